This design comes from an exercise in tuning for a short achievable clock period and few clock cycles on the open sky130 flow, not from production work. At most, simulation tests tie the RTL to the original design; equivalence was not proved. Order is by start time. A run may have started before the one above it ended, and the first run may already hold edits. Not every run is shown, and edits may drop behaviour that the tests do not exercise. For run 2, only the layout was checked, not whether the RTL still works.

==> flow/design.v <==
module fetch(f_PC,imem_data,imem_error,f_icode,f_ifun,instr_valid,need_regids,need_valC,f_rA,f_rB,f_valC,f_valP,predPC,f_stat);
input [63:0]f_PC;
input [79:0]imem_data;
reg [63:0]Bytes18;
output reg imem_error;
output reg[3:0]f_icode,f_ifun;
output reg  instr_valid,need_regids,need_valC;
output reg [3:0]f_rA,f_rB;
output reg[63:0]f_valC;
output reg [63:0] f_valP;
reg halt;
output reg [63:0]predPC;
output reg [2:0] f_stat;
wire [7:0] byte0 = imem_data[7:0];
wire [7:0] byte1 = imem_data[15:8];
always@(*)begin
halt = 0;
imem_error=0;
f_icode=4'h1;
f_ifun=4'h0;
f_rA=4'hF;
f_rB=4'hF;
f_valC=64'd0;
f_valP=f_PC+1;
Bytes18=64'd0;
need_valC=1'b0;
need_regids=1'b0;
instr_valid=1'b1;
if(f_PC>64'd1023)begin
    imem_error=1;
end
else begin
f_icode=byte0[7:4];
f_ifun=byte0[3:0];
if(f_icode==4'h0)begin   
    halt=1;
    f_valP=f_PC+1;
end
if(f_icode==4'h1)begin  
    f_valP=f_PC+1;
end
if(f_icode==4'h2)begin  
    f_rA=byte1[7:4];
    f_rB=byte1[3:0];
    f_valP=f_PC+2;
end
if(f_icode==4'h3 || f_icode==4'h4 || f_icode==4'h5)begin  
    f_rA=byte1[7:4];
    f_rB=byte1[3:0];
    Bytes18 = imem_data[79:16];
    f_valC=Bytes18;
    f_valP=f_PC+10;
end
if(f_icode==4'h6)begin 
    f_rA=byte1[7:4];
    f_rB=byte1[3:0];
    f_valP=f_PC+2;
end
if(f_icode==4'h7 || f_icode==4'h8)begin  
    Bytes18 = imem_data[71:8];
    f_valC=Bytes18;
    f_valP=f_PC+9;
end
if(f_icode==4'h9)begin 
    f_valP=f_PC+1;
end
if(f_icode==4'hA || f_icode==4'hB)begin 
    f_rA=byte1[7:4];
    f_rB=byte1[3:0];
    f_valP=f_PC+2;
end
if((f_icode)==4'h3 || (f_icode)==4'h4 || (f_icode)==4'h5 || (f_icode)==4'h7 || (f_icode)==4'h8 )
begin
     need_valC=1'b1;
end
else begin
     need_valC=1'b0;
end
if((f_icode==4'h2) || (f_icode==4'h3) || (f_icode==4'h4) || (f_icode==4'h5) || (f_icode==4'h6) || (f_icode==4'hA) || (f_icode==4'hB) )begin
     need_regids=1'b1;
end
else begin
     need_regids=1'b0;
end
if(f_icode ==4'h0 || f_icode==4'h1 || f_icode==4'h2 || f_icode==4'h3 ||f_icode==4'h4 ||f_icode==4'h5 ||f_icode==4'h6 ||f_icode==4'h7 ||f_icode==4'h8 ||f_icode==4'h9 ||f_icode==4'hA ||f_icode==4'hB)begin
     instr_valid = 1'b1;
end
else begin
     instr_valid = 1'b0;
end
end
end
always@(*)begin
if(f_icode==4'h7)begin 
    predPC=f_valC;
end
else if(f_icode==4'h8) 
begin
    predPC=f_valC;
end
else begin
    predPC=f_valP;
end
end
always@(*)begin
    if(imem_error==1)begin
        f_stat=3'h2;
    end
    else if(instr_valid==0)begin
        f_stat=3'h3;
    end
    else if(halt==1)begin
        f_stat=3'h4;
    end
    else begin
        f_stat=3'h1;
    end
end
endmodule
module selectPC(F_predPC,W_valM,M_valA,M_Cnd,M_icode,W_icode,updatedPC);
input [63:0]F_predPC,W_valM,M_valA;
input M_Cnd;
input [3:0]M_icode,W_icode;
output reg[63:0]updatedPC;
always@(*)begin
    if(W_icode==4'h9)begin
        updatedPC=W_valM; 
    end
    else if(M_icode==4'h7 && M_Cnd==0)begin
        updatedPC=M_valA;
    end
    else begin
        updatedPC=F_predPC;
    end
end
endmodule
module f_reg(clk,rst,F_stall,f_PC,predPC,F_predPC);
input clk,rst;
input F_stall;
input[63:0]predPC,f_PC;
output reg [63:0]F_predPC;
always@(posedge clk)begin
  if(rst==1)begin
    F_predPC <= 64'd0;
  end
  else if(F_stall==1)begin
    F_predPC <= f_PC;
  end
  else begin
    F_predPC <= predPC;
  end
end
endmodule
module D_register(clk, rst, f_stat, f_icode, f_ifun, f_rA, f_rB, f_valC, f_valP, D_stat, D_stall, D_bubble, D_icode, D_ifun,D_rA,D_rB,D_valC,D_valP);
input clk,rst, D_bubble, D_stall;
input [3:0] f_rA, f_rB, f_icode,f_ifun;
input [63:0] f_valC, f_valP;
input [2:0] f_stat;
output reg [3:0] D_rA, D_rB, D_icode, D_ifun;
output reg [63:0] D_valC, D_valP;
output reg [2:0] D_stat;
always @(posedge(clk)) begin
    if (rst == 1'b1) begin
        D_icode <= 4'h1;
        D_ifun <= 4'h0;
        D_rA <= 4'hF;
        D_rB <= 4'hF;
        D_stat <= 3'd1;
    end
    else if (D_stall == 1'b0)  
    begin
        if (D_bubble == 1'b0) begin
            D_icode <= f_icode;
            D_ifun <= f_ifun;
            D_rA <= f_rA;
            D_rB <= f_rB;
            D_valC <= f_valC;
            D_valP <= f_valP;
            D_stat <= f_stat;
        end
        else begin  
            D_icode <= 4'h1;
            D_ifun <= 4'h0;
            D_rA <= 4'hF;
            D_rB <= 4'hF;
            D_stat <= 3'd1;
        end
    end
end
endmodule
module decode(D_stat,D_icode,D_ifun,D_rA,D_rB,D_valC,D_valP,
e_dstE,e_valE,M_dstE,M_valE,M_dstM,m_valM,W_dstM, W_valM,W_dstE,W_valE,
d_icode, d_ifun, d_valA, d_valB, d_valC, d_dstE,d_dstM, d_srcA,d_srcB, d_stat,
rax, rcx, rdx, rbx, rsp, rbp, rsi, rdi, r8, r9, r10, r11, r12, r13, r14);
input [2:0] D_stat;
input [3:0] D_icode, D_ifun;
input [3:0] D_rA,D_rB;
input [63:0] e_valE, M_valE, m_valM,W_valM,W_valE, D_valC, D_valP;
input [3:0] e_dstE, M_dstE, M_dstM, W_dstM, W_dstE;
input [63:0] rax;
input [63:0] rcx;
input [63:0] rdx;
input [63:0] rbx;
input [63:0] rsp;
input [63:0] rbp;
input [63:0] rsi;
input [63:0] rdi;
input [63:0] r8;
input [63:0] r9;
input [63:0] r10;
input [63:0] r11;
input [63:0] r12;
input [63:0] r13;
input [63:0] r14;
output reg [2:0] d_stat;
output reg [3:0] d_icode, d_ifun;
output reg [63:0] d_valA,d_valB, d_valC;
output reg [3:0] d_dstE, d_dstM, d_srcA, d_srcB;
reg [63:0] register_file[0:14];
always@(*) begin
register_file[0] = rax;
register_file[1] = rcx;
register_file[2] = rdx;
register_file[3] = rbx;
register_file[4] = rsp;
register_file[5] = rbp;
register_file[6] = rsi;
register_file[7] = rdi;
register_file[8] = r8;
register_file[9] = r9;
register_file[10] = r10;
register_file[11] = r11;
register_file[12] = r12;
register_file[13] = r13;
register_file[14] = r14;
d_icode = D_icode;
d_ifun = D_ifun;
d_valC = D_valC;
d_stat = D_stat;
case(D_icode)
    4'h2,4'h4,4'h6,4'hA : d_srcA = D_rA;
    4'h9,4'hB : d_srcA = 4'h4;
    default : d_srcA = 4'hF;
endcase
case(D_icode)
    4'h4,4'h6,4'h5 : d_srcB = D_rB;
    4'hA,4'hB,4'h8, 4'h9 : d_srcB = 4'h4;
    default : d_srcB = 4'hF;
endcase
case(D_icode)
    4'h2,4'h3, 4'h6 : d_dstE = D_rB;
    4'hA,4'hB,4'h8,4'h9 : d_dstE = 4'h4;
    default : d_dstE = 4'hF;
endcase
case(D_icode)
    4'h5,4'hB: d_dstM = D_rA;
    default : d_dstM = 4'hF;
endcase
end
always@(*) begin
    d_valA = 64'd0;
    if (D_icode == 4'h8 ||D_icode == 4'h7)
    d_valA = D_valP;  
    if (d_srcA != 15) begin
    if (d_srcA == e_dstE)
    d_valA = e_valE;  
    else if(d_srcA == M_dstM)
    d_valA = m_valM;  
    else if(d_srcA == M_dstE)
    d_valA = M_valE;  
    else if(d_srcA == W_dstM)
    d_valA = W_valM;  
    else if(d_srcA == W_dstE)
    d_valA = W_valE;  
    else
    d_valA = register_file[d_srcA]; 
    end
end
always @(*) begin
    d_valB = 64'd0;
    if (d_srcB != 15) begin
    if(d_srcB == e_dstE)
    d_valB = e_valE;  
    else if(d_srcB == M_dstM)
    d_valB = m_valM;  
    else if(d_srcB == M_dstE)
    d_valB = M_valE;  
    else if(d_srcB == W_dstM)
    d_valB = W_valM;  
    else if(d_srcB == W_dstE)
    d_valB = W_valE;  
    else
    d_valB = register_file[d_srcB];
    end
end
endmodule
module e_reg(clk,rst,E_bubble,D_icode,D_ifun,D_valC,d_valA,d_valB,d_dstE,d_dstM,D_stat,E_stat,E_icode,E_ifun,E_valC,E_valA,E_valB,E_dstE,E_dstM);
input clk,rst,E_bubble;
input [2:0] D_stat;
input [3:0] D_icode,D_ifun,d_dstE,d_dstM;
input [63:0] D_valC,d_valA,d_valB;
output reg [2:0]E_stat;
output reg [3:0]E_icode,E_ifun;
output reg [63:0]E_valC,E_valB,E_valA;
output reg[3:0]  E_dstE ,E_dstM;
always@(posedge(clk))begin
    if(rst == 1 || E_bubble == 1)begin
        E_icode<=4'h1;
        E_ifun<=4'h0;
        E_dstE<=4'hF;
        E_dstM<=4'hF;
        E_stat<=3'd1;
    end
    else begin  
        E_stat <= D_stat ;
        E_icode<=D_icode;
        E_ifun<=D_ifun;
        E_dstE<=d_dstE;
        E_dstM<=d_dstM;
        E_valA <= d_valA ;
        E_valB <=d_valB ;
        E_valC <= D_valC ;
    end
end
endmodule
module full_adder_1bit(A,B,Cin,Sum,Carry);
input A,B,Cin;
output Sum,Carry;
wire temp1,temp2,temp3,temp4;
xor(temp1,A,B);
xor(Sum,temp1,Cin);
and(temp2,temp1,Cin);
and(temp3,A,B);
or(Carry,temp2,temp3);
endmodule
module adder_64bit(A,B,Sum,carry_overflow);
input [63:0]A;
input [63:0]B;
output [63:0] Sum;
output carry_overflow;
wire [64:0] Cin;
assign Cin[0]=1'b0;
genvar iterator_add;
generate
    for(iterator_add=0;iterator_add<64;iterator_add=iterator_add+1)begin
      full_adder_1bit inst3(A[iterator_add],B[iterator_add],Cin[iterator_add],Sum[iterator_add],Cin[iterator_add+1]);
    end
endgenerate
assign carry_overflow=Cin[64];
endmodule
module and_1bit(A,B,Y);
input A,B;
output Y;
wire temp;
and(temp,A,B);
assign Y=temp;
endmodule
module and_64bit(A,B,Y);
input [63:0] A;
input [63:0] B;
output[63:0] Y;
genvar iterator_and;
generate
    for(iterator_and=0;iterator_and<64;iterator_and=iterator_and+1)begin
      and_1bit inst1(A[iterator_and],B[iterator_and],Y[iterator_and]);
    end
endgenerate
endmodule
module full_subtractor_1bit(A,B,Cin,M,Sum,Carry);
input A,B,Cin,M;
output Sum,Carry;
wire temp1,temp2,temp3,temp4;
wire bxorM;
xor(bxorM,B,M);
xor(temp1,A,bxorM);
xor(Sum,temp1,Cin);
and(temp2,temp1,Cin);
and(temp3,A,bxorM);
or(Carry,temp2,temp3);
endmodule
module subtractor_64bit(A,B,Sum,carry_overflow);
input [63:0]A;
input [63:0]B;
output [63:0] Sum;
output carry_overflow;
wire M;
assign M=1'b1;
wire [64:0] Cin;
assign Cin[0]=1'b1;
genvar iterator_sub;
generate
    for(iterator_sub=0;iterator_sub<64;iterator_sub=iterator_sub+1)begin
      full_subtractor_1bit inst3(A[iterator_sub],B[iterator_sub],Cin[iterator_sub],M,Sum[iterator_sub],Cin[iterator_sub+1]);
    end
endgenerate
assign carry_overflow=Cin[64];
endmodule
module xor_1bit(A,B,Y);
input A,B;
output Y;
wire temp;
xor(temp,A,B);
assign Y=temp;
endmodule
module xor_64bit(A,B,Y);
input [63:0] A;
input [63:0] B;
output[63:0] Y;
genvar iterator_xor;
generate
    for(iterator_xor=0;iterator_xor<64;iterator_xor=iterator_xor+1)begin
      xor_1bit inst2(A[iterator_xor],B[iterator_xor],Y[iterator_xor]);
    end
endgenerate
endmodule
module alu_64bit(Control,X,Y,Result,carry,Zero_flag,Sign_flag,Overflow_flag);
input [63:0]X;
input [63:0]Y;
input [1:0] Control;
output reg [63:0] Result;
output reg carry;
output reg Zero_flag,Sign_flag,Overflow_flag;
wire[63:0]adder_out;
wire adder_overflow;
wire[63:0]subtractor_out;
wire subtractor_overflow;
wire[63:0]and_out;
wire[63:0]xor_out;
adder_64bit inst10(X,Y,adder_out,adder_overflow);
subtractor_64bit inst1(X,Y,subtractor_out,subtractor_overflow);
and_64bit inst2(X,Y,and_out);
xor_64bit inst3(X,Y,xor_out);
always@(*)
begin
    Result=64'd0;
    carry=1'b0;
    Zero_flag=1'b0;
    Sign_flag=1'b0;
    Overflow_flag=1'b0;
    case(Control)
    2'b00:begin
        Result=adder_out;
        carry=adder_overflow;
        Overflow_flag=(X[63]==Y[63]) && (Result[63]!=X[63]);
    end
    2'b01:begin
        Result=subtractor_out;
        carry=subtractor_overflow;
        Overflow_flag=(X[63]!=Y[63]) && (Result[63]!=X[63]);
    end
    2'b10:begin
        Result=and_out;
    end
    2'b11:begin
        Result=xor_out;
    end
    endcase
    Zero_flag=(Result==64'd0);
    Sign_flag=Result[63];
end
endmodule
module ALU_A(E_icode,E_valA,E_valC,alu_A);
input [3:0]E_icode;
input [63:0]E_valA,E_valC;
output reg [63:0] alu_A;
always @(*)begin
alu_A=64'd0;
if(E_icode==4'h2 || E_icode==4'h6)
begin
     alu_A=E_valA;
end
else if(E_icode==4'h3|| E_icode==4'h4||E_icode==4'h5)
begin
     alu_A=E_valC;
end
else if(E_icode==4'h8||E_icode==4'hA)
begin
     alu_A=-64'd8;
end
else if(E_icode==4'h9||E_icode==4'hB)
begin
     alu_A=64'd8;
end
end
endmodule
module ALU_B(E_icode,E_valB,alu_B);
input [3:0]E_icode;
input [63:0]E_valB;
output reg[63:0]alu_B;
always @(*)begin
alu_B=64'b0;
if(E_icode==4'h4||E_icode==4'h5|| E_icode==4'h6|| E_icode==4'h8||E_icode==4'h9|| E_icode==4'hA||E_icode==4'hB)begin
     alu_B=E_valB;
end
else if(E_icode==4'h2||E_icode==4'h3)begin
   alu_B=64'b0;
end
end
endmodule
module alu_exe(clk,rst,set_cc,E_icode,E_ifun,alu_A,alu_B,e_valE,e_Cnd,ZF,SF,OF,alu_fn,carry);
input clk,rst;
input [3:0]E_icode,E_ifun;
input[63:0]alu_A,alu_B;
output reg [63:0]e_valE;
output reg e_Cnd,ZF,SF,OF;
input set_cc;
wire tempzf,tempsf,tempof;
output reg [1:0]alu_fn;
wire[63:0] tempvale;
output reg carry;
wire carrytemp;
always @(*)begin
if(E_icode==4'h6)begin
     alu_fn[0]=E_ifun[0];
     alu_fn[1]=E_ifun[1];
end
else
begin
     alu_fn=2'b0;
end
end
alu_64bit inst(alu_fn,alu_B,alu_A,tempvale,carrytemp,tempzf,tempsf,tempof);
always @(posedge clk)begin
if(rst==1)begin
    ZF<=1'b1;
    SF<=1'b0;
    OF<=1'b0;
end
else if(set_cc==1)begin
    ZF<=tempzf;
    SF<=tempsf;
    OF<=tempof;
end
end
always @(*)begin
    e_valE=tempvale;
    carry=carrytemp;
e_Cnd=0;
if(E_icode==4'h7||E_icode==4'h2)begin
    if(E_ifun==4'h0)begin  
        e_Cnd=1;
    end
    else if (E_ifun==4'h1)begin 
        e_Cnd=(SF^OF)|ZF;
    end
     else if(E_ifun==4'h2)begin 
        e_Cnd=SF^OF;
     end
    else if(E_ifun==4'h3)begin 
        e_Cnd=ZF;
    end
    else if(E_ifun==4'h4)begin 
        e_Cnd=~ZF;
    end
    else if(E_ifun==4'h5)begin 
        e_Cnd=~(SF^OF);
    end
    else if(E_ifun==4'h6)begin 
        e_Cnd=~(SF^OF) & ~ZF;
    end
end
end
endmodule
module execute(clk,rst,E_stat,set_cc,E_icode,E_ifun,E_valC,E_valA,E_valB,E_dstE,E_dstM,e_stat ,e_icode ,e_Cnd ,e_valE ,e_valA ,e_dstE ,e_dstM);
input clk,rst;
input [3:0]E_icode,E_ifun;
input set_cc;
input [2:0] E_stat;
input [63:0]E_valA,E_valC,E_valB;
input [3:0] E_dstE,E_dstM;
wire ZF,SF,OF;
wire[1:0]alu_fn;
wire [63:0] alu_A;
wire [63:0] alu_B;
wire carry;
output reg [63:0] e_valA ;
output wire[63:0] e_valE;
output reg [3:0] e_dstE ,e_dstM;
output reg [3:0]  e_icode;
output reg [2:0]  e_stat ;
output wire e_Cnd;
ALU_A inst1(E_icode,E_valA,E_valC,alu_A);
ALU_B inst2(E_icode,E_valB,alu_B);
alu_exe inst3(clk,rst,set_cc,E_icode,E_ifun,alu_A,alu_B,e_valE,e_Cnd,ZF,SF,OF,alu_fn,carry);
always @(*) begin
    e_icode = E_icode;
    e_stat  = E_stat ;
    e_valA  = E_valA ;
    e_dstM  = E_dstM ;
    if(E_icode==4'h2 && !e_Cnd)
    e_dstE = 4'hF;
    else
    e_dstE = E_dstE;
end
endmodule
module M_register(clk, rst, E_stat, E_icode, e_dstE, E_dstM, E_valA, e_valE, e_Cnd, M_bubble, M_stat, M_icode, M_Cnd, M_valE, M_valA, M_dstE, M_dstM);
input clk, rst;
input [2:0] E_stat;
input [3:0] E_icode;
input [3:0] e_dstE, E_dstM;
input [63:0] E_valA, e_valE;
input e_Cnd, M_bubble;
output reg [2:0] M_stat;
output reg [3:0] M_icode;
output reg [3:0] M_dstE, M_dstM;
output reg [63:0] M_valA, M_valE;
output reg M_Cnd;
always@(posedge clk)
    begin
        if(rst == 1'b1 || M_bubble == 1'b1) 
        begin
            M_icode <= 4'b1;
            M_dstE <= 4'hF;
            M_dstM <= 4'hF;
            M_stat <= 3'd1;
        end
        else begin
            M_icode <= E_icode;
            M_dstE <= e_dstE;
            M_dstM <= E_dstM;
            M_valA <= E_valA;
            M_valE <= e_valE;
            M_Cnd <= e_Cnd;
            M_stat <= E_stat;
        end
    end
endmodule
module memory(M_icode, M_stat, M_valE, M_dstE, M_dstM, M_valA, m_stat, m_icode, m_valE, m_valM,m_dstE, m_dstM,mem_read, mem_write, mem_addr, dmem_error, dmem_rdata, dmem_we);
input [3:0] M_icode;
input [2:0] M_stat;
input [63:0] M_valE, M_valA;
input [3:0] M_dstE, M_dstM;
input [63:0] dmem_rdata;
output reg[2:0] m_stat;
output reg [3:0] m_icode;
output reg [63:0] m_valE, m_valM;
output reg [3:0] m_dstE, m_dstM;
output reg dmem_error;
output reg mem_read,mem_write;
output reg [63:0] mem_addr;
output reg dmem_we;
always@(*) begin
    dmem_error = 0;
    mem_read = 0;
    mem_write= 0;
    mem_addr = 64'd0;
    if (M_icode == 4'h5 || M_icode == 4'hB || M_icode == 4'h9) begin
        mem_read = 1'b1;
    end
    if (M_icode == 4'h4|| M_icode == 4'hA || M_icode == 4'h8) begin
        mem_write = 1'b1;
    end
    if(M_icode == 4'h4 || M_icode == 4'hA || M_icode == 4'h8 || M_icode == 4'h5) begin
        mem_addr = M_valE;
    end
    else if (M_icode == 4'hB || M_icode == 4'h9) begin
        mem_addr = M_valA;
    end
    if ((mem_read || mem_write) && mem_addr > 64'd2000)
    begin
        dmem_error = 1;
    end
    dmem_we = mem_write && !dmem_error;
    m_valM = dmem_rdata;
end
always@(*) begin
    if(dmem_error == 1'b1)
    m_stat = 3'd2;  
    else
    m_stat = M_stat;
end
always@(*) begin
    m_icode = M_icode;
    m_dstE = M_dstE;
    m_dstM = M_dstM;
    m_valE = M_valE;
end
endmodule
module W_register(clk,rst,m_stat,M_icode,M_valE,m_valM, M_dstE, M_dstM,W_stall, W_stat,W_icode, W_valE, W_valM,W_dstE,W_dstM);
input clk,rst;
input [2:0] m_stat;
input [3:0] M_icode;
input [63:0] M_valE, m_valM;
input [3:0] M_dstE, M_dstM;
input W_stall;
output reg [2:0] W_stat;
output reg [3:0] W_icode;
output reg [63:0] W_valE, W_valM;
output reg [3:0] W_dstE, W_dstM;
always @(posedge clk)begin
    if(rst == 1'b1)begin
        W_stat <= 3'd1;
        W_icode <= 4'h1;
        W_dstE <= 4'hF;
        W_dstM <= 4'hF;
    end
    else if(W_stall == 1'b0)begin
        W_stat <= m_stat;
        W_icode <= M_icode;
        W_valE <= M_valE;
        W_valM <= m_valM;
        W_dstE <= M_dstE;
        W_dstM <= M_dstM;
    end
end
endmodule
module writeBack(clk,rst,W_icode, W_stat,W_valE, W_valM, W_dstE, W_dstM, stat, wbe_en, wbm_en, rax, rcx, rdx, rbx, rsp, rbp, rsi, rdi, r8, r9, r10, r11, r12, r13, r14);
input clk,rst;
input [2:0] W_stat;
input [3:0] W_icode;
input [63:0] W_valE,W_valM;
input [3:0] W_dstE, W_dstM;
output reg [2:0] stat;
output reg wbe_en, wbm_en;
output reg [63:0] rax;
output reg [63:0] rcx;
output reg [63:0] rdx;
output reg [63:0] rbx;
output reg [63:0] rsp;
output reg [63:0] rbp;
output reg [63:0] rsi;
output reg [63:0] rdi;
output reg [63:0] r8;
output reg [63:0] r9;
output reg [63:0] r10;
output reg [63:0] r11;
output reg [63:0] r12;
output reg [63:0] r13;
output reg [63:0] r14;
reg [63:0] register_file[0:14];
always @(*) begin
    wbe_en = (W_stat == 3'd1) && (W_dstE != 4'hF);
    wbm_en = (W_stat == 3'd1) && (W_dstM != 4'hF);
end
always@(posedge clk)begin
    if(rst == 1'b1) begin
        register_file[0] <= 64'h1;
        register_file[1] <= 64'h8;
        register_file[2] <= 64'h6;
        register_file[3] <= 64'h5;
        register_file[4] <= 64'h100;
        register_file[5] <= 64'h6;
        register_file[6] <= 64'h7;
        register_file[7] <= 64'h5;
        register_file[8] <= 64'h9;
        register_file[9] <= 64'ha;
        register_file[10] <= 64'hb;
        register_file[11] <= 64'h1;
        register_file[12] <= 64'h2;
        register_file[13] <= 64'h3;
        register_file[14] <= 64'h4;
    end
    else begin
        if(wbe_en)
        register_file[W_dstE] <= W_valE;
        if(wbm_en)
        register_file[W_dstM] <= W_valM;
    end
end
always @(*) begin
    stat = W_stat;
    rax = register_file[0];
    rcx = register_file[1];
    rdx = register_file[2];
    rbx = register_file[3];
    rsp = register_file[4];
    rbp = register_file[5];
    rsi = register_file[6];
    rdi = register_file[7];
    r8 = register_file[8];
    r9 = register_file[9];
    r10 = register_file[10];
    r11 = register_file[11];
    r12 = register_file[12];
    r13 = register_file[13];
    r14 = register_file[14];
end
endmodule
module control(W_stat,m_stat,M_icode,e_Cnd,E_dstM,E_icode,d_srcA,d_srcB,D_icode,W_stall,M_bubble,set_cc,E_bubble,D_bubble,D_stall,F_stall);
input [2:0] W_stat,m_stat;
input [3:0] M_icode,E_icode,D_icode;
input e_Cnd;
input [3:0] E_dstM,d_srcA,d_srcB;
output reg W_stall, M_bubble, set_cc, E_bubble, D_bubble, D_stall, F_stall;
always @(*)begin
    if((E_icode == 4'h5 || E_icode == 4'hB) &&(E_dstM == d_srcA || E_dstM == d_srcB) || (D_icode == 4'h9 || E_icode == 4'h9 ||M_icode == 4'h9))
    F_stall = 1'b1;
    else
    F_stall = 1'b0;
    if((E_icode == 4'h5 || E_icode == 4'hB) &&(E_dstM == d_srcA || E_dstM == d_srcB))
    D_stall= 1'b1;
    else
    D_stall = 1'b0;
    if (((E_icode == 4'h7) && !e_Cnd) || (!((E_icode == 4'h5 || E_icode == 4'hb) && (E_dstM == d_srcA || E_dstM == d_srcB)) && (D_icode == 4'h9 || E_icode == 4'h9 || M_icode == 4'h9)))
    D_bubble =1'b1;
    else
    D_bubble = 1'b0;
    if (((E_icode == 4'h7) && !e_Cnd) || ((E_icode == 4'h5 || E_icode == 4'hb) && (E_dstM == d_srcA || E_dstM == d_srcB)))
    E_bubble =1'b1;
    else
    E_bubble = 1'b0;
    if(E_icode == 4'h6 && !(m_stat==3'd2 || m_stat == 3'd3 || m_stat==3'd4) && !(W_stat==3'd2 || W_stat == 3'd3 || W_stat==3'd4))
    set_cc = 1'b1;
    else
    set_cc=1'b0;
    if(m_stat != 3'd1 || W_stat != 3'd1 )
    M_bubble = 1'b1;
    else
    M_bubble=1'b0;
    if(W_stat != 3'd1)
    W_stall = 1'b1;
    else
    W_stall=1'b0;
end
endmodule
module y86_pipe(clk, rst, imem_addr, imem_data, dmem_addr, dmem_wdata, dmem_we, dmem_rdata,
stat, wbe_en, wbe_dst, wbe_val, wbm_en, wbm_dst, wbm_val);
input clk;
input rst;
output [9:0] imem_addr;
input [79:0] imem_data;
output [10:0] dmem_addr;
output [63:0] dmem_wdata;
output dmem_we;
input [63:0] dmem_rdata;
output [2:0] stat;
output wbe_en;
output [3:0] wbe_dst;
output [63:0] wbe_val;
output wbm_en;
output [3:0] wbm_dst;
output [63:0] wbm_val;
wire [63:0] f_PC;
wire imem_error;
wire[3:0]f_icode,f_ifun;
wire  instr_valid,need_regids,need_f_valC;
wire [3:0]f_rA,f_rB;
wire[63:0]f_valC;
wire [63:0] f_valP;
wire [63:0]predPC;
wire [2:0] f_stat;
wire F_stall;
wire [63:0]F_predPC;
wire [63:0] updatedPC;
wire D_bubble, D_stall;
wire [3:0] D_rA, D_rB, D_icode, D_ifun;
wire [63:0] D_valC, D_valP;
wire [2:0] D_stat;
wire [63:0] rax;
wire [63:0] rcx;
wire [63:0] rdx;
wire [63:0] rbx;
wire [63:0] rsp;
wire [63:0] rbp;
wire [63:0] rsi;
wire [63:0] rdi;
wire [63:0] r8;
wire [63:0] r9;
wire [63:0] r10;
wire [63:0] r11;
wire [63:0] r12;
wire [63:0] r13;
wire [63:0] r14;
wire [2:0] d_stat;
wire [3:0] d_icode, d_ifun;
wire [63:0] d_valA,d_valB, d_valC;
wire [3:0] d_dstE, d_dstM, d_srcA, d_srcB;
wire E_bubble;
wire [2:0]E_stat;
wire [3:0]E_icode,E_ifun;
wire [63:0]E_valC,E_valB,E_valA;
wire[3:0]  E_dstE ,E_dstM;
wire set_cc;
wire [63:0] e_valA ;
wire[63:0] e_valE;
wire [3:0] e_dstE ,e_dstM;
wire [3:0]  e_icode;
wire [2:0]  e_stat ;
wire e_Cnd;
wire M_bubble;
wire [2:0] M_stat;
wire [3:0] M_icode;
wire [3:0] M_dstE, M_dstM;
wire [63:0] M_valA, M_valE;
wire M_Cnd;
wire[2:0] m_stat;
wire [3:0] m_icode;
wire [63:0] m_valE, m_valM;
wire [3:0] m_dstE, m_dstM;
wire dmem_error;
wire mem_read,mem_write;
wire [63:0] mem_addr;
wire W_stall;
wire [2:0] W_stat;
wire [3:0] W_icode;
wire [63:0] W_valE, W_valM;
wire [3:0] W_dstE, W_dstM;
selectPC inst0(F_predPC,W_valM,M_valA,M_Cnd,M_icode,W_icode,updatedPC);
assign f_PC = updatedPC;
f_reg inst1(clk,rst,F_stall,f_PC,predPC,F_predPC);
fetch inst2(f_PC,imem_data,imem_error,f_icode,f_ifun,instr_valid,need_regids,need_f_valC,f_rA,f_rB,f_valC,f_valP,predPC,f_stat);
D_register inst3(clk, rst, f_stat, f_icode, f_ifun, f_rA, f_rB, f_valC, f_valP, D_stat, D_stall, D_bubble, D_icode, D_ifun,D_rA,D_rB,D_valC,D_valP);
decode inst4(D_stat,D_icode,D_ifun,D_rA,D_rB,D_valC,D_valP,
e_dstE,e_valE,M_dstE,M_valE,M_dstM,m_valM,W_dstM, W_valM,W_dstE,W_valE,
d_icode, d_ifun, d_valA, d_valB, d_valC, d_dstE,d_dstM, d_srcA,d_srcB, d_stat,
rax, rcx, rdx, rbx, rsp, rbp, rsi, rdi, r8, r9, r10, r11, r12, r13, r14);
e_reg inst5(clk,rst,E_bubble,D_icode,D_ifun,D_valC,d_valA,d_valB,d_dstE,d_dstM,D_stat,E_stat,E_icode,E_ifun,E_valC,E_valA,E_valB,E_dstE,E_dstM);
execute inst6(clk,rst,E_stat,set_cc,E_icode,E_ifun,E_valC,E_valA,E_valB,E_dstE,E_dstM,e_stat ,e_icode ,e_Cnd ,e_valE ,e_valA ,e_dstE ,e_dstM);
M_register inst7(clk, rst, E_stat, E_icode, e_dstE, E_dstM, E_valA, e_valE, e_Cnd, M_bubble, M_stat, M_icode, M_Cnd, M_valE, M_valA, M_dstE, M_dstM);
memory inst8(M_icode, M_stat, M_valE, M_dstE, M_dstM, M_valA, m_stat, m_icode, m_valE, m_valM,m_dstE, m_dstM,mem_read, mem_write, mem_addr, dmem_error, dmem_rdata, dmem_we);
W_register inst9(clk,rst,m_stat,M_icode,M_valE,m_valM, M_dstE, M_dstM,W_stall, W_stat,W_icode, W_valE, W_valM,W_dstE,W_dstM);
writeBack inst10(clk,rst,W_icode, W_stat,W_valE, W_valM, W_dstE, W_dstM, stat, wbe_en, wbm_en, rax, rcx, rdx, rbx, rsp, rbp, rsi, rdi, r8, r9, r10, r11, r12, r13, r14);
control inst11(W_stat,m_stat,M_icode,e_Cnd,E_dstM,E_icode,d_srcA,d_srcB,D_icode,W_stall,M_bubble,set_cc,E_bubble,D_bubble,D_stall,F_stall);
assign imem_addr = f_PC[9:0];
assign dmem_addr = mem_addr[10:0];
assign dmem_wdata = M_valA;
assign wbe_dst = W_dstE;
assign wbe_val = W_valE;
assign wbm_dst = W_dstM;
assign wbm_val = W_valM;
endmodule
==> flow/run.sh <==
#!/bin/bash
# synth_recipe.tcl (not shown) runs the flow's synth.tcl, then flattens the netlist and writes it again
# the make line also repeats each setting of config.mk as NAME=value (left out here)
make -C /OpenROAD-flow-scripts/flow DESIGN_CONFIG=/design/flow/config.mk WORK_HOME=/design/flow/orfs CLKGATE_MAP_FILE= SYNTH_SCRIPT=/design/flow/synth_recipe.tcl finish
==> flow/config.mk <==
export PLATFORM = sky130hd
export DESIGN_NAME = y86_pipe
export DESIGN_NICKNAME = y86_pipe
export VERILOG_FILES = /design/flow/design.v
export SDC_FILE = /design/flow/constraint.sdc
export NUM_CORES = 4
export LEC_CHECK = 0
export CAP_MARGIN = 20
export CORE_MARGIN = 2
export CORE_UTILIZATION = 25
export GPL_ROUTABILITY_DRIVEN = 1
export PLACE_DENSITY = 0.4
export SLEW_MARGIN = 20
==> flow/constraint.sdc <==
create_clock -name core_clock -period 33.0 [get_ports {clk}]
set_input_delay 6.6000 -clock core_clock [delete_from_list [all_inputs] [get_ports {clk}]]
set_output_delay 6.6000 -clock core_clock [all_outputs]
set_load 0.01 [all_outputs]
==> results of run 1 <==
[final cells by class]
| class | count | area, um2 |
|---|---|---|
| Clock inverter | 98 | 777 |
| Fill cell | 39300 | 269000 |
| Tap cell | 5038 | 6300 |
| Antenna cell | 43 | 108 |
| Timing Repair Buffer | 844 | 7460 |
| Multi-Input combinational cell | 6296 | 42900 |
| Clock buffer | 267 | 5610 |
| Inverter | 196 | 746 |
| Sequential cell | 1672 | 48900 |
[synth_stat cells, drive strengths merged, types with 22 or more instances]
cell type / number
o31ai: 22
fa: 124
a2bb2oi: 29
dfxtp: 135
or3: 45
o2bb2ai: 27
o211ai: 110
inv: 195
a221oi: 95
nor2: 470
a21oi: 296
buf: 230
o21ai: 667
mux2i: 62
and4: 27
and3: 74
a22oi: 668
o221ai: 77
a32oi: 24
a211oi: 71
nor4: 123
ha: 68
a31oi: 123
a21o: 25
nand2b: 53
edfxtp: 1537
and2: 40
clkbuf: 845
a221o: 37
a22o: 770
a311oi: 22
o22ai: 93
nand3: 209
xor2: 36
nand4: 163
a2111oi: 29
xnor2: 71
nor3: 106
nand2: 1111
a222oi: 79
[stage by stage]
step	setup slack (ns)	std cells	hold slack (ns)	util	cell area (um2)
6_report	1.00	14500	0.414	0.295	113000
5_1_grt	0.0171	14400	0.420	0.295	113000
4_1_cts	0.372	14400	0.418	0.295	113000
3_5_place_dp	0.430	14000	0.405	0.278	106000
3_3_place_gp	0.375	14000	0.404	0.278	106000
2_1_floorplan	2.35	9239	0.386	-	95700
[critical path: cells and delay by family (launching register included)]
family | cells | cell delay (ns)
simple gates | 7 | 1.21
compound gates | 4 | 0.69
buf+inv | 5 | 0.52
mux | 1 | 0.12
fa+ha+maj | 63 | 29.08
flops | 1 | 0.35
[sequential cells by signal, indices dropped and copies added (netlist names), 64 cells and up]
name / cells
inst5.E_valB: 64
inst3.D_valC: 64
inst9.W_valE: 64
inst5.E_valA: 64
inst7.M_valE: 64
inst10.register_file: 960
inst5.E_valC: 64
inst3.D_valP: 64
inst1.F_predPC: 64
inst9.W_valM: 64
inst7.M_valA: 64
[cell families after synthesis]
kind of cell               share of synthesized area
adders and majority gates                     0.0349
and+or+nand+nor                                0.123
xor gates and xnor gates                     0.00979
AOI/OAI and AO/OA                              0.261
buffers and inverters                         0.0522
DFF                                            0.510
muxes                                        0.00836
[worst paths after layout]
kind	from	end	slack, ns
worst max-delay path	inst5.E_icode[2]$_SDFF_PP0_	inst6.inst3.ZF$_SDFFE_PP1P_	1.00
worst min-delay path	inst3.D_valC[44]$_DFFE_PP_	inst5.E_valC[44]$_DFFE_PN_	0.41
worst max register to register	inst5.E_icode[2]$_SDFF_PP0_	inst6.inst3.ZF$_SDFFE_PP1P_	1.00
worst min register to register	inst3.D_valC[44]$_DFFE_PP_	inst5.E_valC[44]$_DFFE_PN_	0.41
[metal layers]
metal | GRT usage | share of wire
met2 | 0.480 | 0.42
met4 | 0.237 | 0.090
met1 | 0.396 | 0.38
met3 | 0.0859 | 0.11
met5 | 0.00235 | 0.00048
[cells in the final DEF (no fill, tap or decap), types with 121 or more instances in the layout]
cell type,instances
edfxtp_1,1537
nand2_1,1103
a22o_1,768
a22oi_1,666
o21ai_0,656
buf_4,455
nor2_1,434
clkdlybuf4s50_1,371
a21oi_1,292
clkbuf_16,212
nand3_1,196
inv_1,188
nand4_1,157
dfxtp_1,131
fa_1,121
==> flow_summary.yaml, run 1 <==
outcome:
  status: "complete, no violations"
final_layout:
  final_layout_size_suffix_gt1_frac: 0.110
  area_delta_synth_final_pct: 17.8
  final_nets: 9553
critical_path:
  rr_worst_depth: 80
  cp-start-kind: "flop"
  arrival_ns: 32.83
  cp_slowest_cell: "fa_1"
  cp_common_cell: "fa_1"
  cp-end-kind: "flop"
  crit_required_ns: 33.83
  max_stage_delay_ns: 0.51
  cp_max_fo: 6
  critical_path_class: "reg2reg"
logic_synthesis:
  synth_cell_types: 107
  ys_warn_count: 17
  synth-edff-count: 1537
  syn_area_um2: 95700
  synthTopCellsByArea: "edfxtp_1, a22o_1, a22oi_1"
  async_flop_share: 0
  syn_inst: 9239
  ys_seq_area_frac: 0.510
  avgSynthCellArea_um2: 10.4
  synth_top_cell_by_area: "edfxtp_1"
  netlist.area_leader.share: 0.482
  synth_fp_nets: 9577
  ys.flop_type: "edfxtp_1"
  synth-seq-cells: 1672
clock_network:
  clock_latency_ns: 0.93
  cts_setup_buffers: 0
  numCtsBuffers: 205
  cts_tree: "done"
  clkTransAtPathRegs_ns: 0.06
  cts_buffer_depth: 4
  htree_levels: 4
  clockRootBuffer: "clkbuf_16"
  cts_sinks: 1672
  post_cts_resized: 0
  cts_hold_buf: 0
job:
  max_cap_viol_count: 0
floorplan:
  design.die.area_um2: 388000
  core_um2: 382000
  ioPinCount: 373
  num_rows: 227
  fp.dieH_um: 623
  die_w_um: 623
  start_util: 0.251
timing:
  slew-limit-headroom: 0.145
  slew_violations: 0
  fin_skew_ns: 0.0499
  worst_slew_pin_slew_ns: 1.28
  rsz0062_at_grt: "no"
  timing.fmax_ghz: 0.0313
  hold_violations: 0
  finalSetupViolCount: 0
  finalCritPeriodShare: 0.970
  finalSetupTns_ns: 0
  min_period_ns: 32.00
placed_design:
  io_buffer_count: 372
  gp_congestion: 1.01
  dp_hpwl_um: 423000
detailed_routing:
  final_antenna_net_count: 0
  wl_per_cell_um: 44.8
  drc: 0
  wl_um: 648000
  dr.pass1.iters: 8
  vias: 93400
  via_per_inst: 6.46
  drtIter0Drc: 15700
global_routing:
  antenna_found_initial: 68
  grt_usage: 0.321
  grt_overflow: 0
  grt_max_degree: 130
  grt_pass1_vias: 87900
  grt_pass1_wl_um: 851000
min_path:
  worstHoldPathCells: 0
  min_path_type: "reg2reg"
Testbench counts, summed over its fixed seeds: cycles 37,549.
Power of run 1 is not shown: the default activity estimate is doubtful for this run.
==> run 2: changes to the inputs <==
==> flow/design.v (replaced) <==
module y86_pipe(clk, rst, imem_addr, imem_data, dmem_addr, dmem_wdata, dmem_we, dmem_rdata,
stat, wbe_en, wbe_dst, wbe_val, wbm_en, wbm_dst, wbm_val);
input clk;
input rst;
output [9:0] imem_addr;
input [79:0] imem_data;
output [10:0] dmem_addr;
output [63:0] dmem_wdata;
output dmem_we;
input [63:0] dmem_rdata;
output [2:0] stat;
output wbe_en;
output [3:0] wbe_dst;
output [63:0] wbe_val;
output wbm_en;
output [3:0] wbm_dst;
output [63:0] wbm_val;
localparam [2:0] S_AOK = 3'd1, S_ADR = 3'd2, S_INS = 3'd3, S_HLT = 3'd4;
localparam [3:0] RNONE = 4'hF;
function cond;
    input [3:0] fn;
    input zf, sf, of;
    begin
        case (fn)
            4'h0: cond = 1'b1;
            4'h1: cond = (sf ^ of) | zf;
            4'h2: cond = sf ^ of;
            4'h3: cond = zf;
            4'h4: cond = ~zf;
            4'h5: cond = ~(sf ^ of);
            4'h6: cond = ~(sf ^ of) & ~zf;
            default: cond = 1'b0;
        endcase
    end
endfunction
reg [10:0] pc;
reg        D_valid;
reg [79:0] D_bytes;
reg [10:0] D_valP;
reg [2:0]  D_stat;
reg [10:0] D_pred;
reg        M_valid;
reg [2:0]  M_stat;
reg [3:0]  M_dstE, M_dstM;      
reg [63:0] M_valE, M_valA;
reg [10:0] M_addr;
reg        M_we;
reg        M_ret;
reg [10:0] M_pred;
reg [2:0]  W_stat;
reg        W_en_e, W_en_m;
reg [3:0]  W_dstE, W_dstM;
reg [63:0] W_valE, W_valM;
reg ZF, SF, OF;
reg [10:0] ras [0:7];
reg [2:0]  ras_ptr;
reg [63:0] rf [0:14];
wire halted = (W_stat != S_AOK);
wire [3:0] d_icode = D_bytes[7:4];
wire [3:0] d_ifun  = D_bytes[3:0];
wire [3:0] d_rA    = D_bytes[15:12];
wire [3:0] d_rB    = D_bytes[11:8];
wire [63:0] d_valC = D_bytes[79:16];
wire d_ok = D_valid && (D_stat == S_AOK);
reg [3:0] srcA, srcB, dstE, dstM;
always @(*) begin
    case (d_icode)
        4'h2, 4'h4, 4'h6, 4'hA: srcA = d_rA;
        4'h9, 4'hB: srcA = 4'h4;
        default: srcA = RNONE;
    endcase
    case (d_icode)
        4'h4, 4'h5, 4'h6: srcB = d_rB;
        4'h8, 4'h9, 4'hA, 4'hB: srcB = 4'h4;
        default: srcB = RNONE;
    endcase
    case (d_icode)
        4'h2, 4'h3, 4'h6: dstE = d_rB;
        4'h8, 4'h9, 4'hA, 4'hB: dstE = 4'h4;
        default: dstE = RNONE;
    endcase
    case (d_icode)
        4'h5, 4'hB: dstM = d_rA;
        default: dstM = RNONE;
    endcase
    if (!d_ok) begin
        srcA = RNONE; srcB = RNONE; dstE = RNONE; dstM = RNONE;
    end
end
wire is_store = (d_icode == 4'h4) || (d_icode == 4'hA);
wire hazA = (srcA != RNONE) && (srcA == M_dstM);
wire hazB = (srcB != RNONE) && (srcB == M_dstM);
wire bypassA = hazA && is_store;
wire stall = (hazA && !is_store) || hazB;
wire [63:0] rdA = (srcA == RNONE) ? 64'd0 :
                  (srcA == M_dstE) ? M_valE : rf[srcA];
wire [63:0] rdB = (srcB == RNONE) ? 64'd0 :
                  (srcB == M_dstE) ? M_valE : rf[srcB];
wire [63:0] d_valA = (d_icode == 4'h7 || d_icode == 4'h8) ? {53'd0, D_valP} : rdA;
reg [63:0] aluA, aluB;
always @(*) begin
    case (d_icode)
        4'h2, 4'h6: aluA = rdA;
        4'h3, 4'h4, 4'h5: aluA = d_valC;
        4'h8, 4'hA: aluA = -64'd8;
        4'h9, 4'hB: aluA = 64'd8;
        default: aluA = 64'd0;
    endcase
    case (d_icode)
        4'h4, 4'h5, 4'h6, 4'h8, 4'h9, 4'hA, 4'hB: aluB = rdB;
        default: aluB = 64'd0;
    endcase
end
wire [1:0] alufn = (d_icode == 4'h6) ? d_ifun[1:0] : 2'd0;
wire [63:0] sum  = aluB + aluA;
wire [63:0] diff = aluB - aluA;
reg [63:0] valE;
reg a_of;
always @(*) begin
    case (alufn)
        2'd0: valE = sum;
        2'd1: valE = diff;
        2'd2: valE = aluB & aluA;
        default: valE = aluB ^ aluA;
    endcase
    case (alufn)
        2'd0: a_of = (aluB[63] == aluA[63]) && (sum[63] != aluB[63]);
        2'd1: a_of = (aluB[63] != aluA[63]) && (diff[63] != aluB[63]);
        default: a_of = 1'b0;
    endcase
end
wire a_zf = (valE == 64'd0);
wire a_sf = valE[63];
wire d_cnd = cond(d_ifun, ZF, SF, OF);
wire [3:0] e_dstE = (d_icode == 4'h2 && !d_cnd) ? RNONE : dstE;
wire mem_rd = (d_icode == 4'h5) || (d_icode == 4'hB) || (d_icode == 4'h9);
wire mem_wr = (d_icode == 4'h4) || (d_icode == 4'hA) || (d_icode == 4'h8);
wire [63:0] addr = (d_icode == 4'hB || d_icode == 4'h9) ? rdA : valE;
wire addr_err = d_ok && (mem_rd || mem_wr) && (addr > 64'd2000);
assign dmem_addr  = M_addr;
assign dmem_wdata = M_valA;
assign dmem_we    = M_we;
wire [10:0] ret_tgt = {(|dmem_rdata[63:10]), dmem_rdata[9:0]};
wire redirect = M_ret && (ret_tgt != M_pred);
wire m_err = M_valid && (M_stat != S_AOK);
wire kill = redirect || m_err || halted;
wire de_go = D_valid && !stall && !kill;
wire de_wr = de_go && d_ok && !addr_err;
wire set_cc = de_wr && (d_icode == 4'h6);
wire [3:0] f_icode = imem_data[7:4];
wire [3:0] f_ifun  = imem_data[3:0];
wire f_bad = pc[10];
wire [10:0] pc1  = {1'b0, pc[9:0]} + 11'd1;
wire [10:0] pc2  = {1'b0, pc[9:0]} + 11'd2;
wire [10:0] pc9  = {1'b0, pc[9:0]} + 11'd9;
wire [10:0] pc10 = {1'b0, pc[9:0]} + 11'd10;
reg [10:0] f_valP;
always @(*) begin
    case (f_icode)
        4'h2, 4'h6, 4'hA, 4'hB: f_valP = pc2;
        4'h3, 4'h4, 4'h5: f_valP = pc10;
        4'h7, 4'h8: f_valP = pc9;
        default: f_valP = pc1;
    endcase
end
wire [10:0] f_tgt = {(|imem_data[71:18]), imem_data[17:8]};
wire de_op = d_ok && (d_icode == 4'h6);
wire f_zf = de_op ? a_zf : ZF;
wire f_sf = de_op ? a_sf : SF;
wire f_of = de_op ? a_of : OF;
wire f_cnd = cond(f_ifun, f_zf, f_sf, f_of);
wire [2:0] ras_top = ras_ptr - 3'd1;
wire [10:0] f_pred = ras[ras_top];
reg [10:0] f_next;
always @(*) begin
    if (f_bad) f_next = pc;
    else case (f_icode)
        4'h7: f_next = f_cnd ? f_tgt : pc9;
        4'h8: f_next = f_tgt;
        4'h9: f_next = f_pred;
        default: f_next = f_valP;
    endcase
end
reg [2:0] f_stat;
always @(*) begin
    if (f_bad) f_stat = S_ADR;
    else if (f_icode >= 4'hC) f_stat = S_INS;
    else if (f_icode == 4'h0) f_stat = S_HLT;
    else f_stat = S_AOK;
end
wire f_go = !stall && !redirect;
integer i;
always @(posedge clk) begin
    if (rst) begin
        pc <= 11'd0;
        D_valid <= 1'b0;
        ras_ptr <= 3'd0;
        for (i = 0; i < 8; i = i + 1) ras[i] <= 11'd0;
    end else begin
        if (redirect) begin
            pc <= ret_tgt;
            D_valid <= 1'b0;
        end else if (!stall) begin
            pc <= f_next;
            D_valid <= 1'b1;
            D_bytes <= imem_data;
            D_valP <= f_valP;
            D_stat <= f_stat;
            D_pred <= f_pred;
            if (!f_bad && f_icode == 4'h8) begin
                ras[ras_ptr] <= pc9;
                ras_ptr <= ras_ptr + 3'd1;
            end else if (!f_bad && f_icode == 4'h9) begin
                ras_ptr <= ras_top;
            end
        end
    end
end
always @(posedge clk) begin
    if (rst) begin
        M_valid <= 1'b0;
        M_stat <= S_AOK;
        M_dstE <= RNONE;
        M_dstM <= RNONE;
        M_we <= 1'b0;
        M_ret <= 1'b0;
    end else begin
        M_valid <= de_go;
        M_stat <= !d_ok ? D_stat : (addr_err ? S_ADR : S_AOK);
        M_dstE <= de_wr ? e_dstE : RNONE;
        M_dstM <= de_wr ? dstM : RNONE;
        M_we <= de_wr && mem_wr;
        M_ret <= de_wr && (d_icode == 4'h9);
        M_valE <= valE;
        M_valA <= bypassA ? dmem_rdata : d_valA;
        M_addr <= addr[10:0];
        M_pred <= D_pred;
    end
end
always @(posedge clk) begin
    if (rst) begin
        ZF <= 1'b1; SF <= 1'b0; OF <= 1'b0;
    end else if (set_cc) begin
        ZF <= a_zf; SF <= a_sf; OF <= a_of;
    end
end
always @(posedge clk) begin
    if (rst) begin
        W_stat <= S_AOK;
        W_en_e <= 1'b0;
        W_en_m <= 1'b0;
    end else if (!halted) begin
        W_stat <= M_valid ? M_stat : S_AOK;
        W_en_e <= (M_dstE != RNONE);
        W_en_m <= (M_dstM != RNONE);
        W_dstE <= M_dstE;
        W_dstM <= M_dstM;
        W_valE <= M_valE;
        W_valM <= dmem_rdata;
    end
end
always @(posedge clk) begin
    if (rst) begin
        rf[0] <= 64'h1;   rf[1] <= 64'h8;   rf[2] <= 64'h6;   rf[3] <= 64'h5;
        rf[4] <= 64'h100; rf[5] <= 64'h6;   rf[6] <= 64'h7;   rf[7] <= 64'h5;
        rf[8] <= 64'h9;   rf[9] <= 64'ha;   rf[10] <= 64'hb;  rf[11] <= 64'h1;
        rf[12] <= 64'h2;  rf[13] <= 64'h3;  rf[14] <= 64'h4;
    end else begin
        for (i = 0; i < 15; i = i + 1) begin
            if (M_dstM == i) rf[i] <= dmem_rdata;
            else if (M_dstE == i) rf[i] <= M_valE;
        end
    end
end
assign imem_addr = pc[9:0];
assign stat = W_stat;
assign wbe_en = W_en_e;
assign wbe_dst = W_dstE;
assign wbe_val = W_valE;
assign wbm_en = W_en_m;
assign wbm_dst = W_dstM;
assign wbm_val = W_valM;
endmodule
==> run 2 against run 1 <==
  * Routed wire length down 9.6%
  * Critical endpoint is now pc[3]$_SDFFE_PP0P_
  * Die area down 7.5%
  * Global-route usage down 0.94 points
  * Synthesized cell count up 9.8%
  * Worst hold slack better by 0.0014 ns
  * Clock-buffer cell count up 22
  * Clock skew up 0.037 ns
  * Final cell count up 3.2%
  * Setup slack better by 19 ns
  * Still clean
==> flow_summary.yaml, run 2 <==
logic_synthesis:
  synth_common_cells: "nor2_1, mux2i_1, dfxtp_1"
  synth-seq-cells: 1476
  netlist.area_leader.share: 0.226
  syn_inst: 10100
  synth_top_cell_by_area: "dfxtp_1"
  syn_area_um2: 88500
  synth.most_common_cell: "nor2_1"
  avgSynthCellArea_um2: 8.72
  ys_seq_area_frac: 0.388
  synthTopCellsByArea: "dfxtp_1, edfxtp_1, mux2i_1"
  async_flop_share: 0
  ys_warn_count: 2
  synth-edff-count: 479
  ys.flop_type: "dfxtp_1"
  synth_fp_nets: 10400
  synth_cell_types: 104
clock_network:
  numCtsBuffers: 195
  cts_buffer_depth: 4
  clkTransAtPathRegs_ns: 0.06
  cts_hold_buf: 0
  cts_sinks: 1476
  cts_setup_buffers: 0
  htree_levels: 4
  post_cts_resized: 0
  cts_tree: "done"
  clock_latency_ns: 0.97
  clockRootBuffer: "clkbuf_16"
final_layout:
  largest_reg_flops: 960
  final_cell_mix: "nor2_1, mux2i_1, dfxtp_1"
  largestRegisters: "rf x960, ras x88, D_bytes x80"
  area_delta_synth_final_pct: 18.2
  final_common_cell: "nor2_1"
  top_register: "rf"
  final_nets: 10300
  final_layout_size_suffix_gt1_frac: 0.0936
detailed_routing:
  final_antenna_net_count: 0
  vias: 93900
  via_per_inst: 6.30
  drtIter0Drc: 16000
  wl_um: 586000
  dr.pass1.iters: 11
  wl_per_cell_um: 39.3
  drc: 0
critical_path:
  crit_required_ns: 33.84
  critical_path_class: "reg2reg"
  arrival_ns: 13.66
  cp-start-kind: "flop"
  cp_slowest_cell: "edfxtp_1"
  cp-end-kind: "flop"
  reg2reg_to: "pc[3]$_SDFFE_PP0P_"
  crit_family: "compound AO/OA/AOI/OAI gates"
  cp_max_fo: 24
  cp_num_buf_inv: 4
  r2r_setup_slack_ns: 20.18
  max_stage_delay_ns: 0.85
  cp_common_cell: "buf_4"
  r2r_start: "D_bytes[7]$_DFFE_PP_"
  rr_worst_depth: 31
timing:
  rsz0062_at_grt: "no"
  finalSetupViolCount: 0
  worst_slew_pin_slew_ns: 1.39
  slew_violations: 0
  finalSetupTns_ns: 0
  timing.fmax_ghz: 0.0780
  slew-limit-headroom: 0.0651
  finalCritPeriodShare: 0.388
  min_period_ns: 12.82
  fin_skew_ns: 0.0864
  hold_violations: 0
floorplan:
  ioPinCount: 373
  design.die.area_um2: 359000
  start_util: 0.251
  die_w_um: 599
  num_rows: 218
  fp.dieH_um: 599
  core_um2: 352000
placed_design:
  gp_congestion: 0.979
  dp_hpwl_um: 378000
  io_buffer_count: 372
global_routing:
  grt_pass1_vias: 86400
  grt_pass1_wl_um: 776000
  grt_overflow: 0
  grt_usage: 0.311
  grt_max_degree: 161
  antenna_found_initial: 88
min_path:
  hp-start: "D_pred[2]$_DFFE_PP_"
  worstHoldPathCells: 0
  min_path_type: "reg2reg"
  min_to: "M_pred[2]$_DFFE_PN_"
outcome:
  status: "complete, no violations"
job:
  max_cap_viol_count: 0
[run 2: logic make-up (layout without fill, tap and decap cells)]
family,Yosys count,count (layout),synth area share
xor gates and xnor gates,67,67,0.00663
AOI/OAI and AO/OA,3128,3128,0.256
buffers and inverters,1347,1350,0.0574
DFF,1476,1476,0.388
adders and majority gates,141,141,0.0200
and+or+nand+nor,2855,2855,0.140
muxes,1130,1130,0.132
other,0,35,0
[run 2: metal layers]
metal  vias up  track usage  wire [um]
met5         -     0.000134        277
met4        40        0.188      41600
met3      1870       0.0941      69900
met2      7321        0.454     242000
met1     46600        0.402     232000
li1      38100            -          -
[run 2: final cells by class]
cell class / count / area (um2)
inverter: 201 / 762
tap: 4730 / 5920
multi-input combinational: 7321 / 50100
clock buffer: 289 / 5710
sequential: 1476 / 34300
timing repair buffer: 797 / 7170
clock inverter: 63 / 586
antenna: 35 / 87.6
fill: 37100 / 248000
[run 2: worst reg2reg max path: cells and delay by family (launching register included)]
kind / cells / cell delay (ns)
adder cells (fa/ha/maj): 1 / 0.50
buffers and inverters: 4 / 1.81
flip-flops: 1 / 0.85
multiplexers: 1 / 0.36
AND/OR/NAND/NOR: 11 / 3.09
AO/OA/AOI/OAI: 14 / 6.15
[run 2: worst max-delay path by stage]
stage,startpoint,end,slack [ns],cells after the start
finish,D_bytes[7]$_DFFE_PP_,pc[3]$_SDFFE_PP0P_,20.18,31
global placement,dmem_rdata[50],ras[6][1]$_SDFFCE_PN0P_,19.64,13
detailed placement,dmem_rdata[50],D_bytes[46]$_DFFE_PP_,19.68,11
global route,D_bytes[7]$_DFFE_PP_,pc[3]$_SDFFE_PP0P_,19.95,29
CTS,D_bytes[7]$_DFFE_PP_,pc[3]$_SDFFE_PP0P_,20.64,27
floorplan,rst,W_dstE[0]$_DFFE_PP_,12.04,4
[run 2: stage by stage]
stage                     instance area (um2)  hold slack [ns]   util  setup WS, ns  cells
after global placement                  98100            0.404  0.278         19.64  14500
after floorplan                         88500            0.400      -         12.04  10100
final                                  105000            0.416  0.297         20.18  14900
after CTS                              104000            0.416  0.296         20.64  14900
after global routing                   105000            0.427  0.297         19.95  14900
after detailed placement                98200            0.405  0.279         19.68  14500
Power of run 2 is not shown: the default activity estimate is doubtful for this run.
==> run 3: changes to the inputs <==
--- a/flow/design.v
+++ b/flow/design.v
@@ -146,6 +146,7 @@
 wire kill = redirect || m_err || halted;
 wire de_go = D_valid && !stall && !kill;
 wire de_wr = de_go && d_ok && !addr_err;
+wire de_err = D_valid && !stall && !redirect && !m_err && (!d_ok || addr_err);
 wire set_cc = de_wr && (d_icode == 4'h6);
 wire [3:0] f_icode = imem_data[7:4];
 wire [3:0] f_ifun  = imem_data[3:0];
@@ -249,8 +250,13 @@
         W_stat <= S_AOK;
         W_en_e <= 1'b0;
         W_en_m <= 1'b0;
-    end else if (!halted) begin
-        W_stat <= M_valid ? M_stat : S_AOK;
+    end else if (halted) begin
+        W_en_e <= 1'b0;
+        W_en_m <= 1'b0;
+    end else begin
+        if (m_err) W_stat <= M_stat;
+        else if (de_err) W_stat <= d_ok ? S_ADR : D_stat;
+        else W_stat <= S_AOK;
         W_en_e <= (M_dstE != RNONE);
         W_en_m <= (M_dstM != RNONE);
         W_dstE <= M_dstE;
==> run 3 against run 2 <==
  * Synthesized cell count down 1.2%
  * Routed wire length up 2.4%
  * Fmax down 2.1%
  * Clock-buffer cell count down 33
  * Clock skew up 0.027 ns
  * Via count about the same
==> flow_summary.yaml, run 3 <==
timing:
  finalCritPeriodShare: 0.397
  timing.fmax_ghz: 0.0764
  finalSetupTns_ns: 0
  slew_violations: 0
  worst_slew_pin_slew_ns: 1.36
  fin_skew_ns: 0.114
  min_period_ns: 13.10
  finalSetupViolCount: 0
  hold_violations: 0
  rsz0062_at_grt: "no"
  slew-limit-headroom: 0.0850
global_routing:
  grt_max_degree: 168
  grt_pass1_wl_um: 794000
  grt_overflow: 0
  antenna_found_initial: 60
  grt_usage: 0.320
  grt_pass1_vias: 86300
logic_synthesis:
  synth_fp_nets: 10300
  async_flop_share: 0
  netlist.area_leader.share: 0.225
  synthTopCellsByArea: "dfxtp_1, edfxtp_1, mux2i_1"
  synth-seq-cells: 1476
  avgSynthCellArea_um2: 8.85
  syn_area_um2: 88700
  syn_inst: 10000
  ys.flop_type: "dfxtp_1"
  synth.most_common_cell: "nor2_1"
  synth_top_cell_by_area: "dfxtp_1"
  ys_seq_area_frac: 0.387
  ys_warn_count: 2
  synth_cell_types: 122
  synth-edff-count: 479
  synth_common_cells: "nor2_1, mux2i_1, dfxtp_1"
detailed_routing:
  wl_um: 600000
  wl_per_cell_um: 40.5
  final_antenna_net_count: 0
  vias: 93900
  drc: 0
  met3_length_um: 69700
  highest_layer: "met5"
  dr.pass1.iters: 9
  wl_met2_um: 237000
  drtIter0Drc: 16100
  via_per_inst: 6.33
  m1WireLength_um: 250000
clock_network:
  cts_hold_buf: 0
  numCtsBuffers: 193
  cts_buffer_depth: 4
  htree_levels: 4
  clkTransAtPathRegs_ns: 0.06
  clockRootBuffer: "clkbuf_16"
  cts_setup_buffers: 0
  clock_latency_ns: 0.99
  cts_tree: "done"
  post_cts_resized: 0
  cts_sinks: 1476
placed_design:
  dp_hpwl_um: 397000
  gp_congestion: 0.987
  io_buffer_count: 372
outcome:
  status: "complete, no violations"
final_layout:
  largest_reg_flops: 960
  area_delta_synth_final_pct: 18.7
  largestRegisters: "rf x960, ras x88, D_bytes x80"
  final_layout_size_suffix_gt1_frac: 0.105
  top_register: "rf"
  final_cell_mix: "nor2_1, mux2i_1, dfxtp_1"
  final_common_cell: "nor2_1"
  final_nets: 10200
  n_fill_cell: 37100
critical_path:
  cp_max_fo: 21
  rr_worst_depth: 24
  arrival_ns: 13.86
  critical_path_class: "reg2reg"
  crit_required_ns: 33.76
  cp-end-kind: "flop"
  cp-start-kind: "flop"
floorplan:
  ioPinCount: 373
  core_um2: 353000
  die_w_um: 600
  design.die.area_um2: 360000
  num_rows: 218
  fp.dieH_um: 600
  start_util: 0.251
min_path:
  worstHoldPathCells: 0
  min_path_type: "reg2reg"
job:
  max_cap_viol_count: 0
[run 3: cell count changes in the layout (fill, tap and decap cells not counted), sizes merged, moves of 55 or more]
cell / change
a222oi: -120
a21oi: -75
nor2: -55
a22o: +58
a22oi: +305
nand2: -107
a221oi: -72
[run 3: area by class of cell]
class,count,area [um2],share of cell area
repair buffers,825,7370,0.0700
well taps,4730,5920,0.0562
clock inverters,95,1300,0.0123
clock buffers,256,5390,0.0512
flip-flops and latches,1476,34300,0.326
diodes,33,82.6,0.000784
inverters,179,687,0.00652
multi-input cells,7244,50200,0.477
[run 3: logic make-up (layout without fill, tap and decap cells)]
family / Yosys count / after routing / synth area share
AOI/OAI and AO/OA: 3272 / 3272 / 0.268
xor gates and xnor gates: 58 / 58 / 0.00573
adders and majority gates: 139 / 139 / 0.0198
buffers and inverters: 1304 / 1355 / 0.0579
DFF: 1476 / 1476 / 0.387
muxes: 1084 / 1084 / 0.126
other: 0 / 33 / 0
and+or+nand+nor: 2691 / 2691 / 0.135
[run 3: critical path, cell delays in order, from the launching register on]
cell	delay, ns
edfxtp_1	0.63
and2b_1	0.71
nand3_1	0.65
nor2b_4	0.82
buf_4	0.60
buf_4	0.58
a22oi_1	0.22
nand4_1	0.17
a221oi_1	0.06
a31oi_1	0.82
ha_1	0.67
inv_2	0.23
nor4_4	0.52
o2111ai_1	0.39
a31oi_1	0.78
a41o_2	0.57
a21boi_0	0.20
o31ai_1	0.31
a21oi_1	0.28
nor4_2	0.77
nand4_1	0.75
nor2b_1	0.38
o41ai_2	1.02
and3_1	0.51
nand4b_1	0.13
[run 3: worst paths after layout]
| kind | slack (ns) | to | startpoint |
|---|---|---|---|
| min reg2reg | 0.41 | M_pred[4]$_DFFE_PN_ | D_pred[4]$_DFFE_PP_ |
| min | 0.41 | M_pred[4]$_DFFE_PN_ | D_pred[4]$_DFFE_PP_ |
| max reg2reg | 19.90 | M_dstM[0]$_SDFF_PP1_ | D_bytes[7]$_DFFE_PP_ |
| max | 19.90 | M_dstM[0]$_SDFF_PP1_ | D_bytes[7]$_DFFE_PP_ |
[run 3: through the flow]
stage                util  std cells  hold slack [ns]  instance area [um2]  worst slack (ns)
CTS                 0.298      14800            0.409               105000             20.78
finish              0.298      14800            0.409               105000             19.90
global route        0.298      14800            0.429               105000             20.23
floorplan               -      10000            0.400                88700             15.45
global placement    0.279      14400            0.407                98400             19.18
detailed placement  0.279      14500            0.405                98500             19.91
[run 3: metal layers]
metal  vias to the layer above  GRT usage
met5                         -          0
met4                        22      0.192
met3                      1660     0.0895
met2                      7341      0.443
met1                     47000      0.436
li1                      37900          -
Testbench counts for the RTL of run 3, summed over its fixed seeds: cycles 28,848.
Power of run 3 is not shown: the default activity estimate is doubtful for this run.
==> run 4: changes to the inputs <==
==> flow/design.v (replaced) <==
module y86_pipe(clk, rst, imem_addr, imem_data, dmem_addr, dmem_wdata, dmem_we, dmem_rdata,
stat, wbe_en, wbe_dst, wbe_val, wbm_en, wbm_dst, wbm_val);
input clk;
input rst;
output [9:0] imem_addr;
input [79:0] imem_data;
output [10:0] dmem_addr;
output [63:0] dmem_wdata;
output dmem_we;
input [63:0] dmem_rdata;
output [2:0] stat;
output wbe_en;
output [3:0] wbe_dst;
output [63:0] wbe_val;
output wbm_en;
output [3:0] wbm_dst;
output [63:0] wbm_val;
localparam [2:0] S_AOK = 3'd1, S_ADR = 3'd2, S_INS = 3'd3, S_HLT = 3'd4;
localparam [3:0] RNONE = 4'hF;
function cond;
    input [3:0] fn;
    input zf, sf, of;
    begin
        case (fn)
            4'h0: cond = 1'b1;
            4'h1: cond = (sf ^ of) | zf;
            4'h2: cond = sf ^ of;
            4'h3: cond = zf;
            4'h4: cond = ~zf;
            4'h5: cond = ~(sf ^ of);
            4'h6: cond = ~(sf ^ of) & ~zf;
            default: cond = 1'b0;
        endcase
    end
endfunction
reg [10:0] pc;
reg [52:0] pc_hi;               
reg        D_valid;
reg        D_ok;         
reg [2:0]  D_stat;
reg [3:0]  D_ifun;
reg [63:0] D_valC;
reg [10:0] D_valP;
reg [10:0] D_pred;
reg [3:0]  D_srcA, D_srcB, D_dstE, D_dstM;
reg [14:0] D_selA, D_selB;     
reg        D_fwdA, D_fwdB;     
reg        D_fmA, D_fmB;       
reg        D_hzA, D_hzB;       
reg        D_cmov, D_op, D_store, D_call, D_ret, D_jmp;
reg        D_rd, D_wr, D_addrA, D_stk;   
reg [2:0]  D_aA;               
reg        D_aB;               
reg [1:0]  D_fn;
reg        E_valid;
reg        E_split;            
reg [3:0]  E_ifun;
reg [3:0]  E_srcA, E_srcB, E_dstE;
reg [14:0] E_selA, E_selB;
reg        E_fwdA, E_fwdB, E_fmA, E_fmB, E_hzA, E_hzB;
reg        E_cmov, E_op, E_push;
reg [2:0]  E_aA;
reg        E_aB;
reg [1:0]  E_fn;
reg        M_valid;
reg [2:0]  M_stat;
reg [3:0]  M_dstE, M_dstM;      
reg        M_okE, M_okM;        
reg        M_mALU;              
reg [63:0] M_valE, M_valM2, M_valA;
reg [10:0] M_addr;
reg        M_we;
reg        M_ret;
reg [10:0] M_pred;
reg [2:0]  W_stat;
reg        W_en_e, W_en_m;
reg [3:0]  W_dstE, W_dstM;
reg [63:0] W_valE, W_valM;
reg ZF, SF, OF;
reg [10:0] ras [0:7];
reg [2:0]  ras_ptr;
reg [63:0] rf [0:14];
wire halted = (W_stat != S_AOK);
wire pexec = E_valid && !E_split;      
wire split = D_valid && E_valid && E_split;
wire stall = D_valid && (((D_hzA && !D_store) || D_hzB) || (pexec && (E_hzA || E_hzB)) ||
                         (M_ret && (D_wr || (E_valid && E_push))));
wire bypassA = D_hzA && D_store;
reg [63:0] rfA, rfB, rfA1, rfB1;
integer k;
always @(*) begin
    rfA = 64'd0;
    rfB = 64'd0;
    rfA1 = 64'd0;
    rfB1 = 64'd0;
    for (k = 0; k < 15; k = k + 1) begin
        rfA = rfA | (rf[k] & {64{D_selA[k]}});
        rfB = rfB | (rf[k] & {64{D_selB[k]}});
        rfA1 = rfA1 | (rf[k] & {64{E_selA[k]}});
        rfB1 = rfB1 | (rf[k] & {64{E_selB[k]}});
    end
end
wire [63:0] rdA = D_fmA ? M_valM2 : D_fwdA ? M_valE : rfA;
wire [63:0] rdB = D_fmB ? M_valM2 : D_fwdB ? M_valE : rfB;
wire [63:0] rdA1 = E_fmA ? M_valM2 : E_fwdA ? M_valE : rfA1;
wire [63:0] rdB1 = E_fmB ? M_valM2 : E_fwdB ? M_valE : rfB1;
wire [63:0] d_valA = (D_call || D_jmp) ? {53'd0, D_valP} : rdA;
reg [63:0] aluA, aluA1;
always @(*) begin
    case (D_aA)
        3'd1: aluA = rdA;
        3'd2: aluA = D_valC;
        3'd3: aluA = -64'd8;
        3'd4: aluA = 64'd8;
        default: aluA = 64'd0;
    endcase
    case (E_aA)
        3'd1: aluA1 = rdA1;
        3'd3: aluA1 = -64'd8;
        default: aluA1 = 64'd0;
    endcase
end
wire [63:0] aluB = D_aB ? rdB : 64'd0;
wire [63:0] aluB1 = E_aB ? rdB1 : 64'd0;
wire [63:0] valE, valE1;
wire a_zf, a_sf, a_of, b_zf, b_sf, b_of;
y86_alu alu0(.fn(D_fn), .a(aluA), .b(aluB), .r(valE), .zf(a_zf), .sf(a_sf), .of(a_of));
y86_alu alu1(.fn(E_fn), .a(aluA1), .b(aluB1), .r(valE1), .zf(b_zf), .sf(b_sf), .of(b_of));
wire d_cnd = cond(D_ifun, ZF, SF, OF);
wire [3:0] e_dstE = (D_cmov && !d_cnd) ? RNONE : D_dstE;
wire c_zf = D_op ? a_zf : ZF;
wire c_sf = D_op ? a_sf : SF;
wire c_of = D_op ? a_of : OF;
wire e_cnd = cond(E_ifun, c_zf, c_sf, c_of);
wire [3:0] e_dstE1 = (E_cmov && !e_cnd) ? RNONE : E_dstE;
wire [63:0] addr = D_addrA ? rdA : valE;
wire stk_err = (rdB > 64'd2008) || (rdB < 64'd8);
wire addr_err = D_ok && (D_rd || D_wr) &&
                (D_addrA ? (rdA > 64'd2000) : D_stk ? stk_err : (valE > 64'd2000));
wire addr_err1 = E_push && ((rdB1 > 64'd2008) || (rdB1 < 64'd8));
assign dmem_addr  = M_addr;
assign dmem_wdata = M_valA;
assign dmem_we    = M_we;
reg squash;
reg ZFb, SFb, OFb;       
wire redirect = M_ret && !squash && (dmem_rdata != {53'd0, M_pred});
wire m_valid = M_valid && !squash;
wire m_err = m_valid && (M_stat != S_AOK);
wire kill = squash || m_err || halted;
wire de_go = D_valid && !stall && !kill;
wire de_wr = de_go && D_ok;
wire de_err = D_valid && !stall && !kill && !D_ok;
wire set_cc = de_wr && (D_op || (pexec && E_op && !(D_stk && stk_err)));
wire [63:0] lane_m = M_mALU ? M_valM2 : dmem_rdata;
wire [3:0] f_icode = imem_data[7:4];
wire [3:0] f_ifun  = imem_data[3:0];
wire [3:0] f_rA    = imem_data[15:12];
wire [3:0] f_rB    = imem_data[11:8];
wire [3:0] g_icode = imem_data[23:20];
wire [3:0] g_ifun  = imem_data[19:16];
wire [3:0] g_rA    = imem_data[31:28];
wire [3:0] g_rB    = imem_data[27:24];
wire f_bad = pc[10] || (|pc_hi);
wire f_s0 = (f_icode == 4'h2) || (f_icode == 4'h6) || (f_icode == 4'hA);
wire g_s1 = (g_icode == 4'h2) || (g_icode == 4'h6) || (g_icode == 4'hA);
wire f_pair = !f_bad && f_s0 && g_s1 && !(f_icode == 4'hA && g_icode == 4'hA);
wire f_skip = !f_bad && (f_s0 || f_icode == 4'hB) && (g_icode == 4'h1);
wire [10:0] pc1  = {1'b0, pc[9:0]} + 11'd1;
wire [10:0] pc2  = {1'b0, pc[9:0]} + 11'd2;
wire [10:0] pc3  = {1'b0, pc[9:0]} + 11'd3;
wire [10:0] pc4  = {1'b0, pc[9:0]} + 11'd4;
wire [10:0] pc9  = {1'b0, pc[9:0]} + 11'd9;
wire [10:0] pc10 = {1'b0, pc[9:0]} + 11'd10;
reg [10:0] f_valP;
always @(*) begin
    case (f_icode)
        4'h2, 4'h6, 4'hA, 4'hB: f_valP = pc2;
        4'h3, 4'h4, 4'h5: f_valP = pc10;
        4'h7, 4'h8: f_valP = pc9;
        default: f_valP = pc1;
    endcase
end
wire [10:0] f_tgt = imem_data[18:8];
wire [52:0] f_tgt_hi = imem_data[71:19];
wire f_zf = (D_ok && E_valid && E_op) ? b_zf : (D_ok && D_op) ? a_zf : ZF;
wire f_sf = (D_ok && E_valid && E_op) ? b_sf : (D_ok && D_op) ? a_sf : SF;
wire f_of = (D_ok && E_valid && E_op) ? b_of : (D_ok && D_op) ? a_of : OF;
wire f_cnd = cond(f_ifun, f_zf, f_sf, f_of);
wire [2:0] ras_top = ras_ptr - 3'd1;
wire [10:0] f_pred = ras[ras_top];
reg [10:0] f_next;
reg f_far;       
always @(*) begin
    f_far = 1'b0;
    if (f_bad) f_next = pc;
    else if (f_pair) f_next = pc4;
    else if (f_skip) f_next = pc3;
    else case (f_icode)
        4'h7: begin f_next = f_cnd ? f_tgt : pc9; f_far = f_cnd; end
        4'h8: begin f_next = f_tgt; f_far = 1'b1; end
        4'h9: f_next = f_pred;
        default: f_next = f_valP;
    endcase
end
reg [2:0] f_stat;
always @(*) begin
    if (f_bad) f_stat = S_ADR;
    else if (f_icode >= 4'hC) f_stat = S_INS;
    else if (f_icode == 4'h0) f_stat = S_HLT;
    else f_stat = S_AOK;
end
wire f_ok = (f_stat == S_AOK);
reg [3:0] f_srcA, f_srcB, f_dstE, f_dstM;
reg [2:0] f_aA;
reg f_aB;
always @(*) begin
    case (f_icode)
        4'h2, 4'h4, 4'h6, 4'hA: f_srcA = f_rA;
        4'h9, 4'hB: f_srcA = 4'h4;
        default: f_srcA = RNONE;
    endcase
    case (f_icode)
        4'h4, 4'h5, 4'h6: f_srcB = f_rB;
        4'h8, 4'h9, 4'hA, 4'hB: f_srcB = 4'h4;
        default: f_srcB = RNONE;
    endcase
    case (f_icode)
        4'h2, 4'h3, 4'h6: f_dstE = f_rB;
        4'h8, 4'h9, 4'hA, 4'hB: f_dstE = 4'h4;
        default: f_dstE = RNONE;
    endcase
    case (f_icode)
        4'h5, 4'hB: f_dstM = f_rA;
        default: f_dstM = RNONE;
    endcase
    if (!f_ok) begin
        f_srcA = RNONE; f_srcB = RNONE; f_dstE = RNONE; f_dstM = RNONE;
    end
    case (f_icode)
        4'h2, 4'h6: f_aA = 3'd1;
        4'h3, 4'h4, 4'h5: f_aA = 3'd2;
        4'h8, 4'hA: f_aA = 3'd3;
        4'h9, 4'hB: f_aA = 3'd4;
        default: f_aA = 3'd0;
    endcase
    case (f_icode)
        4'h4, 4'h5, 4'h6, 4'h8, 4'h9, 4'hA, 4'hB: f_aB = 1'b1;
        default: f_aB = 1'b0;
    endcase
end
wire [3:0] g_srcA = g_rA;
wire [3:0] g_srcB = (g_icode == 4'h6) ? g_rB : (g_icode == 4'hA) ? 4'h4 : RNONE;
wire [3:0] g_dstE = (g_icode == 4'hA) ? 4'h4 : g_rB;
wire [3:0] n_dstE = D_ok ? e_dstE : RNONE;
wire [3:0] n_dstM = !D_ok ? RNONE : pexec ? e_dstE1 : D_dstM;
wire n_mALU = pexec;
function [14:0] onehot;
    input [3:0] r;
    integer j;
    begin
        for (j = 0; j < 15; j = j + 1) onehot[j] = (r == j);
    end
endfunction
wire f_fwdA = (f_srcA != RNONE) && (f_srcA == n_dstE) && (f_srcA != n_dstM);
wire f_fwdB = (f_srcB != RNONE) && (f_srcB == n_dstE) && (f_srcB != n_dstM);
wire f_mA = (f_srcA != RNONE) && (f_srcA == n_dstM);
wire f_mB = (f_srcB != RNONE) && (f_srcB == n_dstM);
wire g_fwdA = (g_srcA != RNONE) && (g_srcA == n_dstE) && (g_srcA != n_dstM);
wire g_fwdB = (g_srcB != RNONE) && (g_srcB == n_dstE) && (g_srcB != n_dstM);
wire g_mA = (g_srcA != RNONE) && (g_srcA == n_dstM);
wire g_mB = (g_srcB != RNONE) && (g_srcB == n_dstM);
wire g_dep = (f_dstE != RNONE) &&
             (((g_srcA != RNONE) && (g_srcA == f_dstE)) || ((g_srcB != RNONE) && (g_srcB == f_dstE)));
integer i;
always @(posedge clk) begin
    if (rst) begin
        pc <= 11'd0;
        pc_hi <= 53'd0;
        D_valid <= 1'b0;
        D_ok <= 1'b0;
        E_valid <= 1'b0;
    end else if (squash) begin
        pc <= W_valM[10:0];
        pc_hi <= W_valM[63:11];
        D_valid <= 1'b0;
        D_ok <= 1'b0;
        E_valid <= 1'b0;
    end else if (stall) begin
    end else if (split) begin
        E_valid <= 1'b0;
    end else begin
        pc <= f_next;
        if (!f_bad) pc_hi <= f_far ? f_tgt_hi : 53'd0;
        D_valid <= 1'b1;
        D_ok <= f_ok;
        E_valid <= f_pair;
    end
end
always @(posedge clk) begin
    begin
        if (stall) begin
            D_hzA <= 1'b0;
            D_hzB <= 1'b0;
            D_fwdA <= 1'b0;
            D_fwdB <= 1'b0;
            D_fmA <= 1'b0;
            D_fmB <= 1'b0;
            E_hzA <= 1'b0;
            E_hzB <= 1'b0;
            E_fwdA <= 1'b0;
            E_fwdB <= 1'b0;
            E_fmA <= 1'b0;
            E_fmB <= 1'b0;
        end else if (split) begin
            D_ifun <= E_ifun;
            D_srcA <= E_srcA;
            D_srcB <= E_srcB;
            D_dstE <= E_dstE;
            D_dstM <= RNONE;
            D_selA <= E_selA;
            D_selB <= E_selB;
            D_fwdA <= (E_srcA != RNONE) && (E_srcA == n_dstE);
            D_fwdB <= (E_srcB != RNONE) && (E_srcB == n_dstE);
            D_fmA <= 1'b0;
            D_fmB <= 1'b0;
            D_hzA <= 1'b0;
            D_hzB <= 1'b0;
            D_cmov <= E_cmov;
            D_op <= E_op;
            D_store <= E_push;
            D_call <= 1'b0;
            D_jmp <= 1'b0;
            D_ret <= 1'b0;
            D_rd <= 1'b0;
            D_wr <= E_push;
            D_addrA <= 1'b0;
            D_stk <= E_push;
            D_aA <= E_aA;
            D_aB <= E_aB;
            D_fn <= E_fn;
            E_hzA <= 1'b0;
            E_hzB <= 1'b0;
        end else begin
            D_stat <= f_stat;
            D_ifun <= f_ifun;
            D_valC <= imem_data[79:16];
            D_valP <= f_valP;
            D_pred <= f_pred;
            D_srcA <= f_srcA;
            D_srcB <= f_srcB;
            D_dstE <= f_dstE;
            D_dstM <= f_dstM;
            D_selA <= onehot(f_srcA);
            D_selB <= onehot(f_srcB);
            D_fwdA <= f_fwdA;
            D_fwdB <= f_fwdB;
            D_fmA <= f_mA && n_mALU;
            D_fmB <= f_mB && n_mALU;
            D_hzA <= f_mA && !n_mALU;
            D_hzB <= f_mB && !n_mALU;
            D_cmov <= (f_icode == 4'h2);
            D_op <= (f_icode == 4'h6);
            D_store <= (f_icode == 4'h4) || (f_icode == 4'hA);
            D_call <= (f_icode == 4'h8);
            D_jmp <= (f_icode == 4'h7);
            D_ret <= (f_icode == 4'h9);
            D_rd <= (f_icode == 4'h5) || (f_icode == 4'hB) || (f_icode == 4'h9);
            D_wr <= (f_icode == 4'h4) || (f_icode == 4'hA) || (f_icode == 4'h8);
            D_addrA <= (f_icode == 4'hB) || (f_icode == 4'h9);
            D_stk <= (f_icode == 4'hA) || (f_icode == 4'h8);
            D_aA <= f_aA;
            D_aB <= f_aB;
            D_fn <= (f_icode == 4'h6) ? f_ifun[1:0] : 2'd0;
            E_split <= g_dep;
            E_ifun <= g_ifun;
            E_srcA <= g_srcA;
            E_srcB <= g_srcB;
            E_dstE <= g_dstE;
            E_selA <= onehot(g_srcA);
            E_selB <= onehot(g_srcB);
            E_fwdA <= g_fwdA;
            E_fwdB <= g_fwdB;
            E_fmA <= g_mA && n_mALU;
            E_fmB <= g_mB && n_mALU;
            E_hzA <= f_pair && g_mA && !n_mALU;
            E_hzB <= f_pair && g_mB && !n_mALU;
            E_cmov <= (g_icode == 4'h2);
            E_op <= (g_icode == 4'h6);
            E_push <= (g_icode == 4'hA);
            E_aA <= (g_icode == 4'hA) ? 3'd3 : 3'd1;
            E_aB <= (g_icode != 4'h2);
            E_fn <= (g_icode == 4'h6) ? g_ifun[1:0] : 2'd0;
        end
    end
end
always @(posedge clk) begin
    if (rst) begin
        ras_ptr <= 3'd0;
        for (i = 0; i < 8; i = i + 1) ras[i] <= 11'd0;
    end else begin
        if (!stall && !split && !f_bad && f_icode == 4'h8) begin
            ras[ras_ptr] <= pc9;
            ras_ptr <= ras_ptr + 3'd1;
        end else if (!stall && !split && !f_bad && f_icode == 4'h9) begin
            ras_ptr <= ras_top;
        end
    end
end
always @(posedge clk) begin
        M_mALU <= pexec;
        M_valE <= valE;
        M_valM2 <= valE1;
        M_valA <= (pexec && E_push) ? rdA1 : bypassA ? dmem_rdata : d_valA;
        M_addr <= (pexec && E_push) ? valE1[10:0] : addr[10:0];
        M_pred <= D_pred;
end
always @(posedge clk) begin
    if (rst) begin
        M_valid <= 1'b0;
        M_stat <= S_AOK;
        M_dstE <= RNONE;
        M_okE <= 1'b0;
        M_okM <= 1'b0;
        M_dstM <= RNONE;
        M_we <= 1'b0;
        M_ret <= 1'b0;
    end else begin
        M_valid <= de_go;
        M_stat <= !D_ok ? D_stat : (addr_err || (pexec && addr_err1)) ? S_ADR : S_AOK;
        M_dstE <= de_wr ? e_dstE : RNONE;
        M_dstM <= !de_wr ? RNONE : pexec ? e_dstE1 : D_dstM;
        M_okE <= !addr_err;
        M_okM <= !addr_err && !(pexec && addr_err1);
        M_we <= de_wr && !addr_err && (D_wr || (pexec && E_push && !addr_err1));
        M_ret <= de_wr && D_ret && !addr_err;
    end
end
always @(posedge clk) begin
    if (rst) squash <= 1'b0;
    else squash <= redirect;
    ZFb <= ZF; SFb <= SF; OFb <= OF;
end
always @(posedge clk) begin
    if (rst) begin
        ZF <= 1'b1; SF <= 1'b0; OF <= 1'b0;
    end else if (squash) begin
        ZF <= ZFb; SF <= SFb; OF <= OFb;
    end else if (set_cc) begin
        ZF <= (pexec && E_op) ? b_zf : a_zf;
        SF <= (pexec && E_op) ? b_sf : a_sf;
        OF <= (pexec && E_op) ? b_of : a_of;
    end
end
always @(posedge clk) begin
    if (rst) begin
        W_stat <= S_AOK;
        W_en_e <= 1'b0;
        W_en_m <= 1'b0;
    end else if (halted) begin
        W_en_e <= 1'b0;
        W_en_m <= 1'b0;
    end else begin
        if (m_err) W_stat <= M_stat;
        else if (de_err && !M_ret) W_stat <= D_stat;
        else W_stat <= S_AOK;
        W_en_e <= (M_dstE != RNONE) && M_okE && !squash;
        W_en_m <= (M_dstM != RNONE) && M_okM && !squash;
    end
end
always @(posedge clk) begin
    W_dstE <= M_dstE;
    W_dstM <= M_dstM;
    W_valE <= M_valE;
    W_valM <= lane_m;
end
always @(posedge clk) begin
    if (rst) begin
        rf[0] <= 64'h1;   rf[1] <= 64'h8;   rf[2] <= 64'h6;   rf[3] <= 64'h5;
        rf[4] <= 64'h100; rf[5] <= 64'h6;   rf[6] <= 64'h7;   rf[7] <= 64'h5;
        rf[8] <= 64'h9;   rf[9] <= 64'ha;   rf[10] <= 64'hb;  rf[11] <= 64'h1;
        rf[12] <= 64'h2;  rf[13] <= 64'h3;  rf[14] <= 64'h4;
    end else begin
        for (i = 0; i < 15; i = i + 1) begin
            if (M_dstM == i && M_okM && !squash) rf[i] <= lane_m;
            else if (M_dstE == i && M_okE && !squash) rf[i] <= M_valE;
        end
    end
end
assign imem_addr = pc[9:0];
assign stat = W_stat;
assign wbe_en = W_en_e;
assign wbe_dst = W_dstE;
assign wbe_val = W_valE;
assign wbm_en = W_en_m;
assign wbm_dst = W_dstM;
assign wbm_val = W_valM;
endmodule
module y86_alu(fn, a, b, r, zf, sf, of);
input [1:0] fn;
input [63:0] a, b;
output reg [63:0] r;
output reg zf, of;
output sf;
wire [63:0] sum  = b + a;
wire [63:0] diff = b - a;
wire [63:0] zp_add = b ^ a;
wire [63:0] zk_add = b | a;
wire [63:0] zp_sub = ~(b ^ a);
wire [63:0] zk_sub = b | ~a;
wire zf_add = &(~(zp_add ^ {zk_add[62:0], 1'b0}));
wire zf_sub = &(~(zp_sub ^ {zk_sub[62:0], 1'b1}));
always @(*) begin
    case (fn)
        2'd0: r = sum;
        2'd1: r = diff;
        2'd2: r = b & a;
        default: r = b ^ a;
    endcase
    case (fn)
        2'd0: of = (b[63] == a[63]) && (sum[63] != b[63]);
        2'd1: of = (b[63] != a[63]) && (diff[63] != b[63]);
        default: of = 1'b0;
    endcase
    case (fn)
        2'd0: zf = zf_add;
        2'd1: zf = zf_sub;
        2'd2: zf = ((b & a) == 64'd0);
        default: zf = (b == a);
    endcase
end
assign sf = r[63];
endmodule
==> run 4 against run 3 <==
  * First-iteration DRC count rose by 64%
  * Sequential share of layout area decreased by 6.2 points
  * Fmax is 5.6% higher
  * Critical path type unchanged
  * Largest cell class unchanged
  * Still clean on timing, DRC and antenna
  * Global-route usage up 4.2 points
  * Critical endpoint is now pc_hi[35]$_SDFFE_PP0P_
  * Clock-buffer cell count is 33 higher
  * Register-to-register slack improved by 0.69 ns
==> flow_summary.yaml, run 4 <==
global_routing:
  grt_usage: 0.362
  grt_max_degree: 144
  use_met1: 0.458
  grt_pass1_vias: 127000
  grt_pass1_wl_um: 1230000
  grt_overflow: 0
  grt_use_met3: 0.149
  antenna_found_initial: 142
  grt_use_met2: 0.493
  busiest_layer: "met2"
detailed_routing:
  vias: 141000
  drtIter0Drc: 26400
  wl_per_cell_um: 43.9
  final_antenna_net_count: 0
  via_per_inst: 6.59
  wl_um: 939000
  drc: 0
  dr.pass1.iters: 15
final_layout:
  largest_reg_flops: 960
  area_delta_synth_final_pct: 14.5
  seq_area_um2: 36900
  multiInputGateArea_um2: 77800
  final_common_cell: "a22oi_1"
  final_cell_mix: "a22oi_1, nor2_1, dfxtp_1"
  layout.cells.non_filler: 21400
  final_layout_size_suffix_gt1_frac: 0.0827
  top_register: "rf"
  final_nets: 15400
  n_fill_cell: 52100
  largestRegisters: "rf x960, ras x88"
timing:
  fin_skew_ns: 0.0852
  finalSetupTns_ns: 0
  rsz0062_at_grt: "no"
  setup_ws_ns: 20.59
  finalCritPeriodShare: 0.376
  slew-limit-headroom: 0.104
  worst_slew_pin_slew_ns: 1.33
  timing.fmax_ghz: 0.0806
  finalSetupViolCount: 0
  slew_violations: 0
  min_period_ns: 12.41
  hold_violations: 0
  whs_ns: 0.339
logic_synthesis:
  synth.most_common_cell: "a22oi_1"
  ys.flop_type: "dfxtp_1"
  synth_cell_types: 91
  syn_inst: 15100
  avgSynthCellArea_um2: 8.07
  synthTopCellsByArea: "dfxtp_1, a22oi_1, mux2i_1"
  ys_warn_count: 3
  ys_seq_area_frac: 0.302
  synth-seq-cells: 1701
  synth_common_cells: "a22oi_1, nor2_1, dfxtp_1"
  netlist.area_leader.share: 0.233
  syn_area_um2: 122000
  synth_fp_nets: 15800
  async_flop_share: 0
  synth-edff-count: 280
  synth_top_cell_by_area: "dfxtp_1"
clock_network:
  cts_tree: "done"
  numCtsBuffers: 211
  cts_buffer_depth: 4
  cts_sinks: 1701
  clockRootBuffer: "clkbuf_16"
  cts_setup_buffers: 0
  htree_levels: 4
  post_cts_resized: 0
  clock_latency_ns: 1.02
  clkTransAtPathRegs_ns: 0.06
  cts_hold_buf: 0
outcome:
  status: "complete, no violations"
critical_path:
  cp_common_cell: "buf_4"
  cp_slowest_cell: "edfxtp_1"
  cp-end-kind: "flop"
  arrival_ns: 13.28
  cp_max_fo: 28
  cp_num_buf_inv: 3
  cp-start-kind: "flop"
  critical_path_class: "reg2reg"
  crit_family: "compound AO/OA/AOI/OAI gates"
  r2r_setup_slack_ns: 20.59
  max_stage_delay_ns: 1.08
  crit_required_ns: 33.87
placed_design:
  numPlacedInstances: 20900
  dp_hpwl_um: 634000
  gp_congestion: 1.03
  io_buffer_count: 372
  place_ws_ns: 21.53
floorplan:
  start_util: 0.251
  core_um2: 486000
  ioPinCount: 373
  design.die.area_um2: 494000
  num_rows: 256
  fp.dieH_um: 703
  die_w_um: 703
job:
  max_cap_viol_count: 0
min_path:
  min_path_type: "reg2reg"
## run 4: final cells by class
cell class | count | area share
diodes | 75 | 0.00134
inverters | 452 | 0.0122
clock buffers | 289 | 0.0429
multi-input cells | 11400 | 0.557
well taps | 6450 | 0.0577
repair buffers | 916 | 0.0584
flip-flops and latches | 1701 | 0.264
clock inverters | 91 | 0.00681
## run 4: final timing paths
kind | start | end | cells past startpoint
hold / removal | D_pred[8]$_DFFE_PP_ | M_pred[8]$_DFF_P_ | 0
setup / recovery | D_selB[5]$_DFFE_PN_ | pc_hi[35]$_SDFFE_PP0P_ | 27
setup reg to reg | D_selB[5]$_DFFE_PN_ | pc_hi[35]$_SDFFE_PP0P_ | 27
hold reg to reg | D_pred[8]$_DFFE_PP_ | M_pred[8]$_DFF_P_ | 0
## run 4: per-layer routing
layer	share of wire	routed length (um)
met5	0.00098	918
met4	0.087	82000
met3	0.13	126000
met2	0.39	362000
met1	0.39	368000
## run 4: metrics by stage
stage,util,cell area [um2]
2_1_floorplan,-,122000
3_3_place_gp,0.272,132000
3_5_place_dp,0.273,133000
4_1_cts,0.287,140000
5_1_grt,0.287,140000
6_report,0.288,140000
## run 4: cells by family (layout without fill, tap and decap cells)
logic type | after synthesis | in the layout | share of synthesized area
DFF | 1701 | 1701 | 0.302
buffers and inverters | 2019 | 1748 | 0.0650
muxes | 1155 | 1155 | 0.0983
xor gates and xnor gates | 371 | 371 | 0.0266
AOI/OAI and AO/OA | 5160 | 5160 | 0.295
and+or+nand+nor | 4204 | 4204 | 0.159
adders and majority gates | 525 | 525 | 0.0540
other | 0 | 75 | 0
Testbench counts for the RTL of run 4, summed over its fixed seeds: cycles 26,995.
Power of run 4 is not shown: the default activity estimate is doubtful for this run.

[re-timing with driven ports]
The flow's constraints put no driver on any port. The routed layouts listed below were extracted and timed again, unchanged, in two steps.
Step 1 assumes that a clkbuf_16 drives the clock port and a buf_2 every other input.
Step 2 also shifts input and output timing later by t, the mid clock arrival at the registers, as if the neighbouring blocks saw the same clock.
a / b / c = ideal ports / drivers / drivers and shift; a / b = the first two.
run	shift t [ns]	setup slack, ns	clock arrival spread, ns	worst register clock-pin slew, ns
run 1	1.013	1.001 / 1.001 / 1.001	0.057 / 0.058	0.07 / 0.07
run 2	1.040	20.183 / 20.183 / 19.456	0.087 / 0.086	0.08 / 0.08
run 3	1.042	19.903 / 19.903 / 19.327	0.133 / 0.133	0.07 / 0.07
run 4	1.090	20.592 / 20.592 / 20.592	0.086 / 0.086	0.07 / 0.07
After both steps every run listed still meets setup and hold. For run 2, which loses most, drivers alone change the setup slack by 0.000 ns; drivers and shift together by -0.727 ns.
